Background: an optimization exercise with open tools, aiming at small area. Do not read the settings as production practice. Where RTL was checked, it was by simulation tests only, not by an equivalence proof against the original. Runs are listed by start time; runs that overlapped did not see each other's results, and the first one shown may already differ from the original design. Some runs may be left out. An edit can pass the tests and still lose a function that they never use. Only the layout flow was run in run 2; the RTL was not checked for function there. The clock port is modelled as an ideal driver, which makes a skipped or thinned clock tree look cheaper than it is; a real chip needs a root buffer or a tree. Power figures rest on the tool's default switching activity, not on a simulated workload.

===== flow/run.sh =====
#!/bin/bash
# synth_recipe.tcl (not shown) runs the flow's synth.tcl, then flattens the netlist and writes it again
# the make line also repeats each setting of config.mk as NAME=value (left out here)
make -C /OpenROAD-flow-scripts/flow DESIGN_CONFIG=/design/flow/config.mk WORK_HOME=/design/flow/orfs CLKGATE_MAP_FILE= SYNTH_SCRIPT=/design/flow/synth_recipe.tcl finish

===== flow/config.mk =====
export PLATFORM = sky130hd
export DESIGN_NAME = mp2
export DESIGN_NICKNAME = mp2
export VERILOG_FILES = /design/flow/design.v
export SDC_FILE = /design/flow/constraint.sdc
export NUM_CORES = 4
export LEC_CHECK = 0
export CAP_MARGIN = 20
export CORE_MARGIN = 2
export CORE_UTILIZATION = 40
export SLEW_MARGIN = 20

===== flow/constraint.sdc =====
create_clock -name core_clock -period 30.0 [get_ports {clk}]
set_input_delay 6.0000 -clock core_clock [delete_from_list [all_inputs] [get_ports {clk}]]
set_output_delay 6.0000 -clock core_clock [all_outputs]
set_load 0.01 [all_outputs]

===== flow/design.v =====
module mp2 #(
    parameter CLK_FREQ = 12000000,
    parameter INTERVAL = CLK_FREQ / 360
)(
    input logic clk,
    input logic rst,
    output logic RGB_R,
    output logic RGB_G,
    output logic RGB_B
);
    logic [31:0] counter;
    logic [8:0] hue;
    logic [7:0] pwm_r, pwm_g, pwm_b;
    logic [7:0] pwm_counter;
    always_ff @(posedge clk) begin
        if (rst) begin
            counter <= 0;
            hue <= 0;
        end
        else if (counter >= INTERVAL)
        begin
            counter <= 0;
            hue <= (hue >= 359) ? 0 : hue + 1;
        end
        else
        begin
            counter <= counter + 1;
        end
    end
    always_comb begin
        pwm_r = (hue < 60) ? 255 :
                (hue < 120) ? (255 * (120 - hue) / 60) :
                (hue < 180) ? 0 :
                (hue < 240) ? 0 :
                (hue < 300) ? (255 * (hue - 240) / 60) :
                255;
        pwm_g = (hue < 60) ? (255 * (hue - 0) / 60) :
                (hue < 180) ? 255 :
                (hue < 240) ? (255 * (240 - hue) / 60) :
                0;
        pwm_b = (hue < 120) ? 0 :
                (hue < 180) ? (255 * (hue - 120) / 60) :
                (hue < 300) ? 255 :
                (hue < 360) ? (255 * (360 - hue) / 60) :
                0;
    end
    always_ff @(posedge clk) begin
        if (rst) pwm_counter <= 0;
        else pwm_counter <= pwm_counter + 1;
    end
    assign {RGB_R, RGB_G, RGB_B} = {pwm_counter < pwm_r, pwm_counter < pwm_g, pwm_counter < pwm_b};
endmodule

==> summary.txt, run 1 <==
Worst setup path
The most used cell along the critical path is inv_1. The launching element of the worst setup path is hue[3]$_SDFFE_PP0P_. The maximum single-stage delay on the critical path is 0.85 ns. For flop-to-flop paths, the worst setup slack is 27.18 ns. The startpoint of the worst register-to-register path is counter[1]$_SDFF_PP0_.

STA classifies the critical path endpoint as a primary output. The worst path buffer plus inverter count is 6. The type of the worst setup path is reg2out. The maximum fanout count along the critical path is 17.

The worst register-to-register path has a depth of 12. The reg-to-reg endpoint is hue[3]$_SDFFE_PP0P_. For the worst setup path, the data required time is 24.00 ns. STA puts the critical path data arrival time at 15.88 ns.

The worst setup path is launched from a register. The standard cell with the maximum stage delay on the critical path is dfxtp_1. The dominant delay contributor by cell family on the critical path is compound AO/OA/AOI/OAI gates.

Cells and area
The signed area change from the synthesized netlist to the final layout is 3.82%. Of the cells placed in the final design, the portion with a size suffix greater than 1 is 0.0530. The antenna cell count is 0. At the end of the flow, the number of nets in the layout was 3991.

Synthesis
The fraction of registers with async set/reset is 0. The share of Yosys cell area claimed by the top area cell type is 0.162. The adder and majority gate portion of the synthesized area is 0.276. Of the synthesized area, sequential elements account for 0.0361. Dividing the synthesized area by the synthesized cell count gives 7.58 um2. The compound-cell area share of the yosys netlist is 0.309. After synthesis the netlist holds a flip-flop and latch count of 49. The instance count of the mapped netlist is 3588. By area, the combinational part of the netlist is dominated by compound AO/OA/AOI/OAI gates.

For this run, the number of Yosys warnings is 1. Of the total synthesized cell area, the portion taken by AND, OR, NAND and NOR gates is 0.196. By area the synthesized netlist is led by fa_1 (16%), ha_1 (11%), inv_1 (6.4%). The cell type with the highest aggregate area in the netlist is fa_1. The XOR/XNOR share of the synthesized area is 0.0852. After synthesis, the netlist uses 132 different library cells. The share of synthesized area spent on multiplexers is 0.0148. The netlist area before placement is 27200 um2. The synthesized design contains 0 enable-type register cells. Among all flip-flop cells after synthesis, the most frequent one is dfxtp_1.

Floorplanning
The floorplan step defined a die boundary enclosing 70100 um2. The chip width is 265 um. In this run the core area contains 95 standard-cell rows.

The number of placed I/O pins is 5. The effective utilization at floorplan is 0.404. The core outline area is 67300 um2. The die span in y is 265 um.

GRT
The number of antenna violations at the first check in global routing is 2. The via count of the first global-routing pass is 24200. Entering global routing, the biggest net connects 22 pins. The wire length of the first global-routing pass is 124000 um. The overall global routing resource usage is 0.208. The final global-route overflow total is 0.

STA
The final max-slew violation count is 0. Measured against its own limit, the worst slew margin works out to 0.295. Across the routed clock network, the largest skew measured is 0.00894 ns. Setup violations remaining at the end of the flow were counted as 0. The setup TNS is 0 ns. Setup repair after global routing left no endpoint under its margin. The actual slew at the worst max-slew pin is 1.05 ns.

The smallest clock period supported by the final layout is computed as 21.88 ns. The number of hold violations in the final report is 0. The period utilization is 0.729. Static timing analysis puts the maximum clock frequency at 45.7 MHz.

Clocking
The number of resized instances in the post-cts repair step is 0. Buffers added to address setup during post-CTS repair amount to 0. TritonCTS built the clock tree.

The hold-fix buffer count after cts is 0. The number of clock buffers added by TritonCTS is 5. In this run the number of H-tree levels came out at 2.

The register clock-pin slew on the reported worst setup and hold paths is 0.08 ns. The root buffer cell chosen for the clock tree is clkbuf_16. The number of clock sinks seen by CTS is 49. The number of buffers on the longest clock path is 2. Clock latency on the worst-skew pair, taken at its later pin, is 0.31 ns.

Placed design
Routability-driven placement finished with a final weighted congestion of 0.972. Detailed placement ended at an HPWL of 61100 um. The number of I/O port buffers is 4.

Min path
The worst hold path passes through 2 cells. The min-delay analysis places its worst path in the category reg2reg. The path with the worst hold slack has its endpoint at counter[15]$_SDFF_PP0_.

The critical hold path startpoint is counter[15]$_SDFF_PP0_.

Outcome
The run finished with no timing, DRC or antenna violations.

Route
The detailed router placed 26000 vias in this run. The first routing iteration left 1979 violations. The count of unresolved DRC violations after routing is 0. The detail route stage leaves a number of antenna-violating nets equal to 0. After detailed routing, the average wire length per cell comes to 16.9 um.

The mean number of vias per cell is 5.92. The length of the first detailed-routing pass in iterations is 7. Wires add up to 74500 um.

Run
Max-cap violations in this run came to 0.
[metrics by stage]
| step | hold WS, ns | cells | setup WS [ns] | instance area, um2 | util |
|---|---|---|---|---|---|
| floorplan | 0.438 | 3603 | 11.14 | 27200 | - |
| global route | 0.519 | 4401 | 6.84 | 28200 | 0.419 |
| CTS | 0.489 | 4401 | 8.38 | 28200 | 0.419 |
| detailed placement | 0.470 | 4393 | 8.80 | 28000 | 0.417 |
| finish | 0.492 | 4401 | 8.12 | 28200 | 0.419 |
| global placement | 0.456 | 4393 | 9.08 | 28000 | 0.417 |
[state kept, by name (all words and copies together), names as in the netlist]
signal	cells
pwm_counter	8
counter	32
hue	9
[per-layer routing]
layer	part of all wire	wire (um)	track usage	vias to the layer above
met3	0.039	2900	0.00892	86
li1	-	-	-	12900
met1	0.48	35600	0.294	12300
met5	0.00036	27	0	-
met2	0.46	34200	0.348	673
met4	0.024	1800	0.0544	4
[worst max path at each step]
stage	endpoint	slack (ns)	cells past startpoint
2_1_floorplan	RGB_G	11.14	54
3_3_place_gp	RGB_G	9.08	49
3_5_place_dp	RGB_G	8.80	49
4_1_cts	RGB_G	8.38	49
5_1_grt	RGB_G	6.84	49
6_report	RGB_G	8.12	49
[worst min-delay path, stage by stage, from the launching register on]
cell and delay (ns):
dfxtp_1 0.33, a31oi_1 0.04, nor2_1 0.08
[cell families (layout without fill, tap and decap cells)]
group           count (synthesis)  in the layout
mux                            37             37
other cells                     1             16
compound gates               1153           1153
xor+xnor                      255            255
simple gates                 1049           1049
flops                          49             49
buf+inv                       576            501
fa+ha+maj                     468            468
[Yosys cell counts, types with 39 or more instances]
cell	number
a21oi_1	221
xnor2_1	162
a21o_1	74
clkbuf_1	71
o21a_1	54
a31oi_1	49
or2_2	39
ha_1	242
a211oi_1	71
fa_1	220
nor2_1	243
o211ai_1	62
o21ai_0	154
nand2_1	233
nand3_1	108
and3_1	54
nor3_1	99
inv_1	464
xor2_1	84
dfxtp_1	49
[final cells by class]
type                            count  area (um2)
Clock buffer                        5         125
Clock inverter                      3        50.0
Fill cell                        6922       39100
Inverter                          469        1760
Multi-Input combinational cell   2978       24000
Sequential cell                    49         981
Tap cell                          873        1090
Timing Repair Buffer               24         190
[layout by cell type, fill, tap and decap left out, types with 49 or more instances in the layout]
cell type,count
a211oi_1,71
a21o_1,74
a21oi_1,221
a31oi_1,49
and3_1,54
dfxtp_1,49
fa_1,220
ha_1,242
inv_1,464
nand2_1,233
nand3_1,108
nor2_1,243
nor3_1,99
o211ai_1,62
o21a_1,54
o21ai_0,154
xnor2_1,161
xor2_1,84
Power of run 1 is left out: the tool's default activity adds up to more than one toggle a clock period on the data nets, which glitch-free logic cannot reach.
==> run 2: changes to the inputs <==
==> flow/design.v (replaced) <==
module mp2 #(
    parameter CLK_FREQ = 12000000,
    parameter INTERVAL = CLK_FREQ / 360
)(
    input logic clk,
    input logic rst,
    output logic RGB_R,
    output logic RGB_G,
    output logic RGB_B
);
    logic [7:0] pwm;
    logic [5:0] d;
    logic [2:0] seg;
    logic       tick;
    generate
        if (INTERVAL == 33333) begin : g_lfsr
            logic [15:0] lf;
            always_ff @(posedge clk) begin
                if (rst || tick) lf <= 16'h4230;
                else lf <= {~lf[14:0], lf[15] ^ lf[2]};
            end
            assign tick = ((lf ^ 16'h9c51) & 16'h36df) == 16'h0;
        end else begin : g_bin
            logic [31:0] counter;
            always_ff @(posedge clk) begin
                if (rst || tick) counter <= 0;
                else counter <= counter + 1;
            end
            assign tick = (counter >= INTERVAL);
        end
    endgenerate
    logic [7:0] pc;    
    always_comb begin
        pc[0] = 1'b1;
        for (int i = 1; i < 8; i++) pc[i] = pc[i-1] & pwm[i-1];
    end
    always_ff @(posedge clk) begin
        if (rst) pwm <= 8'd0;
        else pwm <= pwm ^ pc;
    end
    wire down = seg[2] ^ seg[1] ^ seg[0];
    wire last = down ? (d[5:1] == 5'd0) : (d[5] & d[4] & d[3] & d[1] & d[0]);
    logic [5:0] dt;    
    always_comb begin
        dt[0] = tick;
        for (int i = 1; i < 6; i++) dt[i] = dt[i-1] & (d[i-1] ^ down);
    end
    always_ff @(posedge clk) begin
        if (rst) begin
            d <= 6'd0;
            seg <= 3'b000;
        end else begin
            d <= d ^ dt;
            if (tick && last) seg <= {~seg[0], seg[2:1]};
        end
    end
    logic [5:0] lh;    
    logic [6:0] lc;
    always_comb begin
        lc[0] = 1'b0;
        for (int i = 0; i < 6; i++) begin
            lh[i] = d[i] ^ (i < 2 ? d[i+4] : 1'b0) ^ lc[i];
            lc[i+1] = (i < 2) ? ((d[i] & d[i+4]) | (lc[i] & (d[i] ^ d[i+4]))) : (d[i] & lc[i]);
        end
    end
    wire [7:0] level = {lh, d[3:2]};
    logic [8:0] lt;
    always_comb begin
        lt[0] = 1'b0;
        for (int i = 0; i < 8; i++)
            lt[i+1] = (~pwm[i] & level[i]) | (~(pwm[i] ^ level[i]) & lt[i]);
    end
    wire ramp = lt[8];
    wire full = ~&pwm;
    wire a = seg[2] ^ seg[1];
    wire b = seg[1] ^ seg[0];
    assign RGB_R = (~seg[2] & ~seg[1] & full) | (a & ~b & ramp);
    assign RGB_G = (seg[2] & ~seg[0] & full) | (~a & ~b & ramp);
    assign RGB_B = (seg[1] & seg[0] & full) | (~a & b & ramp);
endmodule
==> run 2 against run 1 <==
Setup slack improved by 12 ns; largest cell class unchanged; area after synthesis decreased by 94%; clock skew decreased by 0.0039 ns; final area decreased by 94%; register-to-register slack improved by 0.54 ns; via count decreased by 96%; still clean; non-clock buffer count decreased by 20; wire length decreased by 96%; critical path depth decreased by 37; die area decreased by 94%.
==> summary.txt, run 2 <==
Outcome
Outcome: finished clean (unchanged).

Worst setup path
The sort of element at the end of the critical path is a primary output (unchanged). The arrival time reported for the critical path endpoint is 3.45 ns (was 15.88 ns). The maximum fanout count along the critical path is 9 (was 17). The maximum single-stage delay on the critical path is 0.59 ns (was 0.85 ns). The standard cell with the maximum stage delay on the critical path is clkdlybuf4s50_1 (was dfxtp_1). The category of the worst setup path launch point is a register (unchanged). Traced cell by cell, the critical path runs through ha_1, fa_1, ha_1, ha_1, ha_1, xor2_1, ha_1, o21a_1, nor2_1, or3_1, o32ai_1, clkdlybuf4s50_1. The most used cell along the critical path is ha_1 (was inv_1). The data required time of the critical path is 24.00 ns (about the same). The type of the worst setup path was reg2out (unchanged). The dominant delay contributor by cell family on the critical path is adder cells (was compound AO/OA/AOI/OAI gates). The worst path buffer plus inverter count is 1 (was 6).

Power and ir drop
For this design the total switching power over the nets is 0.0175 mW. The relative contribution of combinational cells to total power is 0.030. The clock share of power is 0.463. The analysis attributes to cell leakage a power of 0.762 nW. The proportion of total power due to net switching is 0.192.

The internal portion of the total power is 0.0738 mW. After layout, the design draws a total of 0.0914 mW. The sequential power share is 0.507. The total power divided by cell area is 50.9 nW/um2. The worst-case vdd ir drop is 0.0000279 V.

Route
The length of the first detailed-routing pass in iterations is 4 (was 7). The wire length after detailed routing is 2790 um (was 74500 um). The count of unresolved DRC violations after routing is 0 (unchanged).

The routed wirelength normalized by instance count is 12.6 um (was 16.9 um). The count of vias placed by the detailed router is 1143 (was 26000). The mean number of vias per cell is 5.15 (was 5.92).

The post-detailed-route count of antenna-violating nets came to 0 (unchanged). The starting DRC count in detailed routing is 46 (was 1979).

Clocking
The CTS tree was yes (unchanged). The worst-skew pair later-pin latency was 0.28 ns (was 0.31 ns). The number of clock sinks seen by CTS is 33 (was 49). The register clock-pin slew on the reported worst setup and hold paths is 0.07 ns (was 0.08 ns). The CTS root buffer is clkbuf_8 (was clkbuf_16). The number of buffers on the longest clock path is 2 (unchanged). The number of clock buffers inserted by TritonCTS was 5 (unchanged). The total number of H-tree levels came to 2 (unchanged). The number of resized instances in the post-cts repair step is 0 (unchanged). The hold-fix buffer count after cts is 0 (unchanged). The post-CTS setup-driven buffer insertion count is 0 (unchanged).

Synthesis
The cell type with the highest aggregate area in the netlist is dfxtp_1 (was fa_1). The count of flip-flops with a built-in enable after synthesis is 0 (unchanged). The count of different cell masters after synthesis came to 38 (was 132). The simple logic cell fraction of the synthesized area is 0.210 (was 0.196). The share of Yosys cell area claimed by the top area cell type is 0.410 (was 0.162). The count of warnings emitted by yosys is 1 (unchanged). The netlist area before placement is 1610 um2 (was 27200 um2). Top cells by instance count after synthesis: dfxtp_1 (33), nor2_1 (21), ha_1 (19) (was inv_1 (464), nor2_1 (243), ha_1 (242)). The sequential share of the synthesized area is 0.410 (was 0.0361). The mean instance size in the synthesized netlist is 9.65 um2 (was 7.58 um2). The XOR/XNOR share of the synthesized area was 0.0575 (was 0.0852). The share of synthesized area spent on multiplexers is 0.0388 (was 0.0148). The most instantiated flip-flop cell in the synthesis netlist is dfxtp_1 (unchanged). The compound-cell area share of the yosys netlist is 0.0745 (was 0.309). The instance count of the mapped netlist was 167 (was 3588). The count of state elements after synthesis is 33 (was 49). The adder and majority gate portion of the synthesized area was 0.160 (was 0.276). The dominant combinational cell family by area after synthesis is simple AND/OR/NAND/NOR gates (was compound AO/OA/AOI/OAI gates). The most numerous cell in the Yosys netlist is dfxtp_1 (was inv_1). Cell types with the largest area share after synthesis: dfxtp_1 (41%), ha_1 (15%), nor2_1 (4.9%) (was fa_1 (16%), ha_1 (11%), inv_1 (6.4%)). The fraction of registers with async set/reset was 0 (unchanged).

STA
Unrepaired setup endpoints after global routing: no (unchanged). The actual slew at the worst max-slew pin was 0.932 ns (was 1.05 ns). The post-layout minimum cycle time came to 9.45 ns (was 21.88 ns). The relative slew slack is 0.377 (was 0.295).

The setup TNS was 0 ns (unchanged). The final clock skew was 0.00501 ns (was 0.00894 ns). The number of hold violations in the final report is 0 (unchanged).

The worst setup margin was 20.55 ns (was 8.12 ns). The period utilization is 0.315 (was 0.729). The final max-slew violation count is 0 (unchanged).

The number of endpoints failing setup at the final stage is 0 (unchanged). The highest clock rate came to 106 MHz (was 45.7 MHz).

Min path
The path type of the worst min-delay path is reg2reg (unchanged).

Floorplanning
The number of placed I/O pins was 5 (unchanged). The chip width is 67.5 um (was 265 um). The number of placement rows is 23 (was 95). The effective utilization at floorplan is 0.409 (was 0.404). The floorplan die area was 4550 um2 (was 70100 um2). The core outline area was 3940 um2 (was 67300 um2). The die span in y is 67.5 um (was 265 um).

Cells and area
The area of the multi-input gates is 872 um2 (was 24000 um2). The antenna cell count is 0 (unchanged). The number of nets in the finished design came to 193 (was 3991). The commonest non-fill, non-tap cell in the layout is dfxtp_1 (was inv_1). The signed area change from the synthesized netlist to the final layout is 11.5% (was 3.82%). The number of flip-flops under the largest register name is 16 (was 32). The register cell area after layout came to 661 um2 (was 981 um2). Registers with the highest flip-flop counts: g_lfsr.lf (16), pwm (8), d (6) (was counter (32), hue (9), pwm_counter (8)). The register containing the most flip-flops in the final layout is g_lfsr.lf (was counter). The number of fillers in the final layout is 373 (was 6922). The fraction of layout instances using a drive strength above 1 came to 0.0640 (was 0.0530). Most frequent cells in the layout: dfxtp_1 (33), nor2_1 (21), ha_1 (19) (was inv_1 (464), nor2_1 (243), ha_1 (242)).

GRT
The final global-route overflow total is 0 (unchanged). The number of antenna violations at the first check in global routing is 0 (was 2). The overall global routing resource usage came to 0.147 (was 0.208).

The largest net degree at the start of global routing was 29 (was 22). The wire length of the first global-routing pass is 4890 um (was 124000 um). The via count of the first global-routing pass came to 1132 (was 24200).

Placed design
The routability-driven placement congestion ratio is 0.820 (was 0.972). The worst setup slack before clock tree synthesis came to 20.88 ns (was 8.80 ns). The detailed placement HPWL is 2030 um (was 61100 um). The number of I/O port buffers is 4 (unchanged).

Run
The max-capacitance violation count was 0 (unchanged).
-- run 2: cell types whose count changed in the layout (fill, tap and decap cells not counted), moves of 216 or more --
cell,previous run,this run
inv_1,464,12
ha_1,242,19
fa_1,220,1
nand2_1,233,3
nor2_1,243,21
a21oi_1,221,5
-- run 2: final timing paths --
kind | from | depth (start not counted) | end | slack [ns]
worst min register to register | g_lfsr.lf[8]$_SDFF_PP0_ | 1 | g_lfsr.lf[9]$_SDFF_PP1_ | 0.38
worst max-delay path | d[4]$_SDFF_PP0_ | 12 | RGB_G | 20.55
worst min-delay path | g_lfsr.lf[8]$_SDFF_PP0_ | 1 | g_lfsr.lf[9]$_SDFF_PP1_ | 0.38
worst max register to register | seg[1]$_SDFFE_PP0P_ | 6 | d[5]$_SDFF_PP0_ | 27.72
-- run 2: cell type report --
type | count | area share
multi-input combinational | 115 | 0.485
clock inverter | 1 | 0.0167
inverter | 12 | 0.0251
tap | 50 | 0.0348
clock buffer | 7 | 0.0481
timing repair buffer | 4 | 0.0223
sequential | 33 | 0.368
-- run 2: cell families after synthesis --
| kind of cell | after synthesis |
|---|---|
| buffers and inverters | 19 |
| muxes | 6 |
| and+or+nand+nor | 62 |
| AOI/OAI and AO/OA | 18 |
| adders and majority gates | 20 |
| DFF | 33 |
| xor gates and xnor gates | 9 |
-- run 2: per-layer routing --
layer  vias up  global-route usage  part of all wire
li1        581                   -                 -
met3         6              0.0483             0.035
met1       538               0.157              0.45
met2        18               0.252              0.49
met4         0              0.0842             0.022
met5         -                   0                 0
-- run 2: metrics by stage --
step	util	area (um2)	std cells	hold slack, ns
floorplan	-	1610	167	0.343
global placement	0.426	1680	214	0.354
detailed placement	0.426	1680	214	0.369
CTS	0.456	1800	222	0.387
global route	0.456	1800	222	0.397
finish	0.456	1800	222	0.381
-- run 2: power by group through the flow --
| stage | clock, mW | combinational, mW | sequential, mW |
|---|---|---|---|
| floorplan | 0 | 0.00222 | 0.0471 |
| global placement | 0 | 0.00264 | 0.0473 |
| detailed placement | 0 | 0.00278 | 0.0474 |
| CTS | 0.0436 | 0.00279 | 0.0464 |
| global route | 0.0453 | 0.00316 | 0.0466 |
| finish | 0.0423 | 0.00271 | 0.0464 |
-- run 2: worst register-to-register path, delay by kind of cell (launching register included) --
family | cells | cell delay (ns)
AO/OA/AOI/OAI | 1 | 0.30
XOR/XNOR | 1 | 0.25
adder cells (fa/ha/maj) | 1 | 0.40
buffers and inverters | 1 | 0.06
flip-flops | 1 | 0.36
multiplexers | 1 | 0.37
AND/OR/NAND/NOR | 1 | 0.43
==> run 3: changes to the inputs <==
==> flow/design.v (replaced) <==
module mp2 #(
    parameter CLK_FREQ = 12000000,
    parameter INTERVAL = CLK_FREQ / 360
)(
    input logic clk,
    input logic rst,
    output logic RGB_R,
    output logic RGB_G,
    output logic RGB_B
);
    logic [7:0] pwm;
    logic [5:0] d;
    logic [2:0] seg;
    logic       tick;
    generate
        if (INTERVAL == 33333) begin : g_lfsr
            logic [13:0] lf;
            always_ff @(posedge clk) begin
                if (rst || tick) lf <= 14'h2b91;
                else lf <= {~lf[12:0], lf[13] ^ lf[0]};
            end
            assign tick = ((lf ^ 14'h20fb) & 14'h18ff) == 14'h0 && pwm[0] && (pwm[1] == d[0]);
        end else begin : g_bin
            logic [31:0] counter;
            always_ff @(posedge clk) begin
                if (rst || tick) counter <= 0;
                else counter <= counter + 1;
            end
            assign tick = (counter >= INTERVAL);
        end
    endgenerate
    always_ff @(posedge clk) begin
        if (rst) pwm <= 8'd0;
        else pwm <= pwm + 8'd1;
    end
    wire down = seg[2] ^ seg[1] ^ seg[0];
    wire last = down ? (d[5:1] == 5'd0) : (d[5] & d[4] & d[3] & d[1] & d[0]);
    always_ff @(posedge clk) begin
        if (rst) begin
            d <= 6'd0;
            seg <= 3'b000;
        end else if (tick) begin
            d <= down ? d - 6'd1 : d + 6'd1;
            if (last) seg <= {~seg[0], seg[2:1]};
        end
    end
    wire [7:0] level = {d + {4'd0, d[5:4]}, d[3:2]};
    wire ramp = pwm < level;
    wire full = ~&pwm;
    assign RGB_R = (~seg[2] & ~seg[1] & full) | ((seg[2] ^ seg[1]) & ramp);
    assign RGB_G = (seg[2] & ~seg[0] & full) | ~(seg[2] ^ seg[0]) & ramp;
    assign RGB_B = (seg[1] & seg[0] & full) | ((seg[1] ^ seg[0]) & ramp);
endmodule
==> run 3 against run 2 <==
Global-route usage decreased by 0.47 points; first-iteration DRC count decreased by 37%; clock-buffer cell count decreased by 1; via count decreased by 1.7%; fmax increased by 0.88%; total power decreased by 14%; clock skew increased by 0.0033 ns; clock power decreased by 26%; critical path depth decreased by 2; critical path type unchanged; sequential power decreased by 6.3%.
==> summary.txt, run 3 <==
Route
The routed wirelength normalized by instance count is 12.0 um (was 12.6 um). The wire length after detailed routing is 2670 um (was 2790 um). The length of the first detailed-routing pass in iterations is 4 (unchanged). The count of unresolved DRC violations after routing is 0 (unchanged). The mean number of vias per cell is 5.04 (was 5.15). The count of vias placed by the detailed router is 1123 (was 1143). The starting DRC count in detailed routing is 29 (was 46). The post-detailed-route count of antenna-violating nets is 0 (unchanged).

Cells and area
The register containing the most flip-flops in the final layout is g_lfsr.lf (unchanged). The fraction of layout instances using a drive strength above 1 is 0.0571 (was 0.0640). Most frequent cells in the layout: dfxtp_1 (31), nor2_1 (26), ha_1 (17) (was dfxtp_1 (33), nor2_1 (21), ha_1 (19)). The signed area change from the synthesized netlist to the final layout came to 10.9% (was 11.5%).

Registers with the highest flip-flop counts: g_lfsr.lf (14), pwm (8), d (6) (was g_lfsr.lf (16), pwm (8), d (6)). The number of nets in the finished design came to 195 (was 193). The commonest non-fill, non-tap cell in the layout is dfxtp_1 (unchanged). The antenna cell count is 0 (unchanged). The final non-filler cell total came to 223 (was 222). The number of flip-flops under the largest register name is 14 (was 16). The post-route core utilization is 0.467 (was 0.456).

Synthesis
The count of different cell masters after synthesis is 30 (was 38). The fraction of registers with async set/reset is 0 (unchanged). The instance count of the mapped netlist is 167 (unchanged). The adder and majority gate portion of the synthesized area is 0.161 (was 0.160).

The XOR/XNOR share of the synthesized area is 0.0951 (was 0.0575). The share of synthesized area spent on multiplexers is 0.0520 (was 0.0388). The sequential share of the synthesized area was 0.396 (was 0.410). The compound-cell area share of the yosys netlist is 0.0823 (was 0.0745). The count of warnings emitted by yosys is 1 (unchanged). Top cells by instance count after synthesis: dfxtp_1 (31), nor2_1 (26), ha_1 (17) (was dfxtp_1 (33), nor2_1 (21), ha_1 (19)).

The most instantiated flip-flop cell in the synthesis netlist is dfxtp_1 (unchanged). The mean instance size in the synthesized netlist was 9.37 um2 (was 9.65 um2). Cell types with the largest area share after synthesis: dfxtp_1 (40%), ha_1 (14%), xnor2_1 (6.7%) (was dfxtp_1 (41%), ha_1 (15%), nor2_1 (4.9%)).

The count of flip-flops with a built-in enable after synthesis is 0 (unchanged). The dominant combinational cell family by area after synthesis is simple AND/OR/NAND/NOR gates (unchanged). The count of state elements after synthesis was 31 (was 33).

The simple logic cell fraction of the synthesized area is 0.177 (was 0.210). The most numerous cell in the Yosys netlist is dfxtp_1 (unchanged). The share of Yosys cell area claimed by the top area cell type is 0.396 (was 0.410). The netlist area before placement is 1570 um2 (was 1610 um2). The cell type with the highest aggregate area in the netlist is dfxtp_1 (unchanged).

GRT
The largest net degree at the start of global routing came to 26 (was 29). The final global-route overflow total was 0 (unchanged). The wire length of the first global-routing pass is 4720 um (was 4890 um). The overall global routing resource usage was 0.142 (was 0.147). The via count of the first global-routing pass is 1089 (was 1132).

The number of antenna violations at the first check in global routing is 0 (unchanged).

Clocking
The hold-fix buffer count after cts is 0 (unchanged). The post-CTS setup-driven buffer insertion count is 0 (unchanged). The worst-skew pair later-pin latency is 0.28 ns (about the same). The number of buffers on the longest clock path was 2 (unchanged). The CTS tree is yes (unchanged). The number of clock sinks seen by CTS is 31 (was 33). The number of resized instances in the post-cts repair step is 0 (unchanged). The number of clock buffers inserted by TritonCTS is 5 (unchanged). The total number of H-tree levels is 2 (unchanged). The CTS root buffer was clkbuf_8 (unchanged). The register clock-pin slew on the reported worst setup and hold paths is 0.06 ns (was 0.07 ns).

Worst setup path
The most used cell along the critical path is ha_1 (unchanged). The type of the worst setup path is reg2out (unchanged). The depth of the worst register-to-register path came to 10 (was 6). The data required time of the critical path is 24.00 ns (about the same). The launching element of the worst setup path is d[0]$_SDFFE_PP0P_ (was d[4]$_SDFF_PP0_). The sort of element at the end of the critical path was a primary output (unchanged). The startpoint of the worst register-to-register path is seg[1]$_SDFFE_PP0P_ (unchanged). The standard cell with the maximum stage delay on the critical path is clkdlybuf4s50_1 (unchanged). The category of the worst setup path launch point is a register (unchanged). The worst path buffer plus inverter count is 2 (was 1). The reg-to-reg endpoint is d[5]$_SDFFE_PP0P_ (was d[5]$_SDFF_PP0_).

Worst path cell trace: ha_1, inv_1, fa_1, nor2_1, xnor2_1, ha_1, and3_1, a221oi_1, a32o_1, clkdlybuf4s50_1 (was ha_1, fa_1, ha_1, ha_1, ha_1, xor2_1, ha_1, o21a_1, nor2_1, or3_1, o32ai_1, clkdlybuf4s50_1). The worst setup path endpoint is RGB_R (was RGB_G). The logic depth of the worst setup path including buffers is 10 (was 12). The maximum fanout count along the critical path is 7 (was 9). The maximum single-stage delay on the critical path was 0.53 ns (was 0.59 ns). The arrival time reported for the critical path endpoint is 3.37 ns (was 3.45 ns). The internal reg-to-reg setup slack came to 27.12 ns (was 27.72 ns). The dominant delay contributor by cell family on the critical path is adder cells (unchanged).

Placed design
The count of placed standard cells including taps came to 215 (was 214). The detailed placement HPWL is 2020 um (was 2030 um). The routability-driven placement congestion ratio is 0.741 (was 0.820).

The number of I/O port buffers is 4 (unchanged).

Power and ir drop
The clock share of power is 0.397 (was 0.463). The sequential power share is 0.555 (was 0.507). The net switching power was 0.0177 mW (was 0.0175 mW).

The total power divided by cell area is 45.1 nW/um2 (was 50.9 nW/um2). The proportion of total power due to net switching came to 0.226 (was 0.192). The internal cell power is 0.0605 mW (was 0.0738 mW). The worst-case vdd ir drop is 0.0000267 V (was 0.0000279 V). The leakage power of the design was 0.741 nW (was 0.762 nW). The sum of internal, switching and leakage power came to 0.0782 mW (was 0.0914 mW).

The relative contribution of combinational cells to total power came to 0.047 (was 0.030).

STA
The actual slew at the worst max-slew pin came to 0.862 ns (was 0.932 ns). The setup TNS was 0 ns (unchanged). The highest clock rate is 107 MHz (was 106 MHz). The period utilization is 0.312 (was 0.315).

The relative slew slack came to 0.424 (was 0.377). The final max-slew violation count is 0 (unchanged). The number of endpoints failing setup at the final stage is 0 (unchanged). The number of hold violations in the final report came to 0 (unchanged). Unrepaired setup endpoints after global routing: no (unchanged). The post-layout minimum cycle time is 9.37 ns (was 9.45 ns). The final clock skew is 0.00835 ns (was 0.00501 ns).

Floorplanning
The number of placed I/O pins is 5 (unchanged). The effective utilization at floorplan was 0.421 (was 0.409). The number of placement rows was 22 (was 23). The die span in y is 66.6 um (was 67.5 um). The chip width was 66.6 um (was 67.5 um). The core outline area is 3720 um2 (was 3940 um2).

The floorplan die area is 4430 um2 (was 4550 um2).

Min path
The path type of the worst min-delay path is reg2reg (unchanged).

Outcome
Outcome: finished clean (unchanged).

Run
The max-capacitance violation count came to 0 (unchanged).
run 3: cell types whose count changed after synthesis, moves of 3 or more:
cell and delta:
nor2_1 +5, or3_1 -4, xnor2_1 +7, mux2i_1 +3
nand2_1 +7, a32o_1 +3, and3_1 +4, nand3_1 +3
nor2b_1 -7, nand2b_1 -3, inv_1 -3, a21o_1 +3
run 3: metrics by stage:
step | hold WS [ns] | worst slack, ns | area (um2)
after floorplan | 0.343 | 21.60 | 1570
after global placement | 0.348 | 21.01 | 1650
after detailed placement | 0.349 | 20.93 | 1650
after CTS | 0.369 | 20.61 | 1740
after global routing | 0.375 | 20.35 | 1740
final | 0.364 | 20.63 | 1740
run 3: layout make-up:
| class | count | area, um2 |
|---|---|---|
| clock buffer | 6 | 72.6 |
| tap | 48 | 60.1 |
| fill | 357 | 1980 |
| sequential | 31 | 621 |
| inverter | 9 | 33.8 |
| clock inverter | 2 | 12.5 |
| multi-input combinational | 122 | 888 |
| timing repair buffer | 5 | 47.5 |
run 3: worst min-delay path by stage:
| stage | start | endpoint | cells after the start |
|---|---|---|---|
| floorplan | g_lfsr.lf[10]$_SDFF_PP0_ | g_lfsr.lf[11]$_SDFF_PP1_ | 1 |
| global placement | g_lfsr.lf[10]$_SDFF_PP0_ | g_lfsr.lf[11]$_SDFF_PP1_ | 1 |
| detailed placement | g_lfsr.lf[10]$_SDFF_PP0_ | g_lfsr.lf[11]$_SDFF_PP1_ | 1 |
| CTS | g_lfsr.lf[8]$_SDFF_PP1_ | g_lfsr.lf[9]$_SDFF_PP1_ | 1 |
| global route | g_lfsr.lf[8]$_SDFF_PP1_ | g_lfsr.lf[9]$_SDFF_PP1_ | 1 |
| finish | g_lfsr.lf[8]$_SDFF_PP1_ | g_lfsr.lf[9]$_SDFF_PP1_ | 1 |
run 3: logic make-up after synthesis:
group,Yosys count
AO/OA/AOI/OAI,19
buffers and inverters,14
XOR/XNOR,17
adder cells (fa/ha/maj),19
flip-flops,31
multiplexers,8
AND/OR/NAND/NOR,59
run 3: power groups by stage:
stage          registers [mW]  clock network [mW]  logic [mW]
6_report               0.0435              0.0311     0.00371
3_3_place_gp           0.0444                   0     0.00371
3_5_place_dp           0.0444                   0     0.00377
2_1_floorplan          0.0441                   0     0.00275
4_1_cts                0.0435              0.0324     0.00380
5_1_grt                0.0436              0.0340     0.00427
run 3: metal layers:
layer	global-route usage	wire, um
met3	0.0507	69
met4	0.0612	54
met2	0.229	1300
met1	0.171	1250
met5	0	0
==> run 4: changes to the inputs <==
==> flow/flow/run.sh (new file) <==
#!/bin/bash
# Own layout flow: the standard synthesis, then an area-oriented re-mapping of the
# combinational logic (registers untouched), then the standard layout with 1-cell port
# buffers and a clock tree collapsed to a single buffer.
set -euo pipefail
W=$(pwd)
F=$W/flow
R=$W/orfs/results/sky130hd/mp2/base
LIB=$FLOW_HOME/platforms/sky130hd/lib/sky130_fd_sc_hd__tt_025C_1v80.lib
YOSYS=$FLOW_HOME/../tools/install/yosys/bin/yosys
[[ -x $YOSYS ]] || YOSYS=$(command -v yosys)

# 1. standard synthesis
bash standard.sh synth > $W/log_1_synth.txt 2>&1

# 2. re-map the combinational logic for area; registers keep their cells and names
python3 $F/genmap.py $LIB $W/cells_func.v > $W/log_2_genmap.txt 2>&1
DU=$(grep -o -- "-dont_use [A-Za-z0-9_]*" $W/orfs/logs/sky130hd/mp2/base/1_2_yosys.log | sort -u | tr '\n' ' ')
cp $R/1_2_yosys.v $W/std_netlist.v
cat > $W/resynth.abc <<EOA
strash; &get -n; &deepsyn -S 2 -T 40; &put; dch -f; map -a; topo
EOA
cat > $W/resynth.ys <<EOY
read_liberty -lib $LIB
read_verilog $W/std_netlist.v
hierarchy -top $FLOW_TOP
techmap -map $W/cells_func.v
techmap
opt -purge
abc -liberty $LIB $DU -script $W/resynth.abc
opt_clean -purge
hilomap -singleton -hicell sky130_fd_sc_hd__conb_1 HI -locell sky130_fd_sc_hd__conb_1 LO
splitnets
opt_clean -purge
tee -o $W/resynth_stat.txt stat -liberty $LIB
write_verilog -noattr -nohex -nodec $W/resynth_netlist.v
EOY
# equivalence of the re-mapped netlist with the standard one: registers cut into
# inputs and outputs named after them, then a SAT proof of the combinational logic
cat > $W/equiv.ys <<EOY
read_verilog $W/std_cut.v
rename $FLOW_TOP gold
read_verilog $W/resynth_cut.v
rename $FLOW_TOP gate
read_verilog -lib $W/cells_func.v
hierarchy -check
techmap -map $W/cells_func.v
techmap
opt -purge
miter -equiv -flatten -make_assert gold gate miter
hierarchy -top miter
sat -verify -prove-asserts miter
EOY
if $YOSYS -l $W/log_2_resynth.txt -q $W/resynth.ys > /dev/null 2>&1 \
   && python3 $F/cutff.py $W/std_netlist.v $W/std_cut.v > $W/log_2_cut.txt 2>&1 \
   && python3 $F/cutff.py $W/resynth_netlist.v $W/resynth_cut.v >> $W/log_2_cut.txt 2>&1 \
   && $YOSYS -l $W/log_2_equiv.txt -q $W/equiv.ys > /dev/null 2>&1; then
  cp $W/resynth_netlist.v $R/1_2_yosys.v
  rm -f $R/1_synth.odb $R/1_synth.sdc
  echo "re-mapped netlist in use" >> $W/log_2_resynth.txt
else
  echo "re-mapping failed or not proven equivalent; standard netlist kept" >> $W/log_2_resynth.txt
fi

# 3. the standard layout from there
export MY_CLKBUF=sky130_fd_sc_hd__clkbuf_16
bash standard.sh POST_CTS_TCL=$F/post_cts.tcl "BUFFER_PORTS_ARGS=-buffer_cell sky130_fd_sc_hd__buf_1" finish > $W/log_3_layout.txt 2>&1
==> flow/flow/cutff.py (new file) <==
# Replace each flip-flop instance of a flat netlist by a primary input (its Q) and a
# primary output (its D), named after the instance, so two netlists whose registers have
# the same names can be compared as combinational logic.
import re, sys
src = open(sys.argv[1]).read()
inst_re = re.compile(r'\n\s*(sky130_fd_sc_hd__df\w+)\s+(\\\S+|\w+)\s*\((.*?)\);', re.S)
ports, decls = [], []
n = 0
def repl(m):
    global n
    cell, name, conns = m.group(1), m.group(2), m.group(3)
    pins = dict(re.findall(r'\.(\w+)\s*\(\s*(.*?)\s*\)\s*(?:,|$)', conns.strip(), re.S))
    key = re.sub(r'[^A-Za-z0-9_]', '_', name.lstrip('\\'))
    ports.extend(['ffq_' + key, 'ffd_' + key])
    decls.append('  input ffq_%s;\n  output ffd_%s;\n  assign %s = ffq_%s;\n  assign ffd_%s = %s;\n'
                 % (key, key, pins['Q'], key, key, pins['D']))
    n += 1
    return ''
body = inst_re.sub(repl, src)
mh = re.search(r'module\s+(\w+)\s*\((.*?)\);', body, re.S)
body = body[:mh.end(2)] + ', ' + ', '.join(ports) + body[mh.end(2):]
body = body.replace('endmodule', ''.join(decls) + 'endmodule', 1)
open(sys.argv[2], 'w').write(body)
print(n, 'registers cut')
==> flow/flow/genmap.py (new file) <==
import re,sys
txt=open(sys.argv[1]).read()
# split cells
out=[]
for m in re.finditer(r'\n\s*cell\s*\(\s*"?(sky130_fd_sc_hd__\w+)"?\s*\)\s*\{', txt):
    name=m.group(1); start=m.end()
    # find matching brace
    depth=1;i=start
    while depth:
        c=txt[i]
        if c=='{': depth+=1
        elif c=='}': depth-=1
        i+=1
    body=txt[start:i]
    if re.search(r'\b(ff|latch|statetable)\s*\(',body): continue
    pins=[]
    for pm in re.finditer(r'\n\s*pin\s*\(\s*"?(\w+)"?\s*\)\s*\{',body):
        ps=pm.end(); d=1;j=ps
        while d:
            c=body[j]
            if c=='{': d+=1
            elif c=='}': d-=1
            j+=1
        pb=body[ps:j]
        dr=re.search(r'direction\s*:\s*"?(\w+)"?',pb)
        fn=re.search(r'\bfunction\s*:\s*"([^"]*)"',pb)
        pins.append((pm.group(1), dr.group(1) if dr else None, fn.group(1) if fn else None))
    outs=[p for p in pins if p[1]=='output']
    ins=[p for p in pins if p[1]=='input']
    if not outs or any(f is None for _,_,f in outs): continue
    if re.search(r'three_state',body): continue
    ports=[p[0] for p in ins]+[p[0] for p in outs]
    s='module %s(%s);\n'%(name,', '.join(ports))
    for p in ins: s+='  input %s;\n'%p[0]
    for p in outs:
        f=p[2].replace('!','~')
        f=re.sub(r"\(\s*\)","",f)
        # liberty: space or juxtaposition may mean AND; sky130 uses explicit & | ^
        s+='  output %s;\n  assign %s = %s;\n'%(p[0],p[0],f)
    s+='endmodule\n'
    out.append(s)
open(sys.argv[2],'w').write(''.join(out))
print(len(out))
==> flow/flow/post_cts.tcl (new file) <==
# Collapse the clock tree to a single buffer: the root buffer drives every clock sink.
set block [ord::get_db_block]
set root [$block findInst clkbuf_0_clk]
set rootnet [[$root findITerm X] getNet]
set dead {}
foreach inst [$block getInsts] {
  if {$inst eq $root} continue
  set m [[$inst getMaster] getName]
  set n [$inst getName]
  if {[string match clkbuf_* $n] || [string match clkload* $n]} { lappend dead $inst }
}
foreach inst $dead {
  foreach it [$inst getITerms] {
    set net [$it getNet]
    if {$net eq "NULL" || $net eq ""} continue
    if {[$it isOutputSignal]} {
      foreach s [$net getITerms] {
        if {$s ne $it} { $s disconnect; $s connect $rootnet }
      }
      $it disconnect
      odb::dbNet_destroy $net
    } else {
      $it disconnect
    }
  }
  puts "removed [$inst getName]"
  odb::dbInst_destroy $inst
}
# one buffer strong enough to keep the flip-flop clock pins' slew low
$root swapMaster [[ord::get_db] findMaster $::env(MY_CLKBUF)]
set_propagated_clock [all_clocks]
estimate_parasitics -placement
detailed_placement
puts "clock sinks on [$rootnet getName]: [llength [$rootnet getITerms]]"
==> flow/standard.sh (new file) <==
#!/bin/bash
# synth_recipe.tcl (not shown) runs the flow's synth.tcl, then flattens the netlist and writes it again
# the make line also repeats each setting of config.mk as NAME=value (left out here)
make -C /OpenROAD-flow-scripts/flow DESIGN_CONFIG=/design/flow/config.mk WORK_HOME=/design/flow/orfs CLKGATE_MAP_FILE= SYNTH_SCRIPT=/design/flow/synth_recipe.tcl "${@:-finish}"
removed: flow/run.sh
==> run 4 against run 3 <==
Area after synthesis decreased by 17%; register-to-register slack better by 0.74 ns; clock power fell by 46%; combinational power fell by 45%; clock-buffer cell count down 5; total power shrank 21%; non-clock buffer count decreased by 1; first-iteration DRC count increased by 100%; final area shrank 20%; global-route usage is 3.1 points higher; via count shrank 2.1%; clock skew shrank 0.0058 ns.
==> summary.txt, run 4 <==
Outcome
Outcome: finished clean (unchanged).

Min path
The path type of the worst min-delay path is reg2reg (unchanged). The critical hold path startpoint was g_lfsr.lf[10]$_SDFF_PP0_ (was g_lfsr.lf[8]$_SDFF_PP1_). The end point of the most critical hold path is g_lfsr.lf[11]$_SDFF_PP1_ (was g_lfsr.lf[9]$_SDFF_PP1_).

The cell depth of the worst hold path is 1 (unchanged).

GRT
The overall global routing resource usage is 0.173 (was 0.142). The final global-route overflow total is 0 (unchanged). The number of antenna violations at the first check in global routing is 0 (unchanged). The largest net degree at the start of global routing is 32 (was 26). The via count of the first global-routing pass is 941 (was 1089). The wire length of the first global-routing pass is 4130 um (was 4720 um).

Cells and area
The antenna cell count is 0 (unchanged). The number of nets in the finished design is 187 (was 195). The commonest non-fill, non-tap cell in the layout was nand2_1 (was dfxtp_1).

The post-route core utilization came to 0.455 (was 0.467). Registers with the highest flip-flop counts: g_lfsr.lf (14), pwm (8), d (6) (unchanged). The number of flip-flops under the largest register name is 14 (unchanged). Most frequent cells in the layout: nand2_1 (40), nor2_1 (32), dfxtp_1 (31) (was dfxtp_1 (31), nor2_1 (26), ha_1 (17)). The signed area change from the synthesized netlist to the final layout is 7.36% (was 10.9%). The fraction of layout instances using a drive strength above 1 is 0.00546 (was 0.0571). The number of fillers in the final layout is 343 (was 357). The register containing the most flip-flops in the final layout is g_lfsr.lf (unchanged).

Clocking
The number of clock sinks seen by CTS came to 31 (unchanged). The register clock-pin slew on the reported worst setup and hold paths came to 0.11 ns (was 0.06 ns). The worst-skew pair later-pin latency came to 0.17 ns (was 0.28 ns).

Route
The post-detailed-route count of antenna-violating nets is 0 (unchanged). The mean number of vias per cell is 4.84 (was 5.04). The count of vias placed by the detailed router came to 1099 (was 1123). The length of the first detailed-routing pass in iterations was 5 (was 4).

The starting DRC count in detailed routing came to 58 (was 29). The routed wirelength normalized by instance count was 10.7 um (was 12.0 um). The wire length after detailed routing was 2420 um (was 2670 um). The count of unresolved DRC violations after routing is 0 (unchanged).

Power and ir drop
The sum of internal, switching and leakage power is 0.0620 mW (was 0.0782 mW). The sequential power share came to 0.698 (was 0.555). The relative contribution of combinational cells to total power is 0.033 (was 0.047). The internal cell power was 0.0494 mW (was 0.0605 mW).

The total power divided by cell area is 44.7 nW/um2 (was 45.1 nW/um2). The worst-case vdd ir drop is 0.0000296 V (was 0.0000267 V). The clock share of power is 0.269 (was 0.397). The leakage power of the design is 0.519 nW (was 0.741 nW). The proportion of total power due to net switching is 0.203 (was 0.226). The net switching power is 0.0126 mW (was 0.0177 mW).

STA
The period utilization is 0.300 (was 0.312). The relative slew slack is 0.674 (was 0.424). The worst-case hold slack was 0.382 ns (was 0.364 ns). The setup TNS came to 0 ns (unchanged). The number of hold violations in the final report was 0 (unchanged). The final max-slew violation count is 0 (unchanged).

Unrepaired setup endpoints after global routing: no (unchanged). The number of endpoints failing setup at the final stage is 0 (unchanged). The highest clock rate is 111 MHz (was 107 MHz). The worst setup margin is 21.01 ns (was 20.63 ns). The actual slew at the worst max-slew pin was 0.490 ns (was 0.862 ns). The post-layout minimum cycle time was 8.99 ns (was 9.37 ns). The final clock skew is 0.00260 ns (was 0.00835 ns).

Placed design
The detailed placement HPWL came to 1800 um (was 2020 um). The routability-driven placement congestion ratio is 0.772 (was 0.741). The worst setup slack before clock tree synthesis was 21.23 ns (was 20.93 ns). The number of I/O port buffers is 4 (unchanged).

Worst setup path
The sort of element at the end of the critical path is a primary output (unchanged). The data required time of the critical path was 24.00 ns (about the same). The category of the worst setup path launch point is a register (unchanged). The depth of the worst register-to-register path came to 11 (was 10).

The reg-to-reg endpoint is d[5]$_SDFFE_PP0P_ (unchanged). The internal reg-to-reg setup slack came to 27.86 ns (was 27.12 ns). The arrival time reported for the critical path endpoint is 2.99 ns (was 3.37 ns). The maximum fanout count along the critical path is 6 (was 7). The startpoint of the worst register-to-register path is seg[0]$_SDFFE_PP0P_ (was seg[1]$_SDFFE_PP0P_). The type of the worst setup path is reg2out (unchanged).

Floorplanning
The effective utilization at floorplan came to 0.423 (was 0.421). The floorplan die area is 3700 um2 (was 4430 um2). The number of placement rows is 20 (was 22). The core outline area is 3050 um2 (was 3720 um2). The number of placed I/O pins is 5 (unchanged).

The die span in y is 60.8 um (was 66.6 um). The chip width was 60.8 um (was 66.6 um).

Synthesis
The netlist area before placement came to 1290 um2 (was 1570 um2). The instance count of the mapped netlist is 178 (was 167). The mean instance size in the synthesized netlist is 7.26 um2 (was 9.37 um2).

The count of warnings emitted by yosys is 1 (unchanged).

Run
The max-capacitance violation count is 0 (unchanged).
## run 4: layer usage
metal,global-route usage,vias up,wire (um)
met4,0.0373,0,48
met5,0,-,0
met2,0.273,24,997
met3,0.0256,5,144
met1,0.253,475,1230
li1,-,595,-
## run 4: cell type report
type,instances,area (um2),share of cell area
flip-flops and latches,31,621,0.447
multi-input cells,125,589,0.425
inverters,22,82.6,0.0595
well taps,44,55.1,0.0397
clock buffers,1,25.0,0.0180
repair buffers,4,15.0,0.0108
## run 4: worst max path at each step
stage | from | endpoint | slack [ns] | depth (start not counted)
2_1_floorplan | d[4]$_SDFFE_PP0P_ | RGB_B | 21.48 | 13
5_1_grt | d[4]$_SDFFE_PP0P_ | RGB_B | 20.66 | 14
3_3_place_gp | d[4]$_SDFFE_PP0P_ | RGB_B | 21.35 | 14
6_report | d[4]$_SDFFE_PP0P_ | RGB_B | 21.01 | 14
3_5_place_dp | d[4]$_SDFFE_PP0P_ | RGB_B | 21.23 | 14
## run 4: critical path, stage by stage (launching register included)
cell	delay, ns
dfxtp_1	0.45
clkinv_1	0.13
nor2_1	0.19
clkinv_1	0.11
o21bai_1	0.25
xor2_1	0.21
nor2_1	0.06
nor3_1	0.13
a21oi_1	0.06
maj3_1	0.33
maj3_1	0.33
nand2_1	0.06
o21ai_0	0.13
o31ai_1	0.23
buf_1	0.18
## run 4: through the flow
stage	cells	area, um2
floorplan	178	1290
global placement	226	1360
detailed placement	226	1360
global route	227	1390
finish	227	1390
## run 4: power by group through the flow
stage	Clock (mW)	Sequential (mW)	Combinational [mW]
2_1_floorplan	0	0.0440	0.00143
3_3_place_gp	0	0.0441	0.00202
3_5_place_dp	0	0.0442	0.00208
5_1_grt	0.0182	0.0434	0.00242
6_report	0.0167	0.0433	0.00205
==> run 5: changes to the inputs <==
==> flow/flow/run.sh (replaced) <==
#!/bin/bash
# Own layout flow: the standard synthesis, then an area-oriented re-mapping of the
# combinational logic (registers keep their cells and names), proven equivalent to the
# standard netlist, then the standard layout with one-cell port buffers and the clock
# tree collapsed to a single buffer.
set -euo pipefail
W=$(pwd)
F=$W/flow
R=$W/orfs/results/sky130hd/mp2/base
LIB=$FLOW_HOME/platforms/sky130hd/lib/sky130_fd_sc_hd__tt_025C_1v80.lib
YOSYS=$FLOW_HOME/../tools/install/yosys/bin/yosys
[[ -x $YOSYS ]] || YOSYS=$(command -v yosys)
SEEDS="1 2 3 4 5 6 7 8"
ABC_T=30

# 1. standard synthesis
bash standard.sh synth > $W/log_1_synth.txt 2>&1

# 2. re-map the combinational logic for area, with several abc seeds
python3 $F/genmap.py $LIB $W/cells_func.v > $W/log_2_genmap.txt 2>&1
DU=$(grep -o -- "-dont_use [A-Za-z0-9_]*" $W/orfs/logs/sky130hd/mp2/base/1_2_yosys.log | sort -u | tr '\n' ' ')
cp $R/1_2_yosys.v $W/std_netlist.v
python3 $F/cutff.py $W/std_netlist.v $W/std_cut.v > $W/log_2_cut_std.txt 2>&1
resynth() {
  local s=$1
  echo "strash; &get -n; &deepsyn -S $s -T $ABC_T; &put; dch -f; map -a; topo" > $W/resynth_$s.abc
  cat > $W/resynth_$s.ys <<EOY
read_liberty -lib $LIB
read_verilog $W/std_netlist.v
hierarchy -top $FLOW_TOP
techmap -map $W/cells_func.v
techmap
opt -purge
abc -liberty $LIB $DU -script $W/resynth_$s.abc
opt_clean -purge
hilomap -singleton -hicell sky130_fd_sc_hd__conb_1 HI -locell sky130_fd_sc_hd__conb_1 LO
splitnets
opt_clean -purge
tee -q -o $W/resynth_$s.stat stat -liberty $LIB
write_verilog -noattr -nohex -nodec $W/resynth_$s.v
EOY
  # equivalence with the standard netlist: registers cut into inputs and outputs named
  # after them, then a SAT proof over the combinational logic
  cat > $W/equiv_$s.ys <<EOY
read_verilog $W/std_cut.v
rename $FLOW_TOP gold
read_verilog $W/resynth_cut_$s.v
rename $FLOW_TOP gate
read_verilog -lib $W/cells_func.v
hierarchy -check
techmap -map $W/cells_func.v
techmap
opt -purge
miter -equiv -flatten -make_assert gold gate miter
hierarchy -top miter
sat -verify -prove-asserts miter
EOY
  if $YOSYS -q -l $W/log_2_resynth_$s.txt $W/resynth_$s.ys > /dev/null 2>&1 \
     && python3 $F/cutff.py $W/resynth_$s.v $W/resynth_cut_$s.v > $W/log_2_cut_$s.txt 2>&1 \
     && $YOSYS -q -l $W/log_2_equiv_$s.txt $W/equiv_$s.ys > /dev/null 2>&1; then
    echo "$(grep 'Chip area' $W/resynth_$s.stat | awk '{print $NF}') $s" > $W/resynth_$s.ok
  fi
}
n=0
for s in $SEEDS; do
  resynth $s &
  n=$((n + 1))
  if (( n % ${NUM_CORES:-4} == 0 )); then wait; fi
done
wait
best=$(cat $W/resynth_*.ok 2>/dev/null | sort -g | head -1 | awk '{print $2}')
if [[ -n "$best" ]]; then
  cp $W/resynth_$best.v $R/1_2_yosys.v
  rm -f $R/1_synth.odb $R/1_synth.sdc
  { echo "proven re-mappings (area seed):"; cat $W/resynth_*.ok; echo "using seed $best"; } > $W/log_2_choice.txt
else
  echo "no re-mapping proven equivalent; standard netlist kept" > $W/log_2_choice.txt
fi

# 3. the standard layout from there
export MY_CLKBUF=sky130_fd_sc_hd__clkbuf_16
bash standard.sh POST_CTS_TCL=$F/post_cts.tcl "BUFFER_PORTS_ARGS=-buffer_cell sky130_fd_sc_hd__buf_1" finish > $W/log_3_layout.txt 2>&1
==> run 5 against run 4 <==
Still clean; sequential share of layout area rose by 0.12 points; non-clock buffer count did not move; cell count fell by 0.88%; critical path type unchanged.
==> summary.txt, run 5 <==
Cells and area
The number of flip-flops under the largest register name is 14 (unchanged). The signed area change from the synthesized netlist to the final layout is 7.38% (was 7.36%). The antenna cell count is 0 (unchanged). The fraction of layout instances using a drive strength above 1 was 0.00552 (was 0.00546). Most frequent cells in the layout: nand2_1 (40), nor2_1 (33), dfxtp_1 (31) (was nand2_1 (40), nor2_1 (32), dfxtp_1 (31)). The commonest non-fill, non-tap cell in the layout is nand2_1 (unchanged). The final non-filler cell total was 225 (was 227). The number of fillers in the final layout came to 332 (was 343). The register containing the most flip-flops in the final layout is g_lfsr.lf (unchanged).

The post-route core utilization is 0.453 (was 0.455). Registers with the highest flip-flop counts: g_lfsr.lf (14), pwm (8), d (6) (unchanged). The number of nets in the finished design is 185 (was 187).

STA
The post-layout minimum cycle time came to 8.88 ns (was 8.99 ns). The final clock skew came to 0.00411 ns (was 0.00260 ns). The relative slew slack is 0.690 (was 0.674). The worst setup margin was 21.12 ns (was 21.01 ns). The number of endpoints failing setup at the final stage is 0 (unchanged). The period utilization was 0.296 (was 0.300). The final max-slew violation count was 0 (unchanged). The setup TNS is 0 ns (unchanged). The number of hold violations in the final report is 0 (unchanged). The highest clock rate is 113 MHz (was 111 MHz). The worst-case hold slack is 0.381 ns (was 0.382 ns). Unrepaired setup endpoints after global routing: no (unchanged).

The actual slew at the worst max-slew pin came to 0.465 ns (was 0.490 ns).

Worst setup path
The arrival time reported for the critical path endpoint was 2.88 ns (was 2.99 ns). The sort of element at the end of the critical path is a primary output (unchanged). The dominant delay contributor by cell family on the critical path was adder cells (was compound AO/OA/AOI/OAI gates). The worst path buffer plus inverter count is 2 (was 3). The standard cell with the maximum stage delay on the critical path is dfxtp_1 (unchanged). The startpoint of the worst register-to-register path is seg[0]$_SDFFE_PP0P_ (unchanged). The category of the worst setup path launch point is a register (unchanged).

The maximum single-stage delay on the critical path is 0.47 ns (was 0.45 ns). Worst path cell trace: clkinv_1, nor3_1, nor2_1, maj3_1, a21oi_1, o22ai_1, o211ai_1, nand2_1, maj3_1, maj3_1, o31ai_1, buf_1 (was clkinv_1, nor2_1, clkinv_1, o21bai_1, xor2_1, nor2_1, nor3_1, a21oi_1, maj3_1, maj3_1, nand2_1, o21ai_0, o31ai_1, buf_1). The maximum fanout count along the critical path was 6 (unchanged). The launching element of the worst setup path is d[2]$_SDFFE_PP0P_ (was d[4]$_SDFFE_PP0P_). The most used cell along the critical path is maj3_1.

The data required time of the critical path is 24.00 ns (about the same). The type of the worst setup path was reg2out (unchanged).

Synthesis
The count of warnings emitted by yosys was 1 (unchanged). The netlist area before placement is 1290 um2 (about the same). The mean instance size in the synthesized netlist is 7.32 um2 (was 7.26 um2). The instance count of the mapped netlist is 176 (was 178).

Outcome
Outcome: finished clean (unchanged).

GRT
The overall global routing resource usage was 0.175 (was 0.173). The number of antenna violations at the first check in global routing is 0 (unchanged). The final global-route overflow total is 0 (unchanged). The via count of the first global-routing pass is 977 (was 941).

The largest net degree at the start of global routing is 32 (unchanged). The wire length of the first global-routing pass is 4130 um (unchanged).

Run
The max-capacitance violation count came to 0 (unchanged).

Placed design
The number of I/O port buffers was 4 (unchanged). The count of placed standard cells including taps is 224 (was 226). The routability-driven placement congestion ratio is 0.839 (was 0.772). The detailed placement HPWL came to 1780 um (was 1800 um). The worst setup slack before clock tree synthesis is 21.33 ns (was 21.23 ns).

Min path
The critical hold path startpoint is g_lfsr.lf[8]$_SDFF_PP1_ (was g_lfsr.lf[10]$_SDFF_PP0_). The path type of the worst min-delay path was reg2reg (unchanged).

Floorplanning
The core outline area is 3050 um2 (unchanged). The floorplan die area is 3690 um2 (was 3700 um2). The effective utilization at floorplan is 0.422 (was 0.423). The die span in y is 60.8 um (about the same).

The number of placed I/O pins is 5 (unchanged). The chip width was 60.8 um (about the same). The number of placement rows is 20 (unchanged).

Route
The post-detailed-route count of antenna-violating nets came to 0 (unchanged). The wire length after detailed routing is 2420 um (about the same). The mean number of vias per cell is 4.92 (was 4.84). The starting DRC count in detailed routing is 110 (was 58). The routed wirelength normalized by instance count came to 10.8 um (was 10.7 um). The count of unresolved DRC violations after routing is 0 (unchanged). The length of the first detailed-routing pass in iterations came to 6 (was 5).

The count of vias placed by the detailed router came to 1107 (was 1099).

Power and ir drop
The total power divided by cell area is 44.5 nW/um2 (was 44.7 nW/um2). The worst-case vdd ir drop is 0.0000313 V (was 0.0000296 V). The leakage power of the design is 0.509 nW (was 0.519 nW).

Clocking
The register clock-pin slew on the reported worst setup and hold paths is 0.11 ns (about the same). The number of clock sinks seen by CTS came to 31 (unchanged). The worst-skew pair later-pin latency is 0.17 ns (about the same).
-- run 5: final cells by class --
| cell class | count | area [um2] | area share |
|---|---|---|---|
| tap | 44 | 55.1 | 0.0398 |
| clock buffer | 1 | 25.0 | 0.0181 |
| sequential | 31 | 621 | 0.448 |
| timing repair buffer | 4 | 15.0 | 0.0108 |
| multi-input combinational | 125 | 593 | 0.429 |
| inverter | 20 | 75.1 | 0.0542 |
-- run 5: final timing paths --
path	end	cells after the start	slack (ns)
max reg2reg	d[5]$_SDFFE_PP0P_	11	27.74
min	g_lfsr.lf[9]$_SDFF_PP1_	1	0.38
min reg2reg	g_lfsr.lf[9]$_SDFF_PP1_	1	0.38
max	RGB_B	12	21.12
-- run 5: layer usage --
layer | track usage | wire (um) | up-vias
met4 | 0.0248 | 7 | 0
li1 | - | - | 582
met2 | 0.281 | 1120 | 36
met1 | 0.258 | 1150 | 487
met3 | 0.0192 | 142 | 2
met5 | 0 | 0 | -
-- run 5: worst register-to-register path: stages (launching register included) --
cell	delay [ns]
dfxtp_1	0.42
clkinv_1	0.11
nand2_1	0.09
nand2_1	0.08
xor2_1	0.33
nand3_1	0.17
o21ai_0	0.11
nand3_1	0.14
nor3_1	0.26
o21ai_0	0.19
o21ai_0	0.19
a21oi_1	0.06
-- run 5: report_power, final --
group / switching, mW / internal, mW
registers: 0.000736 / 0.0425
clock network: 0.0103 / 0.00622
logic: 0.00129 / 0.000654
-- run 5: through the flow --
step | power, mW | area (um2)
5_1_grt | 0.0644 | 1380
3_3_place_gp | 0.0461 | 1360
6_report | 0.0616 | 1380
3_5_place_dp | 0.0461 | 1360
2_1_floorplan | 0.0453 | 1290
==> run 6: changes to the inputs <==
==> flow/flow/run.sh (replaced) <==
#!/bin/bash
# Own layout flow:
#  1. the standard synthesis (its netlist names the registers);
#  2. area-oriented re-synthesis of the combinational logic with abc's deepsyn, several
#     seeds, both from the RTL (registers then renamed to the standard synthesis's names)
#     and by re-mapping the standard netlist; a candidate counts only if it holds the same
#     registers, in the same cells, and a SAT proof shows its logic equals the standard
#     netlist's; the smallest one is laid out;
#  3. the standard layout, with one-cell port buffers and the clock tree collapsed to a
#     single buffer.
set -euo pipefail
W=$(pwd)
F=$W/flow
R=$W/orfs/results/sky130hd/mp2/base
LIB=$FLOW_HOME/platforms/sky130hd/lib/sky130_fd_sc_hd__tt_025C_1v80.lib
YOSYS=$FLOW_HOME/../tools/install/yosys/bin/yosys
[[ -x $YOSYS ]] || YOSYS=$(command -v yosys)
# candidates: source (rtl or the standard netlist, map), abc mapper, deepsyn seed
CANDIDATES="map:amap:1 map:amap:2 map:amap:3 map:amap:4 map:amap:5 map:amap:6 map:mapa:1 map:mapa:3 rtl:amap:1 rtl:amap:2 rtl:amap:3 rtl:mapa:1"
ABC_T=20

# 1. standard synthesis
bash standard.sh synth > $W/log_1_synth.txt 2>&1

# 2. re-synthesis candidates
python3 $F/genmap.py $LIB $W/cells_func.v > $W/log_2_genmap.txt 2>&1
DU=$(grep -o -- "-dont_use [A-Za-z0-9_]*" $W/orfs/logs/sky130hd/mp2/base/1_2_yosys.log | sort -u | tr '\n' ' ')
cp $R/1_2_yosys.v $W/std_netlist.v
python3 $F/cutff.py $W/std_netlist.v $W/std_cut.v > $W/log_2_cut_std.txt 2>&1

candidate() {
  local kind=$1 mapper=$2 s=$3 c=$1_$2_$3
  local m="amap"
  [[ $mapper == mapa ]] && m="map -a"
  echo "strash; &get -n; &deepsyn -S $s -T $ABC_T; &put; dch -f; $m; topo" > $W/cand_$c.abc
  if [[ $kind == rtl ]]; then
    cat > $W/cand_$c.ys <<EOY
read_verilog -sv $W/design.v
hierarchy -check -top $FLOW_TOP
synth -flatten -top $FLOW_TOP -nofsm -noshare -run :fine
opt -full
techmap
opt -fast
dfflegalize -cell \$_DFF_P_ 01
opt_clean -purge
abc -liberty $LIB $DU -script $W/cand_$c.abc
dfflibmap -liberty $LIB $DU
EOY
  else
    cat > $W/cand_$c.ys <<EOY
read_liberty -lib $LIB
read_verilog $W/std_netlist.v
hierarchy -top $FLOW_TOP
techmap -map $W/cells_func.v
techmap
opt -purge
abc -liberty $LIB $DU -script $W/cand_$c.abc
EOY
  fi
  cat >> $W/cand_$c.ys <<EOY
opt_clean -purge
hilomap -singleton -hicell sky130_fd_sc_hd__conb_1 HI -locell sky130_fd_sc_hd__conb_1 LO
splitnets
opt_clean -purge
rename -hide w:*\$func\$*
select -assert-none t:\$*
tee -q -o $W/cand_$c.stat stat -liberty $LIB
write_verilog -noattr -nohex -nodec $W/cand_${c}_raw.v
EOY
  cat > $W/equiv_$c.ys <<EOY
read_verilog $W/std_cut.v
rename $FLOW_TOP gold
read_verilog $W/cand_${c}_cut.v
rename $FLOW_TOP gate
read_verilog -lib $W/cells_func.v
hierarchy -check
techmap -map $W/cells_func.v
techmap
opt -purge
miter -equiv -flatten -make_assert gold gate miter
hierarchy -top miter
sat -verify -prove-asserts miter
EOY
  if $YOSYS -q -l $W/log_2_cand_$c.txt $W/cand_$c.ys > /dev/null 2>&1 \
     && if [[ $kind == rtl ]]; then
          python3 $F/matchff.py $W/std_netlist.v $W/cand_${c}_raw.v $W/cand_$c.v > $W/log_2_match_$c.txt 2>&1
        else
          cp $W/cand_${c}_raw.v $W/cand_$c.v
        fi \
     && python3 $F/cutff.py $W/cand_$c.v $W/cand_${c}_cut.v > $W/log_2_cut_$c.txt 2>&1 \
     && $YOSYS -q -l $W/log_2_equiv_$c.txt $W/equiv_$c.ys > /dev/null 2>&1; then
    echo "$(grep 'Chip area' $W/cand_$c.stat | awk '{print $NF}') $c" > $W/cand_$c.ok
  fi
}
n=0
for c in $CANDIDATES; do
  candidate $(echo $c | tr ':' ' ') &
  n=$((n + 1))
  if (( n % ${NUM_CORES:-4} == 0 )); then wait; fi
done
wait
best=$(cat $W/cand_*.ok 2>/dev/null | sort -g | head -1 | awk '{print $2}')
{ echo "standard netlist: $(grep 'Chip area' $W/orfs/reports/sky130hd/mp2/base/synth_stat.txt | awk '{print $NF}')"
  echo "proven candidates (area name):"; cat $W/cand_*.ok 2>/dev/null || true; } > $W/log_2_choice.txt
if [[ -n "$best" ]]; then
  cp $W/cand_$best.v $R/1_2_yosys.v
  rm -f $R/1_synth.odb $R/1_synth.sdc
  echo "using $best" >> $W/log_2_choice.txt
else
  echo "no candidate proven; standard netlist kept" >> $W/log_2_choice.txt
fi

# 3. the standard layout from there
export MY_CLKBUF=sky130_fd_sc_hd__clkbuf_16
bash standard.sh POST_CTS_TCL=$F/post_cts.tcl "BUFFER_PORTS_ARGS=-buffer_cell sky130_fd_sc_hd__buf_1" finish > $W/log_3_layout.txt 2>&1
==> flow/flow/matchff.py (new file) <==
# Give the flip-flops of netlist B the instance names of the flip-flops of netlist A that
# hold the same register bit (the bit its Q drives in B; the bit in A's instance name,
# which the standard synthesis forms as <register bit>$<cell kind>). Fails unless both
# netlists hold the same register bits in the same cell types.
import re, sys
inst_re = re.compile(r'(\n\s*)(sky130_fd_sc_hd__df\w+)(\s+)(\\\S+|\w+)(\s*\()(.*?)(\);)', re.S)
def norm(x):
    return re.sub(r'\s+', '', x.strip()).lstrip('\\')
a = open(sys.argv[1]).read()
b = open(sys.argv[2]).read()
ref = {}
for m in inst_re.finditer(a):
    name = m.group(4).lstrip('\\')
    bit = name.split('$')[0]
    assert bit not in ref, 'register bit twice in A: ' + bit
    ref[bit] = (m.group(2), m.group(4))
seen = set()
def repl(m):
    q = re.search(r'\.Q\s*\(\s*(.*?)\s*\)\s*(?:,|$)', m.group(6).strip(), re.S).group(1)
    bit = norm(q)
    assert bit in ref, 'register bit not in A: ' + bit
    assert ref[bit][0] == m.group(2), 'cell type differs for ' + bit
    assert bit not in seen, 'register bit twice in B: ' + bit
    seen.add(bit)
    return m.group(1) + m.group(2) + m.group(3) + ref[bit][1] + ' ' + m.group(5) + m.group(6) + m.group(7)
out = inst_re.sub(repl, b)
assert seen == set(ref), 'register bits differ: %s' % sorted(set(ref) ^ seen)
open(sys.argv[3], 'w').write(out)
print(len(seen), 'registers matched')
==> run 6 against run 5 <==
Worst hold slack better by 0.0021 ns; area after synthesis is 2.0% lower; critical path type unchanged; largest power group unchanged; critical path depth is 1 higher; highest routed layer unchanged; non-clock buffer count stayed put; still clean; largest cell class unchanged; wire length is 3.7% higher; combinational power increased by 4%; register-to-register slack worse by 0.39 ns; setup slack improved by 0.29 ns.
==> summary.txt, run 6 <==
Synthesis
The mean instance size in the synthesized netlist came to 7.75 um2 (was 7.32 um2). The instance count of the mapped netlist came to 163 (was 176). The netlist area before placement is 1260 um2 (was 1290 um2). The count of warnings emitted by yosys came to 1 (unchanged).

Worst setup path
The maximum single-stage delay on the critical path is 0.45 ns (was 0.47 ns). The standard cell with the maximum stage delay on the critical path is dfxtp_1 (unchanged). The most used cell along the critical path is nor2_1 (was maj3_1). Worst path cell trace: clkinv_1, nor2_1, nand2_1, o21ai_0, nand2_1, nor2_1, clkinv_1, nor2_1, a21oi_1, a222oi_1, o22a_1, o22ai_1, buf_1 (was clkinv_1, nor3_1, nor2_1, maj3_1, a21oi_1, o22ai_1, o211ai_1, nand2_1, maj3_1, maj3_1, o31ai_1, buf_1). The sort of element at the end of the critical path was a primary output (unchanged). The category of the worst setup path launch point is a register (unchanged). The arrival time reported for the critical path endpoint is 2.59 ns (was 2.88 ns).

The data required time of the critical path came to 24.00 ns (about the same). The maximum fanout count along the critical path is 6 (unchanged). The type of the worst setup path is reg2out (unchanged). The dominant delay contributor by cell family on the critical path is compound AO/OA/AOI/OAI gates (was adder cells).

The worst path buffer plus inverter count is 3 (was 2).

STA
The final clock skew came to 0.00385 ns (was 0.00411 ns). The number of endpoints failing setup at the final stage is 0 (unchanged). The final max-slew violation count is 0 (unchanged). The number of hold violations in the final report came to 0 (unchanged).

Unrepaired setup endpoints after global routing: no (unchanged). The highest clock rate is 116 MHz (was 113 MHz). The actual slew at the worst max-slew pin came to 0.752 ns (was 0.465 ns). The period utilization was 0.286 (was 0.296). The relative slew slack is 0.499 (was 0.690). The setup TNS is 0 ns (unchanged). The post-layout minimum cycle time is 8.59 ns (was 8.88 ns).

Route
The mean number of vias per cell came to 5.05 (was 4.92). The starting DRC count in detailed routing was 82 (was 110). The count of unresolved DRC violations after routing was 0 (unchanged). The length of the first detailed-routing pass in iterations came to 7 (was 6). The wire length after detailed routing is 2510 um (was 2420 um). The post-detailed-route count of antenna-violating nets was 0 (unchanged). The routed wirelength normalized by instance count is 11.8 um (was 10.8 um). The count of vias placed by the detailed router is 1071 (was 1107).

GRT
The largest net degree at the start of global routing is 32 (unchanged). The wire length of the first global-routing pass is 4170 um (was 4130 um). The via count of the first global-routing pass came to 983 (was 977). The overall global routing resource usage came to 0.178 (was 0.175).

The final global-route overflow total is 0 (unchanged). The number of antenna violations at the first check in global routing is 0 (unchanged).

Clocking
The register clock-pin slew on the reported worst setup and hold paths is 0.11 ns (about the same). The worst-skew pair later-pin latency came to 0.17 ns (about the same). The number of clock sinks seen by CTS is 31 (unchanged).

Cells and area
The antenna cell count is 0 (unchanged). The number of nets in the finished design is 172 (was 185). The final non-filler cell total came to 212 (was 225). The number of flip-flops under the largest register name is 14 (unchanged).

Most frequent cells in the layout: dfxtp_1 (31), nor2_1 (26), clkinv_1 (23) (was nand2_1 (40), nor2_1 (33), dfxtp_1 (31)). The number of fillers in the final layout is 313 (was 332). Registers with the highest flip-flop counts: g_lfsr.lf (14), pwm (8), d (6) (unchanged). The register cell area after layout was 621 um2 (unchanged). The signed area change from the synthesized netlist to the final layout is 7.53% (was 7.38%). The commonest non-fill, non-tap cell in the layout is dfxtp_1 (was nand2_1). The fraction of layout instances using a drive strength above 1 is 0.00595 (was 0.00552).

The post-route core utilization was 0.448 (was 0.453). The register containing the most flip-flops in the final layout was g_lfsr.lf (unchanged). The area of the multi-input gates is 556 um2 (was 593 um2).

Power and ir drop
The proportion of total power due to net switching was 0.199 (was 0.200). The worst-case vdd ir drop is 0.0000301 V (was 0.0000313 V). The clock share of power is 0.264 (was 0.268).

The sequential power share is 0.703 (was 0.701). The relative contribution of combinational cells to total power was 0.033 (was 0.031). The internal cell power is 0.0493 mW (about the same).

The leakage power of the design is 0.442 nW (was 0.509 nW). The net switching power is 0.0123 mW (about the same). The total power divided by cell area was 45.3 nW/um2 (was 44.5 nW/um2).

Placed design
The count of placed standard cells including taps is 211 (was 224). The routability-driven placement congestion ratio came to 0.797 (was 0.839). The number of I/O port buffers is 4 (unchanged). The detailed placement HPWL is 1870 um (was 1780 um).

Floorplanning
The chip width came to 60.2 um (was 60.8 um). The die span in y is 60.2 um (was 60.8 um). The number of placement rows came to 20 (unchanged).

The number of placed I/O pins is 5 (unchanged). The floorplan die area is 3620 um2 (was 3690 um2). The core outline area was 3030 um2 (was 3050 um2).

The effective utilization at floorplan was 0.417 (was 0.422).

Min path
The path type of the worst min-delay path is reg2reg (unchanged).

Outcome
Outcome: finished clean (unchanged).

Run
The max-capacitance violation count is 0 (unchanged).
## run 6: layout make-up
class,instances,area share
sequential,31,0.457
tap,44,0.0406
clock buffer,1,0.0184
inverter,23,0.0636
timing repair buffer,4,0.0111
multi-input combinational,109,0.409
## run 6: power groups by stage
| stage | Clock, mW | Combinational [mW] | Sequential (mW) |
|---|---|---|---|
| 2_1_floorplan | 0 | 0.00133 | 0.0440 |
| 3_3_place_gp | 0 | 0.00201 | 0.0442 |
| 3_5_place_dp | 0 | 0.00207 | 0.0442 |
| 5_1_grt | 0.0183 | 0.00241 | 0.0435 |
| 6_report | 0.0162 | 0.00202 | 0.0433 |
## run 6: worst paths after layout
path / start / slack, ns / endpoint / cells after the start
worst min register to register: g_lfsr.lf[8]$_SDFF_PP1_ / 0.38 / g_lfsr.lf[9]$_SDFF_PP1_ / 1
worst max register to register: g_lfsr.lf[2]$_SDFF_PP0_ / 27.35 / d[4]$_SDFFE_PP0P_ / 10
worst min-delay path: g_lfsr.lf[8]$_SDFF_PP1_ / 0.38 / g_lfsr.lf[9]$_SDFF_PP1_ / 1
worst max-delay path: d[0]$_SDFFE_PP0P_ / 21.41 / RGB_R / 13
## run 6: routing by layer
layer	track usage	vias to the layer above	part of all wire
met3	0.0195	4	0.034
li1	-	572	-
met4	0.0317	0	0.0044
met5	0	-	0
met1	0.246	476	0.46
met2	0.303	19	0.50
## run 6: stage by stage
step | hold WS (ns) | instance area, um2 | setup WS, ns | power, mW
6_report | 0.383 | 1360 | 21.41 | 0.0615
5_1_grt | 0.399 | 1360 | 21.07 | 0.0642
3_5_place_dp | 0.355 | 1330 | 21.67 | 0.0463
3_3_place_gp | 0.347 | 1330 | 21.79 | 0.0462
2_1_floorplan | 0.343 | 1260 | 22.07 | 0.0453
==> run 7: changes to the inputs <==
--- a/flow/flow/run.sh
+++ b/flow/flow/run.sh
@@ -16,7 +16,7 @@
 YOSYS=$FLOW_HOME/../tools/install/yosys/bin/yosys
 [[ -x $YOSYS ]] || YOSYS=$(command -v yosys)
 # candidates: source (rtl or the standard netlist, map), abc mapper, deepsyn seed
-CANDIDATES="map:amap:1 map:amap:2 map:amap:3 map:amap:4 map:amap:5 map:amap:6 map:mapa:1 map:mapa:3 rtl:amap:1 rtl:amap:2 rtl:amap:3 rtl:mapa:1"
+CANDIDATES="map:amap:1 map:amap:2 map:amap:3 map:amap:4 map:amap:5 map:amap:6 map:amap:7 map:amap:8 map:amap:9 map:amap:10 map:amap:11 map:amap:12 rtl:amap:1 rtl:amap:2 rtl:amap:3 rtl:amap:4"
 ABC_T=20
 
 # 1. standard synthesis
@@ -111,5 +111,5 @@
 fi
 
 # 3. the standard layout from there
-export MY_CLKBUF=sky130_fd_sc_hd__clkbuf_16
+export MY_CLKBUF=${MY_CLKBUF:-sky130_fd_sc_hd__buf_12}
 bash standard.sh POST_CTS_TCL=$F/post_cts.tcl "BUFFER_PORTS_ARGS=-buffer_cell sky130_fd_sc_hd__buf_1" finish > $W/log_3_layout.txt 2>&1
==> run 7 against run 6 <==
Still clean; first-iteration DRC count decreased by 35%; non-clock buffer count unchanged; clock skew decreased by 0.00075 ns; cell count increased by 0.47%; setup slack improved by 0.092 ns; critical path type unchanged; largest power group unchanged.
==> summary.txt, run 7 <==
Clocking
The number of clock sinks seen by CTS came to 31 (unchanged). The worst-skew pair later-pin latency came to 0.14 ns (was 0.17 ns). The register clock-pin slew on the reported worst setup and hold paths is 0.11 ns (about the same).

Floorplanning
The number of placed I/O pins is 5 (unchanged). The number of placement rows was 20 (unchanged). The chip width is 60.1 um (was 60.2 um).

The effective utilization at floorplan was 0.416 (was 0.417). The floorplan die area is 3610 um2 (was 3620 um2). The core outline area came to 3030 um2 (unchanged). The die span in y came to 60.1 um (was 60.2 um).

Cells and area
The signed area change from the synthesized netlist to the final layout was 7.16% (was 7.53%). The antenna cell count came to 0 (unchanged). Registers with the highest flip-flop counts: g_lfsr.lf (14), pwm (8), d (6) (unchanged).

Most frequent cells in the layout: nor2_1 (32), dfxtp_1 (31), clkinv_1 (23) (was dfxtp_1 (31), nor2_1 (26), clkinv_1 (23)). The number of nets in the finished design came to 173 (was 172). The commonest non-fill, non-tap cell in the layout was nor2_1 (was dfxtp_1). The fraction of layout instances using a drive strength above 1 is 0.00592 (was 0.00595). The number of flip-flops under the largest register name is 14 (unchanged). The register containing the most flip-flops in the final layout was g_lfsr.lf (unchanged). The area of all placed cells without fillers was 1350 um2 (was 1360 um2).

GRT
The via count of the first global-routing pass is 900 (was 983). The final global-route overflow total is 0 (unchanged). The wire length of the first global-routing pass came to 3800 um (was 4170 um). The overall global routing resource usage is 0.162 (was 0.178). The number of antenna violations at the first check in global routing is 0 (unchanged).

The largest net degree at the start of global routing is 32 (unchanged).

Power and ir drop
The total power divided by cell area was 44.8 nW/um2 (was 45.3 nW/um2). The worst-case vdd ir drop is 0.0000275 V (was 0.0000301 V). The leakage power of the design is 0.438 nW (was 0.442 nW).

Route
The routed wirelength normalized by instance count was 10.3 um (was 11.8 um). The count of unresolved DRC violations after routing is 0 (unchanged). The mean number of vias per cell is 5.00 (was 5.05). The post-detailed-route count of antenna-violating nets came to 0 (unchanged). The starting DRC count in detailed routing is 53 (was 82). The count of vias placed by the detailed router is 1065 (was 1071). The wire length after detailed routing is 2190 um (was 2510 um). The length of the first detailed-routing pass in iterations is 4 (was 7).

Worst setup path
The maximum fanout count along the critical path is 5 (was 6). The dominant delay contributor by cell family on the critical path is compound AO/OA/AOI/OAI gates (unchanged). The type of the worst setup path is reg2out (unchanged).

The data required time of the critical path came to 24.00 ns (about the same). The category of the worst setup path launch point is a register (unchanged). The sort of element at the end of the critical path is a primary output (unchanged).

The standard cell with the maximum stage delay on the critical path was dfxtp_1 (unchanged). The arrival time reported for the critical path endpoint is 2.49 ns (was 2.59 ns). The maximum single-stage delay on the critical path was 0.42 ns (was 0.45 ns). Worst path cell trace: clkinv_1, nor2_1, clkinv_1, o21ai_0, nor2_1, o221ai_1, nand2_1, a21oi_1, o22ai_1, nand3_1, o21ai_0, o21ai_0, a21boi_0, o22ai_1, buf_1 (was clkinv_1, nor2_1, nand2_1, o21ai_0, nand2_1, nor2_1, clkinv_1, nor2_1, a21oi_1, a222oi_1, o22a_1, o22ai_1, buf_1). The most used cell along the critical path is o21ai_0 (was nor2_1). The worst path buffer plus inverter count is 3 (unchanged).

STA
The setup TNS is 0 ns (unchanged). The final clock skew is 0.00310 ns (was 0.00385 ns). The worst-case hold slack is 0.379 ns (was 0.383 ns). The number of endpoints failing setup at the final stage is 0 (unchanged). Unrepaired setup endpoints after global routing: no (unchanged). The relative slew slack is 0.484 (was 0.499).

The highest clock rate was 118 MHz (was 116 MHz). The number of hold violations in the final report is 0 (unchanged). The actual slew at the worst max-slew pin is 0.774 ns (was 0.752 ns). The post-layout minimum cycle time came to 8.49 ns (was 8.59 ns). The final max-slew violation count came to 0 (unchanged).

The period utilization was 0.283 (was 0.286).

Outcome
Outcome: finished clean (unchanged).

Synthesis
The netlist area before placement was 1260 um2 (about the same). The instance count of the mapped netlist is 164 (was 163). The count of warnings emitted by yosys is 1 (unchanged). The mean instance size in the synthesized netlist is 7.68 um2 (was 7.75 um2).

Placed design
The instance area after placement came to 1330 um2 (about the same). The routability-driven placement congestion ratio is 0.884 (was 0.797). The detailed placement HPWL is 1720 um (was 1870 um). The number of I/O port buffers is 4 (unchanged).

Min path
The path type of the worst min-delay path is reg2reg (unchanged).

Run
The max-capacitance violation count came to 0 (unchanged).
-- run 7: changes by cell type in the layout (fill, tap and decap cells not counted), moves of 2 or more --
cell | before | now
a211oi_1 | 4 | 7
o21ai_0 | 18 | 13
nor2_1 | 26 | 32
o22ai_1 | 8 | 10
a21oi_1 | 10 | 8
nor3_1 | 3 | 1
nand3_1 | 0 | 3
o22a_1 | 2 | 0
-- run 7: through the flow --
stage	setup WS, ns	total power, mW	instances	utilization
detailed placement	21.66	0.0462	212	0.439
global route	21.18	0.0628	213	0.445
floorplan	22.05	0.0453	164	-
finish	21.51	0.0604	213	0.445
global placement	21.73	0.0462	212	0.439
-- run 7: area by class of cell --
cell class / count / area (um2)
clock buffer: 1 / 20.0
fill: 297 / 1680
inverter: 23 / 86.3
multi-input combinational: 110 / 552
sequential: 31 / 621
tap: 44 / 55.1
timing repair buffer: 4 / 15.0
-- run 7: where the power goes --
| group | internal (mW) | switching (mW) | leakage, nW | total, mW |
|---|---|---|---|---|
| Combinational | 0.000637 | 0.00150 | 0.175 | 0.00214 |
| Clock | 0.00545 | 0.00975 | 0.00940 | 0.0152 |
| Sequential | 0.0424 | 0.000672 | 0.254 | 0.0431 |
| Total | 0.0485 | 0.0119 | 0.438 | 0.0604 |
-- run 7: final timing paths --
check                                              from  depth (start not counted)                 endpoint  slack, ns
worst min-delay path            g_lfsr.lf[8]$_SDFF_PP1_                          1  g_lfsr.lf[9]$_SDFF_PP1_       0.38
worst max register to register        pwm[0]$_SDFF_PP0_                         12        d[4]$_SDFFE_PP0P_      27.59
worst min register to register  g_lfsr.lf[8]$_SDFF_PP1_                          1  g_lfsr.lf[9]$_SDFF_PP1_       0.38
worst max-delay path                  d[0]$_SDFFE_PP0P_                         15                    RGB_R      21.51
-- run 7: per-layer routing --
layer	global-route usage	up-vias	wire, um
li1	-	587	-
met1	0.212	459	1030
met2	0.286	17	1060
met3	0.0195	2	87
met4	0.0286	0	17
met5	0	-	0
==> run 8: changes to the inputs <==
--- a/flow/design.v
+++ b/flow/design.v
@@ -8,10 +8,13 @@
     output logic RGB_G,
     output logic RGB_B
 );
-    logic [7:0] pwm;
+    logic [3:0] a;
+    logic [4:0] s;
     logic [5:0] d;
     logic [2:0] seg;
     logic       tick;
+    wire top = &a;                         
+    wire [1:0] pm = a[1:0] + s[1:0];       
     generate
         if (INTERVAL == 33333) begin : g_lfsr
             logic [13:0] lf;
@@ -19,7 +22,7 @@
                 if (rst || tick) lf <= 14'h2b91;
                 else lf <= {~lf[12:0], lf[13] ^ lf[0]};
             end
-            assign tick = ((lf ^ 14'h20fb) & 14'h18ff) == 14'h0 && pwm[0] && (pwm[1] == d[0]);
+            assign tick = ((lf ^ 14'h20fb) & 14'h18ff) == 14'h0 && pm[0] && (pm[1] == d[0]);
         end else begin : g_bin
             logic [31:0] counter;
             always_ff @(posedge clk) begin
@@ -30,8 +33,15 @@
         end
     endgenerate
     always_ff @(posedge clk) begin
-        if (rst) pwm <= 8'd0;
-        else pwm <= pwm + 8'd1;
+        if (rst || top) begin
+            a <= 4'd0;
+            s <= 5'd0;
+        end else if (s[4]) begin
+            a <= a + 4'd1;
+            s <= 5'd0;
+        end else begin
+            s <= s + 5'd1;
+        end
     end
     wire down = seg[2] ^ seg[1] ^ seg[0];
     wire last = down ? (d[5:1] == 5'd0) : (d[5] & d[4] & d[3] & d[1] & d[0]);
@@ -44,9 +54,8 @@
             if (last) seg <= {~seg[0], seg[2:1]};
         end
     end
-    wire [7:0] level = {d + {4'd0, d[5:4]}, d[3:2]};
-    wire ramp = pwm < level;
-    wire full = ~&pwm;
+    wire ramp = {a, s[3:2] | {2{s[4]}}} < d;     
+    wire full = ~top;                             
     assign RGB_R = (~seg[2] & ~seg[1] & full) | ((seg[2] ^ seg[1]) & ramp);
     assign RGB_G = (seg[2] & ~seg[0] & full) | ~(seg[2] ^ seg[0]) & ramp;
     assign RGB_B = (seg[1] & seg[0] & full) | ((seg[1] ^ seg[0]) & ramp);
==> run 8 against run 7 <==
Sequential share of layout area rose by 3.6 points; global-route usage increased by 0.23 points; critical path depth shrank 6; die area fell by 3.2%; total power increased by 3.1%; still clean on timing, DRC and antenna; largest power group unchanged; setup slack better by 0.77 ns; synthesized cell count is 7.3% lower; worst hold slack improved by 0.00066 ns.
==> summary.txt, run 8 <==
Cells and area
The antenna cell count is 0 (unchanged). Most frequent cells in the layout: dfxtp_1 (32), nor2_1 (30), clkinv_1 (22) (was nor2_1 (32), dfxtp_1 (31), clkinv_1 (23)). The commonest non-fill, non-tap cell in the layout is dfxtp_1 (was nor2_1). Registers with the highest flip-flop counts: g_lfsr.lf (14), d (6), s (5) (was g_lfsr.lf (14), pwm (8), d (6)). The post-route core utilization is 0.434 (was 0.445).

The fraction of layout instances using a drive strength above 1 is 0.00637 (was 0.00592). The final non-filler cell total is 190 (was 213). The number of fillers in the final layout is 306 (was 297). The register containing the most flip-flops in the final layout is g_lfsr.lf (unchanged).

The signed area change from the synthesized netlist to the final layout is 6.28% (was 7.16%). The number of nets in the finished design is 161 (was 173). The area of all placed cells without fillers is 1290 um2 (was 1350 um2). The number of flip-flops under the largest register name is 14 (unchanged).

Floorplanning
The number of placement rows is 20 (unchanged). The chip width is 59.1 um (was 60.1 um). The number of placed I/O pins is 5 (unchanged). The core outline area came to 2980 um2 (was 3030 um2). The floorplan die area came to 3500 um2 (was 3610 um2). The die span in y is 59.1 um (was 60.1 um). The effective utilization at floorplan is 0.408 (was 0.416).

GRT
The met3 routing resource usage after global routing is 0.0240 (was 0.0195). The peak-usage layer in the global routing report is met2 (unchanged). The largest net degree at the start of global routing came to 33 (was 32). The overall global routing resource usage is 0.164 (was 0.162). The number of antenna violations at the first check in global routing is 0 (unchanged). The fraction of met2 tracks used by global routing is 0.289 (was 0.286).

The via count of the first global-routing pass is 930 (was 900). The wire length of the first global-routing pass came to 3770 um (was 3800 um). The global routing met1 resource utilization is 0.214 (was 0.212).

The final global-route overflow total is 0 (unchanged).

STA
The period utilization is 0.257 (was 0.283). The worst setup margin is 22.28 ns (was 21.51 ns). The actual slew at the worst max-slew pin is 0.580 ns (was 0.774 ns). The number of hold violations in the final report came to 0 (unchanged).

Unrepaired setup endpoints after global routing: no (unchanged). The highest clock rate is 130 MHz (was 118 MHz). The final clock skew is 0.00331 ns (was 0.00310 ns). The relative slew slack came to 0.613 (was 0.484). The number of endpoints failing setup at the final stage was 0 (unchanged). The setup TNS is 0 ns (unchanged).

The final max-slew violation count was 0 (unchanged). The post-layout minimum cycle time is 7.72 ns (was 8.49 ns).

Worst setup path
The type of the worst setup path is reg2out (unchanged). The worst path buffer plus inverter count came to 2 (was 3). The reg-to-reg endpoint is d[5]$_SDFFE_PP0P_ (was d[4]$_SDFFE_PP0P_). The startpoint of the worst register-to-register path is g_lfsr.lf[2]$_SDFF_PP0_ (was pwm[0]$_SDFF_PP0_). The launching element of the worst setup path is d[0]$_SDFFE_PP0P_ (unchanged). The maximum single-stage delay on the critical path came to 0.38 ns (was 0.42 ns). Worst path cell trace: clkinv_1, nor2_1, a21oi_1, o22ai_1, o221ai_1, o221ai_1, a32oi_1, o22ai_1, buf_1 (was clkinv_1, nor2_1, clkinv_1, o21ai_0, nor2_1, o221ai_1, nand2_1, a21oi_1, o22ai_1, nand3_1, o21ai_0, o21ai_0, a21boi_0, o22ai_1, buf_1). The maximum fanout count along the critical path was 3 (was 5). The internal reg-to-reg setup slack came to 27.56 ns (was 27.59 ns). The category of the worst setup path launch point is a register (unchanged). The logic depth of the worst setup path including buffers is 9 (was 15). The data required time of the critical path was 24.00 ns (about the same).

The dominant delay contributor by cell family on the critical path was compound AO/OA/AOI/OAI gates (unchanged). The depth of the worst register-to-register path is 13 (was 12). The arrival time reported for the critical path endpoint is 1.72 ns (was 2.49 ns). The worst setup path endpoint is RGB_B (was RGB_R).

The standard cell with the maximum stage delay on the critical path is dfxtp_1 (unchanged). The sort of element at the end of the critical path is a primary output (unchanged).

Placed design
The number of I/O port buffers is 4 (unchanged). The routability-driven placement congestion ratio is 0.866 (was 0.884). The count of placed standard cells including taps is 189 (was 212).

The worst setup slack before clock tree synthesis is 22.50 ns (was 21.66 ns). The detailed placement HPWL was 1720 um (about the same). The instance area after placement is 1270 um2 (was 1330 um2).

Route
The length of the first detailed-routing pass in iterations was 7 (was 4). The wire length after detailed routing came to 2260 um (was 2190 um). The starting DRC count in detailed routing is 58 (was 53).

The count of vias placed by the detailed router is 1048 (was 1065). The routed wirelength normalized by instance count is 11.9 um (was 10.3 um). The count of unresolved DRC violations after routing was 0 (unchanged). The mean number of vias per cell was 5.52 (was 5.00). The post-detailed-route count of antenna-violating nets is 0 (unchanged).

Outcome
Outcome: finished clean (unchanged).

Power and ir drop
The total power divided by cell area is 48.2 nW/um2 (was 44.8 nW/um2). The worst-case vdd ir drop is 0.0000310 V (was 0.0000275 V). The leakage power of the design is 0.437 nW (was 0.438 nW).

Clocking
The register clock-pin slew on the reported worst setup and hold paths was 0.12 ns (was 0.11 ns). The number of clock sinks seen by CTS is 32 (was 31). The worst-skew pair later-pin latency is 0.15 ns (was 0.14 ns).

Synthesis
The count of warnings emitted by yosys is 1 (unchanged). The netlist area before placement came to 1220 um2 (was 1260 um2). The mean instance size in the synthesized netlist is 8.00 um2 (was 7.68 um2). The instance count of the mapped netlist is 152 (was 164).

Min path
The path type of the worst min-delay path was reg2reg (unchanged).

Run
The max-capacitance violation count is 0 (unchanged).
run 8: cell count changes in the layout (fill, tap and decap cells not counted), moves of 2 or more:
| cell | delta |
|---|---|
| a21oi_1 | -5 |
| a22oi_1 | -2 |
| nor2_1 | -2 |
| o21ai_0 | -3 |
| o221ai_1 | +2 |
run 8: area by class of cell:
type	count	area (um2)	area share
flip-flops and latches	32	641	0.496
multi-input cells	98	493	0.381
inverters	22	82.6	0.0639
well taps	33	41.3	0.0319
clock buffers	1	20.0	0.0155
repair buffers	4	15.0	0.0116
run 8: worst min-delay path by stage:
| stage | startpoint | end | slack, ns | cells after the start |
|---|---|---|---|---|
| 3_3_place_gp | g_lfsr.lf[8]$_SDFF_PP1_ | g_lfsr.lf[9]$_SDFF_PP1_ | 0.35 | 1 |
| 2_1_floorplan | g_lfsr.lf[10]$_SDFF_PP0_ | g_lfsr.lf[11]$_SDFF_PP1_ | 0.34 | 1 |
| 5_1_grt | g_lfsr.lf[8]$_SDFF_PP1_ | g_lfsr.lf[9]$_SDFF_PP1_ | 0.40 | 1 |
| 3_5_place_dp | g_lfsr.lf[8]$_SDFF_PP1_ | g_lfsr.lf[9]$_SDFF_PP1_ | 0.36 | 1 |
| 6_report | g_lfsr.lf[8]$_SDFF_PP1_ | g_lfsr.lf[9]$_SDFF_PP1_ | 0.38 | 1 |
run 8: per-layer routing:
layer / vias up / routed length, um
met3: 7 / 115
met4: 0 / 41
li1: 536 / -
met1: 480 / 1010
met5: - / 0
met2: 25 / 1080
run 8: where the power goes:
| part | switching, mW | internal [mW] |
|---|---|---|
| Clock | 0.0104 | 0.00546 |
| Combinational | 0.00142 | 0.000634 |
| Sequential | 0.000649 | 0.0437 |
| Total | 0.0124 | 0.0498 |
run 8: through the flow:
stage	power, mW	hold WS [ns]
after floorplan	0.0467	0.343
after global placement	0.0474	0.353
after detailed placement	0.0475	0.358
after global routing	0.0645	0.398
final	0.0623	0.379
==> run 9: changes to the inputs <==
--- a/flow/design.v
+++ b/flow/design.v
@@ -11,7 +11,8 @@
     logic [3:0] a;
     logic [4:0] s;
     logic [5:0] d;
-    logic [2:0] seg;
+    logic       dir;
+    logic [1:0] ph;
     logic       tick;
     wire top = &a;                         
     wire [1:0] pm = a[1:0] + s[1:0];       
@@ -43,20 +44,26 @@
             s <= s + 5'd1;
         end
     end
-    wire down = seg[2] ^ seg[1] ^ seg[0];
-    wire last = down ? (d[5:1] == 5'd0) : (d[5] & d[4] & d[3] & d[1] & d[0]);
+    wire last = dir ? (d[5:1] == 5'd0) : (d[5] & d[4] & d[3] & d[1] & d[0]);
     always_ff @(posedge clk) begin
         if (rst) begin
             d <= 6'd0;
-            seg <= 3'b000;
+            dir <= 1'b0;
+            ph <= 2'd0;
         end else if (tick) begin
-            d <= down ? d - 6'd1 : d + 6'd1;
-            if (last) seg <= {~seg[0], seg[2:1]};
+            d <= dir ? d - 6'd1 : d + 6'd1;
+            if (last) begin
+                dir <= ~dir;
+                ph <= ph[1] ? 2'd0 : ph + 2'd1;
+            end
         end
     end
     wire ramp = {a, s[3:2] | {2{s[4]}}} < d;     
     wire full = ~top;                             
-    assign RGB_R = (~seg[2] & ~seg[1] & full) | ((seg[2] ^ seg[1]) & ramp);
-    assign RGB_G = (seg[2] & ~seg[0] & full) | ~(seg[2] ^ seg[0]) & ramp;
-    assign RGB_B = (seg[1] & seg[0] & full) | ((seg[1] ^ seg[0]) & ramp);
+    wire p0 = ~ph[1] & ~ph[0];
+    wire p1 = ph[0];
+    wire p2 = ph[1];
+    assign RGB_R = (p1 & ramp) | (((~dir & p0) | (dir & p2)) & full);
+    assign RGB_G = (p0 & ramp) | (((~dir & p2) | (dir & p1)) & full);
+    assign RGB_B = (p2 & ramp) | (((~dir & p1) | (dir & p0)) & full);
 endmodule
==> run 9 against run 8 <==
Total power up 1.9%; critical path type unchanged; area after synthesis up 0.93%; clock-buffer cell count unchanged; global-route usage up 0.73 points; sequential share of layout area down 0.43 points; cell count down 2.1%; flip-flop and latch count unchanged; first-iteration DRC count up 3.4%; still clean; largest power group unchanged.
==> summary.txt, run 9 <==
Floorplanning
The chip width is 59.4 um (was 59.1 um). The effective utilization at floorplan was 0.412 (was 0.408). The core outline area is 2980 um2 (unchanged). The number of placed I/O pins is 5 (unchanged).

The die span in y came to 59.4 um (was 59.1 um). The number of placement rows is 20 (unchanged). The floorplan die area is 3530 um2 (was 3500 um2).

Run
The max-capacitance violation count is 0 (unchanged).

Cells and area
The area of all placed cells without fillers was 1300 um2 (was 1290 um2). Most frequent cells in the layout: dfxtp_1 (32), nor2_1 (28), clkinv_1 (23) (was dfxtp_1 (32), nor2_1 (30), clkinv_1 (22)). The number of flip-flops under the largest register name is 14 (unchanged). The number of nets in the finished design is 157 (was 161). The register containing the most flip-flops in the final layout is g_lfsr.lf (unchanged). The antenna cell count is 0 (unchanged).

The commonest non-fill, non-tap cell in the layout is dfxtp_1 (unchanged). The signed area change from the synthesized netlist to the final layout is 6.22% (was 6.28%). Registers with the highest flip-flop counts: g_lfsr.lf (14), d (6), s (5) (unchanged).

The fraction of layout instances using a drive strength above 1 came to 0.00654 (was 0.00637).

Placed design
The detailed placement HPWL was 1700 um (was 1720 um). The number of I/O port buffers is 4 (unchanged). The routability-driven placement congestion ratio is 0.839 (was 0.866). The instance area after placement is 1280 um2 (was 1270 um2).

STA
The relative slew slack is 0.611 (was 0.613). The post-layout minimum cycle time is 7.71 ns (was 7.72 ns). The actual slew at the worst max-slew pin came to 0.584 ns (was 0.580 ns). Unrepaired setup endpoints after global routing: no (unchanged). The final clock skew is 0.00323 ns (was 0.00331 ns). The worst-case hold slack is 0.403 ns (was 0.379 ns).

The setup TNS is 0 ns (unchanged). The period utilization was 0.257 (about the same). The highest clock rate came to 130 MHz (about the same).

The number of hold violations in the final report is 0 (unchanged). The number of endpoints failing setup at the final stage is 0 (unchanged). The final max-slew violation count came to 0 (unchanged).

Power and ir drop
The leakage power of the design is 0.442 nW (was 0.437 nW). The relative contribution of combinational cells to total power was 0.052 (was 0.033). The worst-case vdd ir drop is 0.0000333 V (was 0.0000310 V). The sum of internal, switching and leakage power is 0.0634 mW (was 0.0623 mW).

The clock share of power is 0.244 (was 0.254). The proportion of total power due to net switching is 0.203 (was 0.200). The net switching power came to 0.0129 mW (was 0.0124 mW). The internal cell power is 0.0505 mW (was 0.0498 mW). The sequential power share is 0.704 (was 0.713). The total power divided by cell area was 48.7 nW/um2 (was 48.2 nW/um2).

GRT
The via count of the first global-routing pass is 951 (was 930). The final global-route overflow total is 0 (unchanged). The number of antenna violations at the first check in global routing is 0 (unchanged). The overall global routing resource usage is 0.171 (was 0.164). The wire length of the first global-routing pass is 3880 um (was 3770 um).

The largest net degree at the start of global routing came to 33 (unchanged).

Synthesis
The count of warnings emitted by yosys is 1 (unchanged). The instance count of the mapped netlist is 148 (was 152). The netlist area before placement is 1230 um2 (was 1220 um2). The mean instance size in the synthesized netlist is 8.29 um2 (was 8.00 um2).

Route
The length of the first detailed-routing pass in iterations was 4 (was 7). The count of vias placed by the detailed router is 1028 (was 1048). The count of unresolved DRC violations after routing is 0 (unchanged). The mean number of vias per cell is 5.53 (was 5.52). The routed wirelength normalized by instance count is 12.3 um (was 11.9 um). The post-detailed-route count of antenna-violating nets was 0 (unchanged). The starting DRC count in detailed routing is 60 (was 58). The wire length after detailed routing came to 2290 um (was 2260 um).

Worst setup path
The internal reg-to-reg setup slack came to 27.10 ns (was 27.56 ns). The sort of element at the end of the critical path is a primary output (unchanged). The type of the worst setup path was reg2out (unchanged). The category of the worst setup path launch point is a register (unchanged). The arrival time reported for the critical path endpoint is 1.71 ns (was 1.72 ns). The data required time of the critical path is 24.00 ns (about the same).

The launching element of the worst setup path is s[3]$_SDFF_PP0_ (was d[0]$_SDFFE_PP0P_). The startpoint of the worst register-to-register path was g_lfsr.lf[0]$_SDFF_PP1_ (was g_lfsr.lf[2]$_SDFF_PP0_). The maximum fanout count along the critical path was 4 (was 3).

Min path
The path type of the worst min-delay path is reg2reg (unchanged). The critical hold path startpoint is g_lfsr.lf[9]$_SDFF_PP1_ (was g_lfsr.lf[8]$_SDFF_PP1_).

Clocking
The register clock-pin slew on the reported worst setup and hold paths was 0.11 ns (was 0.12 ns). The number of clock sinks seen by CTS is 32 (unchanged). The worst-skew pair later-pin latency is 0.14 ns (was 0.15 ns).

Outcome
Outcome: finished clean (unchanged).
[run 9: stage by stage]
step	utilization	instances	worst slack (ns)
after global placement	0.431	185	22.49
after global routing	0.438	186	22.06
final	0.438	186	22.29
after floorplan	-	148	22.68
after detailed placement	0.431	185	22.47
[run 9: worst paths after layout]
path,end,cells past startpoint
setup / recovery,RGB_G,9
hold / removal,g_lfsr.lf[10]$_SDFF_PP0_,1
hold reg to reg,g_lfsr.lf[10]$_SDFF_PP0_,1
setup reg to reg,dir$_SDFFE_PP0P_,10
[run 9: routing by layer]
| metal | global-route usage | routed length (um) | vias up |
|---|---|---|---|
| met2 | 0.283 | 1120 | 20 |
| met3 | 0.0197 | 93 | 4 |
| li1 | - | - | 530 |
| met4 | 0.0390 | 32 | 0 |
| met5 | 0 | 0 | - |
| met1 | 0.240 | 1040 | 474 |
[run 9: layout make-up]
type | instances | area, um2
Multi-Input combinational cell | 93 | 500
Clock buffer | 1 | 20.0
Tap cell | 33 | 41.3
Sequential cell | 32 | 641
Timing Repair Buffer | 4 | 15.0
Inverter | 23 | 86.3
Fill cell | 316 | 1670
[run 9: worst max-delay path: stages, from the launching register on]
cell and delay [ns]:
dfxtp_1 0.35, clkinv_1 0.11, a21oi_1 0.16, o22ai_1 0.09, o221ai_1 0.07, o221ai_1 0.15
a22oi_1 0.24, o22a_1 0.19, o21ai_0 0.07, buf_1 0.13
[run 9: power groups by stage]
| stage | Clock, mW | Combinational [mW] | Sequential, mW |
|---|---|---|---|
| final | 0.0155 | 0.00331 | 0.0447 |
| after global placement | 0 | 0.00327 | 0.0457 |
| after global routing | 0.0179 | 0.00380 | 0.0448 |
| after floorplan | 0 | 0.00239 | 0.0454 |
| after detailed placement | 0 | 0.00331 | 0.0457 |
==> run 10: changes to the inputs <==
--- a/flow/design.v
+++ b/flow/design.v
@@ -11,8 +11,7 @@
     logic [3:0] a;
     logic [4:0] s;
     logic [5:0] d;
-    logic       dir;
-    logic [1:0] ph;
+    logic [2:0] seg;
     logic       tick;
     wire top = &a;                         
     wire [1:0] pm = a[1:0] + s[1:0];       
@@ -44,26 +43,20 @@
             s <= s + 5'd1;
         end
     end
-    wire last = dir ? (d[5:1] == 5'd0) : (d[5] & d[4] & d[3] & d[1] & d[0]);
+    wire down = seg[2] ^ seg[1] ^ seg[0];
+    wire last = down ? (d[5:1] == 5'd0) : (d[5] & d[4] & d[3] & d[1] & d[0]);
     always_ff @(posedge clk) begin
         if (rst) begin
             d <= 6'd0;
-            dir <= 1'b0;
-            ph <= 2'd0;
+            seg <= 3'b000;
         end else if (tick) begin
-            d <= dir ? d - 6'd1 : d + 6'd1;
-            if (last) begin
-                dir <= ~dir;
-                ph <= ph[1] ? 2'd0 : ph + 2'd1;
-            end
+            d <= down ? d - 6'd1 : d + 6'd1;
+            if (last) seg <= {~seg[0], seg[2:1]};
         end
     end
     wire ramp = {a, s[3:2] | {2{s[4]}}} < d;     
     wire full = ~top;                             
-    wire p0 = ~ph[1] & ~ph[0];
-    wire p1 = ph[0];
-    wire p2 = ph[1];
-    assign RGB_R = (p1 & ramp) | (((~dir & p0) | (dir & p2)) & full);
-    assign RGB_G = (p0 & ramp) | (((~dir & p2) | (dir & p1)) & full);
-    assign RGB_B = (p2 & ramp) | (((~dir & p1) | (dir & p0)) & full);
+    assign RGB_R = (~seg[2] & ~seg[1] & full) | ((seg[2] ^ seg[1]) & ramp);
+    assign RGB_G = (seg[2] & ~seg[0] & full) | ~(seg[2] ^ seg[0]) & ramp;
+    assign RGB_B = (seg[1] & seg[0] & full) | ((seg[1] ^ seg[0]) & ramp);
 endmodule
--- a/flow/flow/run.sh
+++ b/flow/flow/run.sh
@@ -16,7 +16,7 @@
 YOSYS=$FLOW_HOME/../tools/install/yosys/bin/yosys
 [[ -x $YOSYS ]] || YOSYS=$(command -v yosys)
 # candidates: source (rtl or the standard netlist, map), abc mapper, deepsyn seed
-CANDIDATES="map:amap:1 map:amap:2 map:amap:3 map:amap:4 map:amap:5 map:amap:6 map:amap:7 map:amap:8 map:amap:9 map:amap:10 map:amap:11 map:amap:12 rtl:amap:1 rtl:amap:2 rtl:amap:3 rtl:amap:4"
+CANDIDATES="$(for s in $(seq 1 16); do echo map:amap:$s; done; for s in $(seq 1 8); do echo map:amapm:$s; done) rtl:amap:1 rtl:amap:2 rtl:amap:3 rtl:amap:4"
 ABC_T=20
 
 # 1. standard synthesis
@@ -30,9 +30,10 @@
 
 candidate() {
   local kind=$1 mapper=$2 s=$3 c=$1_$2_$3
-  local m="amap"
-  [[ $mapper == mapa ]] && m="map -a"
-  echo "strash; &get -n; &deepsyn -S $s -T $ABC_T; &put; dch -f; $m; topo" > $W/cand_$c.abc
+  local m="dch -f; amap"
+  [[ $mapper == amapm ]] && m="dch; amap -m"
+  [[ $mapper == mapa ]] && m="dch -f; map -a"
+  echo "strash; &get -n; &deepsyn -S $s -T $ABC_T; &put; $m; topo" > $W/cand_$c.abc
   if [[ $kind == rtl ]]; then
     cat > $W/cand_$c.ys <<EOY
 read_verilog -sv $W/design.v
==> run 10 against run 9 <==
Sequential share of layout area is 0.43 points higher; clock power hardly changed; die area is 0.86% lower; worst hold slack worse by 0.023 ns; combinational power is 38% lower; global-route usage is 0.73 points lower; cell count is 2.2% higher; non-clock buffer count stayed put; area after synthesis is 0.92% lower; fmax is 0.12% lower; largest power group unchanged.
==> summary.txt, run 10 <==
Route
The starting DRC count in detailed routing was 58 (was 60). The length of the first detailed-routing pass in iterations came to 7 (was 4). The count of vias placed by the detailed router is 1048 (was 1028). The count of unresolved DRC violations after routing is 0 (unchanged). The mean number of vias per cell is 5.52 (was 5.53). The post-detailed-route count of antenna-violating nets came to 0 (unchanged).

The routed wirelength normalized by instance count is 11.9 um (was 12.3 um). The wire length after detailed routing is 2260 um (was 2290 um).

Worst setup path
The reg-to-reg endpoint is d[5]$_SDFFE_PP0P_ (was dir$_SDFFE_PP0P_). The standard cell with the maximum stage delay on the critical path is dfxtp_1 (unchanged). The internal reg-to-reg setup slack is 27.56 ns (was 27.10 ns).

The launching element of the worst setup path is d[0]$_SDFFE_PP0P_ (was s[3]$_SDFF_PP0_). The startpoint of the worst register-to-register path is g_lfsr.lf[2]$_SDFF_PP0_ (was g_lfsr.lf[0]$_SDFF_PP1_). The type of the worst setup path is reg2out (unchanged). The category of the worst setup path launch point is a register (unchanged). The worst setup path endpoint is RGB_B (was RGB_G). The depth of the worst register-to-register path is 13 (was 10). The data required time of the critical path is 24.00 ns (about the same). The arrival time reported for the critical path endpoint came to 1.72 ns (was 1.71 ns). The sort of element at the end of the critical path is a primary output (unchanged). The maximum fanout count along the critical path came to 3 (was 4). The maximum single-stage delay on the critical path is 0.38 ns (was 0.35 ns). Worst path cell trace: clkinv_1, nor2_1, a21oi_1, o22ai_1, o221ai_1, o221ai_1, a32oi_1, o22ai_1, buf_1 (was clkinv_1, a21oi_1, o22ai_1, o221ai_1, o221ai_1, a22oi_1, o22a_1, o21ai_0, buf_1).

STA
The number of hold violations in the final report was 0 (unchanged). The period utilization is 0.257 (about the same). The highest clock rate is 130 MHz (about the same).

The relative slew slack is 0.613 (was 0.611). The final max-slew violation count came to 0 (unchanged). The final clock skew is 0.00331 ns (was 0.00323 ns). The actual slew at the worst max-slew pin was 0.580 ns (was 0.584 ns). The setup TNS was 0 ns (unchanged). The number of endpoints failing setup at the final stage is 0 (unchanged). Unrepaired setup endpoints after global routing: no (unchanged). The post-layout minimum cycle time came to 7.72 ns (was 7.71 ns).

Outcome
Outcome: finished clean (unchanged).

Run
The max-capacitance violation count is 0 (unchanged).

Cells and area
The number of nets in the finished design is 161 (was 157). Registers with the highest flip-flop counts: g_lfsr.lf (14), d (6), s (5) (unchanged). The fraction of layout instances using a drive strength above 1 is 0.00637 (was 0.00654). The final non-filler cell total was 190 (was 186). The register containing the most flip-flops in the final layout is g_lfsr.lf (unchanged).

The post-route core utilization is 0.434 (was 0.438). The commonest non-fill, non-tap cell in the layout is dfxtp_1 (unchanged). The antenna cell count was 0 (unchanged). The number of flip-flops under the largest register name was 14 (unchanged). The signed area change from the synthesized netlist to the final layout is 6.28% (was 6.22%). Most frequent cells in the layout: dfxtp_1 (32), nor2_1 (30), clkinv_1 (22) (was dfxtp_1 (32), nor2_1 (28), clkinv_1 (23)).

Floorplanning
The number of placement rows was 20 (unchanged). The floorplan die area is 3500 um2 (was 3530 um2). The die span in y was 59.1 um (was 59.4 um).

The effective utilization at floorplan came to 0.408 (was 0.412). The chip width is 59.1 um (was 59.4 um). The core outline area is 2980 um2 (unchanged). The number of placed I/O pins was 5 (unchanged).

GRT
The global routing met1 resource utilization was 0.214 (was 0.240). The final global-route overflow total is 0 (unchanged). The number of antenna violations at the first check in global routing is 0 (unchanged). The via count of the first global-routing pass is 930 (was 951). The overall global routing resource usage was 0.164 (was 0.171). The fraction of met2 tracks used by global routing is 0.289 (was 0.283). The peak-usage layer in the global routing report was met2 (unchanged). The largest net degree at the start of global routing is 33 (unchanged).

The wire length of the first global-routing pass is 3770 um (was 3880 um). The met3 routing resource usage after global routing is 0.0240 (was 0.0197).

Power and ir drop
The worst-case vdd ir drop is 0.0000310 V (was 0.0000333 V). The leakage power of the design is 0.437 nW (was 0.442 nW). The total power divided by cell area was 48.2 nW/um2 (was 48.7 nW/um2).

Placed design
The routability-driven placement congestion ratio is 0.866 (was 0.839). The number of I/O port buffers was 4 (unchanged). The count of placed standard cells including taps is 189 (was 185). The detailed placement HPWL is 1720 um (was 1700 um).

Min path
The path type of the worst min-delay path is reg2reg (unchanged). The critical hold path startpoint was g_lfsr.lf[8]$_SDFF_PP1_ (was g_lfsr.lf[9]$_SDFF_PP1_).

Clocking
The number of clock sinks seen by CTS is 32 (unchanged). The register clock-pin slew on the reported worst setup and hold paths is 0.12 ns (was 0.11 ns). The worst-skew pair later-pin latency is 0.15 ns (was 0.14 ns).

Synthesis
The instance count of the mapped netlist is 152 (was 148). The count of warnings emitted by yosys is 1 (unchanged). The mean instance size in the synthesized netlist is 8.00 um2 (was 8.29 um2).

The netlist area before placement is 1220 um2 (was 1230 um2).
run 10: worst min-delay path by stage:
stage	end	slack (ns)	depth (start not counted)
global route	g_lfsr.lf[9]$_SDFF_PP1_	0.40	1
finish	g_lfsr.lf[9]$_SDFF_PP1_	0.38	1
floorplan	g_lfsr.lf[11]$_SDFF_PP1_	0.34	1
global placement	g_lfsr.lf[9]$_SDFF_PP1_	0.35	1
detailed placement	g_lfsr.lf[9]$_SDFF_PP1_	0.36	1
run 10: layout make-up:
cell class	instances	area, um2
fill	306	1690
sequential	32	641
multi-input combinational	98	493
inverter	22	82.6
tap	33	41.3
clock buffer	1	20.0
timing repair buffer	4	15.0
run 10: per-layer routing:
layer	share of wire	up-vias
met5	0	-
li1	-	536
met4	0.018	0
met3	0.051	7
met2	0.48	25
met1	0.45	480
run 10: critical path: cells and delay by family, from the launching register on:
family / cells / cell delay, ns
buffers and inverters: 2 / 0.27
DFF: 1 / 0.38
AOI/OAI and AO/OA: 6 / 0.80
and+or+nand+nor: 1 / 0.11
run 10: per-stage QoR:
step	hold WS, ns	total power, mW	setup slack (ns)	cell area, um2
2_1_floorplan	0.343	0.0467	22.72	1220
6_report	0.379	0.0623	22.28	1290
5_1_grt	0.398	0.0645	22.07	1290
3_3_place_gp	0.353	0.0474	22.51	1270
3_5_place_dp	0.358	0.0475	22.50	1270
run 10: power by group:
group	total [mW]	switching (mW)	leakage [nW]	internal [mW]
logic	0.00205	0.00142	0.166	0.000634
clock network	0.0158	0.0104	0.00940	0.00546
registers	0.0444	0.000649	0.262	0.0437
total	0.0623	0.0124	0.437	0.0498
==> run 11: changes to the inputs <==
--- a/flow/design.v
+++ b/flow/design.v
@@ -11,7 +11,8 @@
     logic [3:0] a;
     logic [4:0] s;
     logic [5:0] d;
-    logic [2:0] seg;
+    logic       dir;
+    logic [1:0] ph;
     logic       tick;
     wire top = &a;                         
     wire [1:0] pm = a[1:0] + s[1:0];       
@@ -43,20 +44,26 @@
             s <= s + 5'd1;
         end
     end
-    wire down = seg[2] ^ seg[1] ^ seg[0];
-    wire last = down ? (d[5:1] == 5'd0) : (d[5] & d[4] & d[3] & d[1] & d[0]);
+    wire last = dir ? (d[5:1] == 5'd0) : (d[5] & d[4] & d[3] & d[1] & d[0]);
     always_ff @(posedge clk) begin
         if (rst) begin
             d <= 6'd0;
-            seg <= 3'b000;
+            dir <= 1'b0;
+            ph <= 2'd0;
         end else if (tick) begin
-            d <= down ? d - 6'd1 : d + 6'd1;
-            if (last) seg <= {~seg[0], seg[2:1]};
+            d <= dir ? d - 6'd1 : d + 6'd1;
+            if (last) begin
+                dir <= ~dir;
+                ph <= ph[1] ? 2'd0 : ph + 2'd1;
+            end
         end
     end
     wire ramp = {a, s[3:2] | {2{s[4]}}} < d;     
     wire full = ~top;                             
-    assign RGB_R = (~seg[2] & ~seg[1] & full) | ((seg[2] ^ seg[1]) & ramp);
-    assign RGB_G = (seg[2] & ~seg[0] & full) | ~(seg[2] ^ seg[0]) & ramp;
-    assign RGB_B = (seg[1] & seg[0] & full) | ((seg[1] ^ seg[0]) & ramp);
+    wire p0 = ~ph[1] & ~ph[0];
+    wire p1 = ph[0];
+    wire p2 = ph[1];
+    assign RGB_R = (p1 & ramp) | (((~dir & p0) | (dir & p2)) & full);
+    assign RGB_G = (p0 & ramp) | (((~dir & p2) | (dir & p1)) & full);
+    assign RGB_B = (p2 & ramp) | (((~dir & p1) | (dir & p0)) & full);
 endmodule
==> run 11 against run 10 <==
Sequential share of layout area shrank 0.43 points; fmax grew 0.12%; global-route usage grew 0.73 points; worst hold slack better by 0.023 ns; critical endpoint is now RGB_G; final area up 0.87%; largest power group unchanged; core utilization rose by 0.38 points; sequential power hardly changed; critical path depth stayed put; still clean; flip-flop and latch count unchanged; combinational power is 61% higher.
==> summary.txt, run 11 <==
Floorplanning
The number of placement rows is 20 (unchanged). The core outline area came to 2980 um2 (unchanged). The chip width is 59.4 um (was 59.1 um). The number of placed I/O pins is 5 (unchanged).

The effective utilization at floorplan is 0.412 (was 0.408). The die span in y is 59.4 um (was 59.1 um). The floorplan die area is 3530 um2 (was 3500 um2).

Worst setup path
The depth of the worst register-to-register path came to 10 (was 13). The startpoint of the worst register-to-register path is g_lfsr.lf[0]$_SDFF_PP1_ (was g_lfsr.lf[2]$_SDFF_PP0_). The dominant delay contributor by cell family on the critical path is compound AO/OA/AOI/OAI gates (unchanged). The data required time of the critical path is 24.00 ns (about the same).

The maximum single-stage delay on the critical path came to 0.35 ns (was 0.38 ns). The standard cell with the maximum stage delay on the critical path is dfxtp_1 (unchanged). Worst path cell trace: clkinv_1, a21oi_1, o22ai_1, o221ai_1, o221ai_1, a22oi_1, o22a_1, o21ai_0, buf_1 (was clkinv_1, nor2_1, a21oi_1, o22ai_1, o221ai_1, o221ai_1, a32oi_1, o22ai_1, buf_1). The category of the worst setup path launch point is a register (unchanged). The worst path buffer plus inverter count is 2 (unchanged). The sort of element at the end of the critical path is a primary output (unchanged). The internal reg-to-reg setup slack came to 27.10 ns (was 27.56 ns). The arrival time reported for the critical path endpoint came to 1.71 ns (was 1.72 ns). The reg-to-reg endpoint is dir$_SDFFE_PP0P_ (was d[5]$_SDFFE_PP0P_).

The maximum fanout count along the critical path was 4 (was 3). The most used cell along the critical path is o221ai_1. The type of the worst setup path was reg2out (unchanged).

Power and ir drop
The total power divided by cell area is 48.7 nW/um2 (was 48.2 nW/um2). The internal cell power was 0.0505 mW (was 0.0498 mW). The net switching power came to 0.0129 mW (was 0.0124 mW). The sequential power share came to 0.704 (was 0.713). The proportion of total power due to net switching was 0.203 (was 0.200). The clock share of power came to 0.244 (was 0.254). The relative contribution of combinational cells to total power came to 0.052 (was 0.033). The worst-case vdd ir drop was 0.0000333 V (was 0.0000310 V).

The leakage power of the design was 0.442 nW (was 0.437 nW).

Placed design
The number of I/O port buffers is 4 (unchanged). The worst setup slack before clock tree synthesis is 22.47 ns (was 22.50 ns). The routability-driven placement congestion ratio is 0.839 (was 0.866). The detailed placement HPWL is 1700 um (was 1720 um).

Clocking
The number of clock sinks seen by CTS is 32 (unchanged). The register clock-pin slew on the reported worst setup and hold paths was 0.11 ns (was 0.12 ns). The worst-skew pair later-pin latency came to 0.14 ns (was 0.15 ns).

STA
The worst-case hold slack is 0.403 ns (was 0.379 ns). The worst setup margin is 22.29 ns (was 22.28 ns). Unrepaired setup endpoints after global routing: no (unchanged). The highest clock rate is 130 MHz (about the same). The post-layout minimum cycle time was 7.71 ns (was 7.72 ns). The period utilization was 0.257 (about the same).

The final clock skew is 0.00323 ns (was 0.00331 ns). The number of hold violations in the final report is 0 (unchanged). The actual slew at the worst max-slew pin is 0.584 ns (was 0.580 ns). The relative slew slack is 0.611 (was 0.613). The final max-slew violation count is 0 (unchanged). The number of endpoints failing setup at the final stage is 0 (unchanged).

The setup TNS is 0 ns (unchanged).

Route
The post-detailed-route count of antenna-violating nets came to 0 (unchanged). The routed wirelength normalized by instance count is 12.3 um (was 11.9 um). The starting DRC count in detailed routing is 60 (was 58).

The length of the first detailed-routing pass in iterations is 4 (was 7). The count of vias placed by the detailed router came to 1028 (was 1048). The wire length after detailed routing is 2290 um (was 2260 um). The count of unresolved DRC violations after routing is 0 (unchanged). The mean number of vias per cell is 5.53 (was 5.52).

GRT
The via count of the first global-routing pass is 951 (was 930). The overall global routing resource usage is 0.171 (was 0.164). The wire length of the first global-routing pass came to 3880 um (was 3770 um). The number of antenna violations at the first check in global routing is 0 (unchanged).

The final global-route overflow total came to 0 (unchanged). The largest net degree at the start of global routing came to 33 (unchanged).

Synthesis
The count of warnings emitted by yosys came to 1 (unchanged). The netlist area before placement is 1230 um2 (was 1220 um2). The mean instance size in the synthesized netlist came to 8.29 um2 (was 8.00 um2). The instance count of the mapped netlist is 148 (was 152).

Min path
The cell depth of the worst hold path came to 1 (unchanged). The critical hold path startpoint is g_lfsr.lf[9]$_SDFF_PP1_ (was g_lfsr.lf[8]$_SDFF_PP1_). The path type of the worst min-delay path is reg2reg (unchanged). The end point of the most critical hold path was g_lfsr.lf[10]$_SDFF_PP0_ (was g_lfsr.lf[9]$_SDFF_PP1_).

Cells and area
The signed area change from the synthesized netlist to the final layout was 6.22% (was 6.28%). The register containing the most flip-flops in the final layout is g_lfsr.lf (unchanged). The number of flip-flops under the largest register name is 14 (unchanged). The antenna cell count is 0 (unchanged). Registers with the highest flip-flop counts: g_lfsr.lf (14), d (6), s (5) (unchanged). The commonest non-fill, non-tap cell in the layout is dfxtp_1 (unchanged). The fraction of layout instances using a drive strength above 1 is 0.00654 (was 0.00637). The number of nets in the finished design was 157 (was 161). Most frequent cells in the layout: dfxtp_1 (32), nor2_1 (28), clkinv_1 (23) (was dfxtp_1 (32), nor2_1 (30), clkinv_1 (22)). The post-route core utilization was 0.438 (was 0.434).

Outcome
Outcome: finished clean (unchanged).

Run
The max-capacitance violation count is 0 (unchanged).
==> run 11: metal layers <==
layer / GRT usage / share of wire / vias to the layer above
li1: - / - / 530
met1: 0.240 / 0.46 / 474
met2: 0.283 / 0.49 / 20
met3: 0.0197 / 0.041 / 4
met4: 0.0390 / 0.014 / 0
met5: 0 / 0 / -
==> run 11: cell type report <==
cell class / count / area [um2]
inverter: 23 / 86.3
clock buffer: 1 / 20.0
sequential: 32 / 641
multi-input combinational: 93 / 500
tap: 33 / 41.3
timing repair buffer: 4 / 15.0
fill: 316 / 1670
==> run 11: worst max path at each step <==
stage / cells past startpoint / slack, ns / from / endpoint
after floorplan: 8 / 22.68 / s[3]$_SDFF_PP0_ / RGB_G
after global placement: 8 / 22.49 / d[2]$_SDFFE_PP0P_ / RGB_G
after detailed placement: 9 / 22.47 / s[3]$_SDFF_PP0_ / RGB_G
after global routing: 9 / 22.06 / s[3]$_SDFF_PP0_ / RGB_G
final: 9 / 22.29 / s[3]$_SDFF_PP0_ / RGB_G
==> run 11: stage by stage <==
step           power, mW  cells  area (um2)
2_1_floorplan     0.0478    148        1230
3_3_place_gp      0.0489    185        1280
3_5_place_dp      0.0490    185        1280
5_1_grt           0.0665    186        1300
6_report          0.0634    186        1300
==> run 11: power by group through the flow <==
stage          Sequential, mW  Combinational (mW)  Clock, mW
2_1_floorplan          0.0454             0.00239          0
3_3_place_gp           0.0457             0.00327          0
3_5_place_dp           0.0457             0.00331          0
5_1_grt                0.0448             0.00380     0.0179
6_report               0.0447             0.00331     0.0155
==> run 12: changes to the inputs <==
==> flow/design.v (replaced) <==
module mp2 #(
    parameter CLK_FREQ = 12000000,
    parameter INTERVAL = CLK_FREQ / 360
)(
    input logic clk,
    input logic rst,
    output logic RGB_R,
    output logic RGB_G,
    output logic RGB_B
);
    logic [3:0] an;
    wire  [3:0] a = ~an;
    logic [4:0] s;
    logic [5:0] d;
    logic [2:0] seg;
    logic       tick;
    wire top = (an == 4'd0);               
    wire [1:0] pm = a[1:0] + s[1:0];       
    generate
        if (INTERVAL == 33333) begin : g_lfsr
            logic [13:0] lf;
            always_ff @(posedge clk) begin
                if (rst || tick) lf <= 14'h2b91;
                else lf <= {~lf[12:0], lf[13] ^ lf[0]};
            end
            assign tick = ((lf ^ 14'h20fb) & 14'h18ff) == 14'h0 && pm[0] && (pm[1] == d[0]);
        end else begin : g_bin
            logic [31:0] counter;
            always_ff @(posedge clk) begin
                if (rst || tick) counter <= 0;
                else counter <= counter + 1;
            end
            assign tick = (counter >= INTERVAL);
        end
    endgenerate
    always_ff @(posedge clk) begin
        if (rst || top) begin
            an <= 4'hf;
            s <= 5'd0;
        end else if (s[4]) begin
            an <= an - 4'd1;
            s <= 5'd0;
        end else begin
            s <= s + 5'd1;
        end
    end
    wire down = seg[2] ^ seg[1] ^ seg[0];
    wire last = down ? (d[5:1] == 5'd0) : (d[5] & d[4] & d[3] & d[1] & d[0]);
    always_ff @(posedge clk) begin
        if (rst) begin
            d <= 6'd0;
            seg <= 3'b000;
        end else if (tick) begin
            d <= down ? d - 6'd1 : d + 6'd1;
            if (last) seg <= {~seg[0], seg[2:1]};
        end
    end
    wire ramp = {a, s[3:2] | {2{s[4]}}} < d;     
    wire full = ~top;                             
    assign RGB_R = (~seg[2] & ~seg[1] & full) | ((seg[2] ^ seg[1]) & ramp);
    assign RGB_G = (seg[2] & ~seg[0] & full) | ~(seg[2] ^ seg[0]) & ramp;
    assign RGB_B = (seg[1] & seg[0] & full) | ((seg[1] ^ seg[0]) & ramp);
endmodule
--- a/flow/flow/run.sh
+++ b/flow/flow/run.sh
@@ -16,7 +16,7 @@
 YOSYS=$FLOW_HOME/../tools/install/yosys/bin/yosys
 [[ -x $YOSYS ]] || YOSYS=$(command -v yosys)
 # candidates: source (rtl or the standard netlist, map), abc mapper, deepsyn seed
-CANDIDATES="$(for s in $(seq 1 16); do echo map:amap:$s; done; for s in $(seq 1 8); do echo map:amapm:$s; done) rtl:amap:1 rtl:amap:2 rtl:amap:3 rtl:amap:4"
+CANDIDATES="$(for s in $(seq 1 10); do echo map:amap:$s; done; for s in $(seq 1 6); do echo map:amapm:$s; done; for s in $(seq 1 12); do echo rtl:amap:$s; done)"
 ABC_T=20
 
 # 1. standard synthesis
--- a/flow/config.mk
+++ b/flow/config.mk
@@ -6,6 +6,6 @@
 export NUM_CORES = 4
 export LEC_CHECK = 0
 export CAP_MARGIN = 20
-export CORE_MARGIN = 2
-export CORE_UTILIZATION = 40
+export CORE_AREA = 2 2 60 60
+export DIE_AREA = 0 0 62 62
 export SLEW_MARGIN = 20
==> run 12 against run 11 <==
Clock skew grew 0.0055 ns; cell count is 5.4% higher; synthesized cell count shrank 2.0%; first-iteration DRC count increased to 2.9 times the previous value; highest routed layer unchanged.
==> summary.txt, run 12 <==
Route
The count of unresolved DRC violations after routing was 0 (unchanged). The length of the first detailed-routing pass in iterations is 4 (unchanged). The mean number of vias per cell came to 5.16 (was 5.53). The detailed-route wire length on metal 1 is 1060 um (was 1040 um). The post-detailed-route count of antenna-violating nets was 0 (unchanged). The count of vias placed by the detailed router is 1012 (was 1028). The starting DRC count in detailed routing came to 172 (was 60).

The wire length after detailed routing was 2360 um (was 2290 um). The routed wirelength normalized by instance count was 12.0 um (was 12.3 um). The routed length on met3 is 116 um (was 93 um). The uppermost metal layer occupied by signal nets is met4 (unchanged). The met2 wire length was 1160 um (was 1120 um).

Worst setup path
The type of the worst setup path is reg2out (unchanged). Worst path cell trace: clkinv_1, nor2_1, a21oi_1, a211oi_1, a221oi_1, a221oi_1, o22ai_1, o22ai_1, buf_1 (was clkinv_1, a21oi_1, o22ai_1, o221ai_1, o221ai_1, a22oi_1, o22a_1, o21ai_0, buf_1). The maximum single-stage delay on the critical path was 0.42 ns (was 0.35 ns). The internal reg-to-reg setup slack is 27.00 ns (was 27.10 ns). The category of the worst setup path launch point is a register (unchanged). The depth of the worst register-to-register path is 11 (was 10). The startpoint of the worst register-to-register path is an[0]$_SDFFE_PP1P_ (was g_lfsr.lf[0]$_SDFF_PP1_). The sort of element at the end of the critical path was a primary output (unchanged). The standard cell with the maximum stage delay on the critical path is dfxtp_1 (unchanged). The data required time of the critical path was 24.00 ns (about the same). The arrival time reported for the critical path endpoint was 1.86 ns (was 1.71 ns).

The maximum fanout count along the critical path was 5 (was 4). The dominant delay contributor by cell family on the critical path is compound AO/OA/AOI/OAI gates (unchanged). The reg-to-reg endpoint was d[4]$_SDFFE_PP0P_ (was dir$_SDFFE_PP0P_). The worst path buffer plus inverter count is 2 (unchanged).

Power and ir drop
The sum of internal, switching and leakage power is 0.0623 mW (was 0.0634 mW). The leakage power of the design is 0.427 nW (was 0.442 nW). The total power divided by cell area is 48.0 nW/um2 (was 48.7 nW/um2). The worst-case vdd ir drop is 0.0000266 V (was 0.0000333 V).

Placed design
The worst setup slack before clock tree synthesis is 22.32 ns (was 22.47 ns). The instance area after placement is 1280 um2 (about the same). The routability-driven placement congestion ratio is 0.862 (was 0.839). The number of I/O port buffers came to 4 (unchanged). The detailed placement HPWL came to 1750 um (was 1700 um).

STA
The setup TNS was 0 ns (unchanged). The final max-slew violation count was 0 (unchanged). The actual slew at the worst max-slew pin is 0.756 ns (was 0.584 ns). The number of hold violations in the final report is 0 (unchanged). The final clock skew came to 0.00875 ns (was 0.00323 ns). The period utilization came to 0.262 (was 0.257). The post-layout minimum cycle time is 7.86 ns (was 7.71 ns).

The number of endpoints failing setup at the final stage is 0 (unchanged). Unrepaired setup endpoints after global routing: no (unchanged). The highest clock rate is 127 MHz (was 130 MHz). The worst setup margin is 22.14 ns (was 22.29 ns). The relative slew slack is 0.491 (was 0.611).

GRT
The wire length of the first global-routing pass is 3690 um (was 3880 um). The largest net degree at the start of global routing is 33 (unchanged). The number of antenna violations at the first check in global routing is 0 (unchanged). The overall global routing resource usage came to 0.149 (was 0.171).

The via count of the first global-routing pass is 860 (was 951). The final global-route overflow total came to 0 (unchanged).

Clocking
The worst-skew pair later-pin latency was 0.15 ns (was 0.14 ns). The number of clock sinks seen by CTS was 32 (unchanged). The register clock-pin slew on the reported worst setup and hold paths is 0.12 ns (was 0.11 ns).

Min path
The path type of the worst min-delay path was reg2reg (unchanged). The critical hold path startpoint is g_lfsr.lf[8]$_SDFF_PP1_ (was g_lfsr.lf[9]$_SDFF_PP1_). The end point of the most critical hold path is g_lfsr.lf[9]$_SDFF_PP1_ (was g_lfsr.lf[10]$_SDFF_PP0_). The cell depth of the worst hold path is 1 (unchanged).

Synthesis
The instance count of the mapped netlist is 145 (was 148). The netlist area before placement is 1210 um2 (was 1230 um2). The mean instance size in the synthesized netlist is 8.32 um2 (was 8.29 um2). The count of warnings emitted by yosys is 1 (unchanged).

Floorplanning
The number of placed I/O pins came to 5 (unchanged). The chip width was 62 um (was 59.4 um). The floorplan die area is 3840 um2 (was 3530 um2). The effective utilization at floorplan is 0.367 (was 0.412). The number of placement rows was 21 (was 20).

The core outline area is 3280 um2 (was 2980 um2). The die span in y came to 62 um (was 59.4 um).

Cells and area
The number of nets in the finished design came to 154 (was 157). Registers with the highest flip-flop counts: g_lfsr.lf (14), d (6), s (5) (unchanged). Most frequent cells in the layout: dfxtp_1 (32), nor2_1 (22), clkinv_1 (20) (was dfxtp_1 (32), nor2_1 (28), clkinv_1 (23)). The register containing the most flip-flops in the final layout is g_lfsr.lf (unchanged). The number of flip-flops under the largest register name is 14 (unchanged). The area of all placed cells without fillers is 1300 um2 (about the same). The signed area change from the synthesized netlist to the final layout came to 7.68% (was 6.22%).

The fraction of layout instances using a drive strength above 1 was 0.00667 (was 0.00654). The antenna cell count is 0 (unchanged). The commonest non-fill, non-tap cell in the layout was dfxtp_1 (unchanged). The number of fillers in the final layout came to 343 (was 316).

Outcome
Outcome: finished clean (unchanged).

Run
The max-capacitance violation count came to 0 (unchanged).
==> run 12: final cells by class <==
| cell class | count | area, um2 | area share |
|---|---|---|---|
| flip-flops and latches | 32 | 641 | 0.493 |
| clock buffers | 1 | 20.0 | 0.0154 |
| multi-input cells | 93 | 490 | 0.378 |
| inverters | 20 | 75.1 | 0.0578 |
| well taps | 46 | 57.6 | 0.0443 |
| repair buffers | 4 | 15.0 | 0.0116 |
==> run 12: worst register-to-register path, delay by kind of cell (launching register included) <==
family / cells / cell delay (ns)
and+or+nand+nor: 2 / 1.06
AOI/OAI and AO/OA: 6 / 1.00
buffers and inverters: 3 / 0.43
DFF: 1 / 0.42
==> run 12: through the flow <==
stage                      util  hold slack [ns]  std cells
after global placement    0.389            0.346        195
after floorplan               -            0.343        145
after global routing      0.395            0.406        196
after detailed placement  0.389            0.349        195
final                     0.395            0.380        196
==> run 12: power breakdown <==
part           total [mW]  switching, mW  internal (mW)
logic             0.00193        0.00125       0.000678
clock network      0.0159         0.0104        0.00546
registers          0.0445       0.000753         0.0437
==> run 12: worst max path at each step <==
stage | slack (ns) | depth (start not counted) | startpoint | end
6_report | 22.14 | 9 | d[0]$_SDFFE_PP0P_ | RGB_B
5_1_grt | 21.87 | 9 | d[0]$_SDFFE_PP0P_ | RGB_G
3_5_place_dp | 22.32 | 9 | d[0]$_SDFFE_PP0P_ | RGB_B
3_3_place_gp | 22.39 | 9 | d[0]$_SDFFE_PP0P_ | RGB_B
2_1_floorplan | 22.55 | 8 | d[0]$_SDFFE_PP0P_ | RGB_B
==> run 12: layer usage <==
| metal | GRT usage | vias to the layer above |
|---|---|---|
| li1 | - | 525 |
| met1 | 0.208 | 464 |
| met2 | 0.249 | 21 |
| met3 | 0.0207 | 2 |
| met4 | 0.0243 | 0 |
| met5 | 0 | - |

==> re-timing with driven ports <==
The flow's constraints put no driver on any port. The routed layouts listed below were extracted and timed again, unchanged, in two steps. Step 1, drivers: a clkbuf_16 drives clk and a buf_2 each remaining input, both assumed. Step 2, shift: input delay + t, output delay - t, t = (earliest + latest rising clock arrival at the registers) / 2. This alone moves slack from input paths to output paths. a / b / c = ideal / step 1 / step 2; a / b = the first two.
run	t, ns	setup WS [ns]	hold WS [ns]	worst setup path at the end	pins driven straight from the clock port
run 1	0.360	8.124 / 8.071 / 8.431	0.492 / 0.492 / 0.492	register to output	1
run 2	0.301	20.548 / 20.523 / 20.825	0.381 / 0.381 / 0.381	register to output	1
run 3	0.299	20.631 / 20.608 / 20.907	0.364 / 0.364 / 0.364	register to output	1
run 4	0.203	21.008 / 20.976 / 21.178	0.382 / 0.382 / 0.382	register to output	1
run 5	0.197	21.123 / 21.096 / 21.293	0.381 / 0.381 / 0.381	register to output	1
run 6	0.193	21.414 / 21.388 / 21.581	0.383 / 0.383 / 0.383	register to output	1
run 7	0.170	21.506 / 21.477 / 21.647	0.379 / 0.379 / 0.379	register to output	1
run 8	0.174	22.279 / 22.250 / 22.424	0.379 / 0.379 / 0.379	register to output	1
run 9	0.171	22.288 / 22.258 / 22.430	0.403 / 0.403 / 0.403	register to output	1
run 10	0.174	22.279 / 22.250 / 22.424	0.379 / 0.379 / 0.379	register to output	1
run 11	0.171	22.288 / 22.258 / 22.430	0.403 / 0.403 / 0.403	register to output	1
run 12	0.173	22.139 / 22.111 / 22.284	0.380 / 0.380 / 0.380	register to output	1
After both steps setup and hold are still met in every run listed.
